This design comes from an exercise in tuning for a short achievable clock period and few clock cycles on the open sky130 flow, not from production work.
In this exercise RTL edits were held to simulation tests only and were not proved equivalent to the original.
Order is by start time. A run may have started before the one above it ended, and the first run may already hold edits.
Not every run is shown, and edits may drop behaviour that the tests do not exercise.
Power figures rest on the tool's default switching activity, not on a simulated workload.

[flow/design.v]
package pipeline_types_pkg;
  typedef struct packed {
    logic [31:0] instr;
    logic [31:0] pc_plus4;
  } id_pipe_t;
  typedef struct packed {
    logic        we_reg;
    logic [1:0]  dm2reg;
    logic        we_dm;
    logic [1:0]  rf_awd_src;
    logic [2:0]  alu_ctrl;
    logic        alu_src;
    logic [1:0]  reg_dst;
    logic        hilo_we;
    logic [31:0] rd1_rf;
    logic [31:0] rd2_rf;
    logic [31:0] sext_imm;
    logic [4:0]  rs;
    logic [4:0]  rt;
    logic [4:0]  rd;
    logic [4:0]  shamt;
    logic [31:0] pc_plus4;
  } exe_pipe_t;
  typedef struct packed {
    logic [31:0] alu_out;
    logic [31:0] lowd_rf;
    logic [31:0] hiwd_rf;
    logic [4:0]  rf_wa;
    logic        we_reg;
    logic [1:0]  dm2reg;
    logic        we_dm;
    logic [1:0]  rf_awd_src;
    logic [31:0] wd_dm;
    logic [31:0] pc_plus4;
  } mem_pipe_t;
  typedef struct packed {
    logic [31:0] rd_dm;
    logic [31:0] awd_rf;
    logic        we_reg;
    logic [1:0]  dm2reg;
    logic [4:0]  rf_wa;
    logic [31:0] pc_plus4;
  } wb_pipe_t;
endpackage
module adder #(
    parameter int WIDTH = 32
) (
    input  wire [WIDTH-1:0] a,
    input  wire [WIDTH-1:0] b,
    output wire [WIDTH-1:0] y
);
  assign y = a + b;
endmodule
module alu #(
    parameter int WIDTH = 32
) (
    input  wire [      2:0] op,
    input  wire [WIDTH-1:0] a,
    input  wire [WIDTH-1:0] b,
    input  wire [      4:0] shamt,
    output wire             zero,
    output reg  [WIDTH-1:0] y
);
  assign zero = (y == 0);
  always_comb begin
    case (op)
      3'b010:  y = a + b;   
      3'b110:  y = a - b;   
      3'b000:  y = a & b;   
      3'b001:  y = a | b;   
      3'b111:  y = ($signed(a) < $signed(b)) ? 32'd1 : 32'd0;   
      3'b100:  y = b << shamt;   
      3'b101:  y = b >> shamt;   
      default: y = 'x;
    endcase
  end
endmodule
module down_cnt #(
    parameter int WIDTH = 32
) (
    input clk,
    input en,
    input load_cnt,
    input [WIDTH-1:0] d,
    output reg [WIDTH-1:0] q
);
  always @(posedge clk) begin
    if (load_cnt) q <= d;
    else if (en) q <= q - 1;
  end
endmodule
module dreg #(
    parameter int WIDTH = 32
) (
    input wire clk,
    input wire rst,
    input wire clr,
    input wire en,
    input wire [WIDTH-1:0] d,
    output reg [WIDTH-1:0] q
);
  always @(posedge clk) begin
    if (rst) q <= 0;
    else if (clr && en) q <= 0;
    else if (en) q <= d;
  end
endmodule
module mult #(
    parameter int WIDTH = 32
) (
    input wire [WIDTH-1:0] a,
    input wire [WIDTH-1:0] b,
    output wire [(WIDTH*2)-1:0] y
);
  assign y = a * b;
endmodule
module mux2 #(
    parameter int WIDTH = 32
) (
    input  wire             sel,
    input  wire [WIDTH-1:0] a,
    input  wire [WIDTH-1:0] b,
    output wire [WIDTH-1:0] y
);
  assign y = (sel) ? b : a;
endmodule
module mux3 #(
    parameter int WIDTH = 32
) (
    input  wire [      1:0] sel,
    input  wire [WIDTH-1:0] a,
    input  wire [WIDTH-1:0] b,
    input  wire [WIDTH-1:0] c,
    output wire [WIDTH-1:0] y
);
  assign y = (sel == 2'd2) ? c : (sel == 2'd1) ? b : a;
endmodule
module mux4 #(
    parameter int WIDTH = 32
) (
    input  wire [      1:0] sel,
    input  wire [WIDTH-1:0] a,
    input  wire [WIDTH-1:0] b,
    input  wire [WIDTH-1:0] c,
    input  wire [WIDTH-1:0] d,
    output wire [WIDTH-1:0] y
);
  assign y = (sel == 2'd3) ? d : (sel == 2'd2) ? c : (sel == 2'd1) ? b : a;
endmodule
module signext #(
    parameter int INWIDTH  = 16,
    parameter int OUTWIDTH = 32
) (
    input  wire [ INWIDTH-1:0] a,
    output wire [OUTWIDTH-1:0] y
);
  localparam int EXTBITS = OUTWIDTH - INWIDTH;
  assign y = {{EXTBITS{a[INWIDTH-1]}}, a};
endmodule
module maindec (
    input  wire [5:0] opcode,
    output wire       we_reg,
    output wire [1:0] reg_dst,   
    output wire       alu_src,   
    output wire       branch,
    output wire       we_dm,
    output wire [1:0] dm2reg,    
    output wire       jump,
    output wire [1:0] alu_op
);
  localparam logic [1:0] REGDSTRT = 2'b00;
  localparam logic [1:0] REGDSTRD = 2'b01;
  localparam logic [1:0] REGDSTRA = 2'b10;
  localparam logic [1:0] DM2REGALU = 2'b00;
  localparam logic [1:0] DM2REGDM = 2'b01;
  localparam logic [1:0] DM2REGPC4 = 2'b10;
  localparam logic [1:0] ALUOPADD = 2'b00;
  localparam logic [1:0] ALUOPSUB = 2'b01;
  localparam logic [1:0] ALUOPFUNCT = 2'b10;
  localparam logic WREGEN = 1'b1;
  localparam logic ALUSRCREG = 1'b0;
  localparam logic ALUSRCIMM = 1'b1;
  localparam logic BRANCHEN = 1'b1;
  localparam logic WDMEN = 1'b1;
  localparam logic JUMPEN = 1'b1;
  reg [10:0] ctrl;
  assign {we_reg, reg_dst, alu_src, branch, we_dm, dm2reg, jump, alu_op} = ctrl;
  always_comb begin
    case (opcode)
      6'b00_0000:   
      ctrl = {WREGEN, REGDSTRD, ALUSRCREG, !BRANCHEN, !WDMEN, DM2REGALU, !JUMPEN, ALUOPFUNCT};
      6'b10_0011:   
      ctrl = {WREGEN, REGDSTRT, ALUSRCIMM, !BRANCHEN, !WDMEN, DM2REGDM, !JUMPEN, ALUOPADD};
      6'b10_1011:   
      ctrl = {!WREGEN, REGDSTRT, ALUSRCIMM, !BRANCHEN, WDMEN, DM2REGALU, !JUMPEN, ALUOPADD};
      6'b00_0100:   
      ctrl = {!WREGEN, REGDSTRT, ALUSRCREG, BRANCHEN, !WDMEN, DM2REGALU, !JUMPEN, ALUOPSUB};
      6'b00_1000:   
      ctrl = {WREGEN, REGDSTRT, ALUSRCIMM, !BRANCHEN, !WDMEN, DM2REGALU, !JUMPEN, ALUOPADD};
      6'b00_0010:   
      ctrl = {!WREGEN, REGDSTRT, ALUSRCREG, !BRANCHEN, !WDMEN, DM2REGALU, JUMPEN, ALUOPADD};
      6'b00_0011:   
      ctrl = {WREGEN, REGDSTRA, ALUSRCREG, !BRANCHEN, !WDMEN, DM2REGPC4, JUMPEN, ALUOPADD};
      default: ctrl = 11'bx_xx_x_x_x_xx_x_xx;
    endcase
  end
endmodule
module auxdec (
    input  wire [1:0] alu_op,
    input  wire [5:0] funct,
    output wire [2:0] alu_ctrl,     
    output wire [1:0] rf_awd_src,   
    output wire       hilo_we,      
    output wire       j_src         
);
  localparam logic [2:0] ALUADD = 3'b010;
  localparam logic [2:0] ALUSUB = 3'b110;
  localparam logic [2:0] ALUAND = 3'b000;
  localparam logic [2:0] ALUOR = 3'b001;
  localparam logic [2:0] ALUSLT = 3'b111;
  localparam logic [2:0] ALUSLL = 3'b100;
  localparam logic [2:0] ALUSRL = 3'b101;
  localparam logic [1:0] RFAWDALU = 2'b00;
  localparam logic [1:0] RFAWDHI = 2'b01;
  localparam logic [1:0] RFAWDLO = 2'b10;
  localparam logic HILOEN = 1'b1;
  localparam logic JNEXTPC = 1'b0;
  localparam logic JREG = 1'b1;
  reg [6:0] ctrl;
  assign {alu_ctrl, rf_awd_src, hilo_we, j_src} = ctrl;
  always_comb begin
    case (alu_op)
      2'b00:   
      ctrl = {ALUADD, RFAWDALU, !HILOEN, JNEXTPC};
      2'b01:   
      ctrl = {ALUSUB, RFAWDALU, !HILOEN, JNEXTPC};
      2'b10:   
      case (funct)
        6'b10_0000:   
        ctrl = {ALUADD, RFAWDALU, !HILOEN, JNEXTPC};
        6'b10_0010:   
        ctrl = {ALUSUB, RFAWDALU, !HILOEN, JNEXTPC};
        6'b10_0100:   
        ctrl = {ALUAND, RFAWDALU, !HILOEN, JNEXTPC};
        6'b10_0101:   
        ctrl = {ALUOR, RFAWDALU, !HILOEN, JNEXTPC};
        6'b10_1010:   
        ctrl = {ALUSLT, RFAWDALU, !HILOEN, JNEXTPC};
        6'b00_0000:   
        ctrl = {ALUSLL, RFAWDALU, !HILOEN, JNEXTPC};
        6'b00_0010:   
        ctrl = {ALUSRL, RFAWDALU, !HILOEN, JNEXTPC};
        6'b01_1001:   
        ctrl = {ALUAND, RFAWDALU, HILOEN, JNEXTPC};
        6'b01_0000:   
        ctrl = {ALUAND, RFAWDHI, !HILOEN, JNEXTPC};
        6'b01_0010:   
        ctrl = {ALUAND, RFAWDLO, !HILOEN, JNEXTPC};
        6'b00_1000:   
        ctrl = {ALUAND, RFAWDALU, !HILOEN, JREG};
        default: ctrl = 7'bxxx_xx_x_x;
      endcase
      default: ctrl = 7'bxxx_xx_x_x;
    endcase
  end
endmodule
module controlunit (
    input  wire [5:0] opcode,
    output wire       we_reg,
    output wire [1:0] reg_dst,
    output wire       alu_src,
    output wire       branch,
    output wire       we_dm,
    output wire [1:0] dm2reg,
    output wire       jump,
    input  wire [5:0] funct,
    output wire [2:0] alu_ctrl,
    output wire [1:0] rf_awd_src,
    output wire       hilo_we,
    output wire       j_src
);
  wire [1:0] alu_op;
  maindec md (
      .opcode (opcode),
      .we_reg (we_reg),
      .reg_dst(reg_dst),
      .alu_src(alu_src),
      .branch (branch),
      .we_dm  (we_dm),
      .dm2reg (dm2reg),
      .alu_op (alu_op),
      .jump   (jump)
  );
  auxdec ad (
      .alu_op    (alu_op),
      .funct     (funct),
      .alu_ctrl  (alu_ctrl),
      .rf_awd_src(rf_awd_src),
      .hilo_we   (hilo_we),
      .j_src     (j_src)
  );
endmodule
module hazardunit (
    input wire [4:0] rse,
    input wire [4:0] rte,
    input wire [4:0] rf_wae,
    input wire [4:0] rf_wam,
    input wire [4:0] rf_waw,
    input wire       we_rege,
    input wire       we_regm,
    input wire       we_regw,
    input wire       lw_dm2rege,
    input wire [1:0] dm2regm,
    input wire [ 4:0] rsd,
    input wire [ 4:0] rtd,
    input wire        branch,
    input wire        j_src,
    output wire       stall_f,
    output wire [1:0] forward_ae,
    output wire [1:0] forward_be,
    output wire       forward_ad,
    output wire       forward_bd,
    output wire       stall_d,
    output wire       flush_e
);
  assign forward_ae =   
      ((rse != 5'd0) && (rse == rf_wam) && we_regm) ? 2'b10 :   
      ((rse != 5'd0) && (rse == rf_waw) && we_regw) ? 2'b01 :   
      2'b00;
  assign forward_be =
        ((rte != 5'd0) && (rte == rf_wam) && we_regm) ? 2'b10 :
        ((rte != 5'd0) && (rte == rf_waw) && we_regw) ? 2'b01 :
        2'b00;
  assign forward_ad =   
      (rsd != 5'd0) && (rsd == rf_wam) && we_regm;
  assign forward_bd = (rtd != 5'd0) && (rtd == rf_wam) && we_regm;
  wire lwstall =  
    ((rsd == rte) || (rtd == rte)) && lw_dm2rege;
  wire branchstall =
        (branch && we_rege &&  
            ((rsd == rf_wae) || (rtd == rf_wae))) ||
        (branch && (dm2regm[0] || dm2regm[1]) &&  
            ((rsd == rf_wam) || (rtd == rf_wam)));
  wire jrstall =
        (j_src && we_rege && (rsd == rf_wae)) ||
        (j_src && (dm2regm[0] || dm2regm[1]) && (rsd == rf_wam));
  wire stall_all = lwstall || branchstall || jrstall;
  assign stall_f = stall_all;
  assign stall_d = stall_all;
  assign flush_e = stall_all;
endmodule
module pipeline (
    input wire clk,
    input wire rst,
    input wire [31:0] awd_rf,
    input wire [31:0] rd_dm,
    input wire [ 4:0] rf_wa,
    input wire [31:0] hiwd_rf,
    input wire [31:0] lowd_rf,
    input wire [31:0] alu_out,
    input wire [31:0] wd_rf,
    input wire [31:0] sext_imm,
    input wire [31:0] rd2_rf,
    input wire [31:0] rd1_rf,
    input wire [31:0] pc_plus4,
    input wire [31:0] instr,
    input wire       hilo_we,
    input wire [1:0] reg_dst,
    input wire       alu_src,
    input wire [2:0] alu_ctrl,
    input wire [1:0] rf_awd_src,
    input wire       we_dm,
    input wire [1:0] dm2reg,
    input wire       we_reg,
    input wire       jump,
    input wire       j_src,
    input wire       branch,
    input wire       stall_d,
    input wire       forward_ad,
    input wire       forward_bd,
    input wire       flush_e,
    input wire [1:0] forward_ae,
    input wire [1:0] forward_be,
    output wire [31:0] instrd,
    output wire [31:0] pc_plus4d,
    output wire [31:0] rd1_rfd,
    output wire pc_src,
    output wire [31:0] sext_imme,
    output wire [ 4:0] rse,
    output wire [ 4:0] rte,
    output wire [ 4:0] rde,
    output wire [ 4:0] shamte,
    output wire [31:0] alu_pae,
    output wire [31:0] wd_dme,
    output wire        we_rege,
    output wire [ 1:0] dm2rege,
    output wire [ 2:0] alu_ctrle,
    output wire        alu_srce,
    output wire [ 1:0] reg_dste,
    output wire        hilo_wee,
    output wire [31:0] alu_outm,
    output wire [31:0] lowd_rfm,
    output wire [31:0] hiwd_rfm,
    output wire [ 4:0] rf_wam,
    output wire [31:0] wd_dmm,
    output wire        we_regm,
    output wire [ 1:0] dm2regm,
    output wire        we_dmm,
    output wire [ 1:0] rf_awd_srcm,
    output wire [31:0] rd_dmw,
    output wire [31:0] awd_rfw,
    output wire [ 4:0] rf_waw,
    output wire [31:0] pc_plus4w,
    output wire        we_regw,
    output wire [ 1:0] dm2regw
);
  localparam int IdW = 64;
  localparam int ExeW = 161;
  localparam int MemW = 171;
  localparam int WbW = 104;
  pipeline_types_pkg::id_pipe_t id_next, id_current;
  pipeline_types_pkg::exe_pipe_t exe_next, exe_current;
  pipeline_types_pkg::mem_pipe_t mem_next, mem_current;
  pipeline_types_pkg::wb_pipe_t wb_next, wb_current;
  logic [IdW-1:0] id_next_flat, id_current_flat;
  logic [ExeW-1:0] exe_next_flat, exe_current_flat;
  logic [MemW-1:0] mem_next_flat, mem_current_flat;
  logic [WbW-1:0] wb_next_flat, wb_current_flat;
  wire        we_dme;
  wire [31:0] rd2_rfd;
  wire        cmp_out;
  wire [ 1:0] rf_awd_srce;
  wire [31:0] pc_plus4e;
  wire [31:0] rd1_rfe;
  wire [31:0] rd2_rfe;
  wire [31:0] pc_plus4m;
  wire [31:0] fwd_m;
  always_comb begin
    id_next.instr    = instr;   
    id_next.pc_plus4 = pc_plus4;   
  end
  assign instrd    = id_current.instr;
  assign pc_plus4d = id_current.pc_plus4;
  assign cmp_out   = rd1_rfd == rd2_rfd;
  assign pc_src    = branch && cmp_out;
  assign id_next_flat = id_next;
  assign id_current   = id_current_flat;
  dreg #(IdW) id (
      .en (!stall_d),
      .rst(rst),
      .clr(jump | j_src | pc_src),
      .clk(clk),
      .d  (id_next_flat),
      .q  (id_current_flat)
  );
  assign fwd_m = (dm2regm == 2'b10) ? pc_plus4m : awd_rf;
  mux2 #(32) rd1_rf_mux (
      .sel(forward_ad),
      .a  (rd1_rf),
      .b  (fwd_m),
      .y  (rd1_rfd)
  );
  mux2 #(32) rd2_rf_mux (
      .sel(forward_bd),
      .a  (rd2_rf),
      .b  (fwd_m),
      .y  (rd2_rfd)
  );
  always_comb begin
    exe_next.we_reg     = we_reg;   
    exe_next.dm2reg     = dm2reg;   
    exe_next.we_dm      = we_dm;   
    exe_next.rf_awd_src = rf_awd_src;   
    exe_next.alu_ctrl   = alu_ctrl;   
    exe_next.alu_src    = alu_src;   
    exe_next.reg_dst    = reg_dst;   
    exe_next.hilo_we    = hilo_we;   
    exe_next.sext_imm   = sext_imm;   
    exe_next.rd1_rf     = rd1_rfd;   
    exe_next.rd2_rf     = rd2_rfd;   
    exe_next.rs         = instrd[25:21];   
    exe_next.rt         = instrd[20:16];   
    exe_next.rd         = instrd[15:11];   
    exe_next.shamt      = instrd[10:6];   
    exe_next.pc_plus4   = pc_plus4d;   
  end
  assign we_rege     = exe_current.we_reg;
  assign dm2rege     = exe_current.dm2reg;
  assign we_dme      = exe_current.we_dm;
  assign rf_awd_srce = exe_current.rf_awd_src;
  assign alu_ctrle   = exe_current.alu_ctrl;
  assign alu_srce    = exe_current.alu_src;
  assign reg_dste    = exe_current.reg_dst;
  assign hilo_wee    = exe_current.hilo_we;
  assign sext_imme   = exe_current.sext_imm;
  assign rd1_rfe     = exe_current.rd1_rf;
  assign rd2_rfe     = exe_current.rd2_rf;
  assign rse         = exe_current.rs;
  assign rte         = exe_current.rt;
  assign rde         = exe_current.rd;
  assign shamte      = exe_current.shamt;
  assign pc_plus4e   = exe_current.pc_plus4;
  assign exe_next_flat = exe_next;
  assign exe_current   = exe_current_flat;
  dreg #(ExeW) exe (
      .en (1'b1),
      .rst(rst),
      .clr(flush_e),
      .clk(clk),
      .d  (exe_next_flat),
      .q  (exe_current_flat)
  );
  mux3 #(32) rd1_rfe_mux (
      .sel(forward_ae),
      .a  (rd1_rfe),
      .b  (wd_rf),
      .c  (fwd_m),
      .y  (alu_pae)
  );
  mux3 #(32) rd2_rfe_mux (
      .sel(forward_be),
      .a  (rd2_rfe),
      .b  (wd_rf),
      .c  (fwd_m),
      .y  (wd_dme)
  );
  always_comb begin
    mem_next.alu_out    = alu_out;   
    mem_next.lowd_rf    = lowd_rf;   
    mem_next.hiwd_rf    = hiwd_rf;   
    mem_next.rf_wa      = rf_wa;   
    mem_next.we_reg     = we_rege;   
    mem_next.dm2reg     = dm2rege;   
    mem_next.we_dm      = we_dme;   
    mem_next.rf_awd_src = rf_awd_srce;   
    mem_next.pc_plus4   = pc_plus4e;   
    mem_next.wd_dm      = wd_dme;   
  end
  assign alu_outm    = mem_current.alu_out;
  assign lowd_rfm    = mem_current.lowd_rf;
  assign hiwd_rfm    = mem_current.hiwd_rf;
  assign rf_wam      = mem_current.rf_wa;
  assign we_regm     = mem_current.we_reg;
  assign dm2regm     = mem_current.dm2reg;
  assign we_dmm      = mem_current.we_dm;
  assign rf_awd_srcm = mem_current.rf_awd_src;
  assign wd_dmm      = mem_current.wd_dm;
  assign pc_plus4m   = mem_current.pc_plus4;
  assign mem_next_flat = mem_next;
  assign mem_current   = mem_current_flat;
  dreg #(MemW) mem (
      .en (1'b1),
      .rst(rst),
      .clr(1'b0),
      .clk(clk),
      .d  (mem_next_flat),
      .q  (mem_current_flat)
  );
  always_comb begin
    wb_next.rd_dm    = rd_dm;   
    wb_next.awd_rf   = awd_rf;   
    wb_next.we_reg   = we_regm;   
    wb_next.dm2reg   = dm2regm;   
    wb_next.rf_wa    = rf_wam;   
    wb_next.pc_plus4 = pc_plus4m;   
  end
  assign rd_dmw    = wb_current.rd_dm;
  assign awd_rfw   = wb_current.awd_rf;
  assign we_regw   = wb_current.we_reg;
  assign dm2regw   = wb_current.dm2reg;
  assign rf_waw    = wb_current.rf_wa;
  assign pc_plus4w = wb_current.pc_plus4;
  assign wb_next_flat = wb_next;
  assign wb_current   = wb_current_flat;
  dreg #(WbW) wb (
      .en (1'b1),
      .rst(rst),
      .clr(1'b0),
      .clk(clk),
      .d  (wb_next_flat),
      .q  (wb_current_flat)
  );
endmodule
module regfile (
    input  wire        clk,
    input  wire        rst,
    input  wire        we,
    input  wire [ 4:0] ra1,
    input  wire [ 4:0] ra2,
    input  wire [ 4:0] ra3,
    input  wire [ 4:0] wa,
    input  wire [31:0] wd,
    output logic [31:0] rd1,
    output logic [31:0] rd2,
    output logic [31:0] rd3
);
  reg [31:0] rf[32];
  integer i;
  always @(posedge clk) begin
    if (rst) begin
      for (i = 0; i < 32; i = i + 1)
        rf[i] <= 32'b0;
      rf[29] <= 32'h100;  
    end
    else if (we && wa != 0) begin
      rf[wa] <= wd;
    end
  end
  always_comb begin
    rd1 = (ra1 == 0) ? 32'b0 : rf[ra1];
    rd2 = (ra2 == 0) ? 32'b0 : rf[ra2];
    rd3 = (ra3 == 0) ? 32'b0 : rf[ra3];
    if (we && (wa != 0) && (wa == ra1)) rd1 = wd;
    if (we && (wa != 0) && (wa == ra2)) rd2 = wd;
    if (we && (wa != 0) && (wa == ra3)) rd3 = wd;
  end
endmodule
module datapath (
    input wire clk,
    input wire rst,
    input wire [31:0] awd_rfw,
    input wire [31:0] rd_dmw,
    input wire [ 4:0] rte,
    input wire [ 4:0] rde,
    input wire [25:0] targetd,  
    input wire [15:0] immd,  
    input wire [ 4:0] ra1d,  
    input wire [ 4:0] ra2d,  
    input wire [ 4:0] ra3,
    input wire [31:0] rd1_rfd,
    input wire [31:0] pc_plus4d,
    input wire [31:0] pc_plus4w,
    input wire [31:0] alu_pae,
    input wire [31:0] wd_dme,
    input wire [31:0] sext_imme,
    input wire [ 4:0] rf_waw,
    input wire [31:0] alu_outm,
    input wire [31:0] hiwd_rfm,
    input wire [31:0] lowd_rfm,
    input wire [ 4:0] shamte,
    input wire       hilo_wee,
    input wire       alu_srce,
    input wire [2:0] alu_ctrle,
    input wire [1:0] rf_awd_srcm,
    input wire [1:0] dm2regw,
    input wire [1:0] reg_dste,
    input wire       we_regw,
    input wire       pc_src,
    input wire       jump,
    input wire       j_src,
    input wire stall_f,
    output wire [31:0] lowd_rf,
    output wire [31:0] hiwd_rf,
    output wire [31:0] alu_out,
    output wire [31:0] awd_rf,
    output wire [31:0] wd_rf,
    output wire [ 4:0] rf_wa,
    output wire [31:0] sext_imm,
    output wire [31:0] rd3,
    output wire [31:0] rd2_rf,
    output wire [31:0] rd1_rf,
    output wire [31:0] pc_plus4,
    output wire [31:0] pc_current
);
  wire [63:0] mult_out;
  wire [31:0] alu_pb;
  wire [31:0] ba;
  wire [31:0] bta;
  wire [31:0] jta;
  wire [31:0] pc_pre_jmp;
  wire [31:0] pc_pre_jr;
  wire [31:0] pc_next;
  assign ba  = {sext_imm[29:0], 2'b0};
  assign jta = {pc_plus4d[31:28], targetd, 2'b0};
  mult #(32) mult (
      .a(alu_pae),
      .b(wd_dme),
      .y(mult_out)
  );
  dreg #(32) lo (
      .en (hilo_wee),
      .rst(rst),
      .clr(1'b0),
      .clk(clk),
      .d  (mult_out[31:0]),
      .q  (lowd_rf)
  );
  dreg #(32) hi (
      .en (hilo_wee),
      .rst(rst),
      .clr(1'b0),
      .clk(clk),
      .d  (mult_out[63:32]),
      .q  (hiwd_rf)
  );
  mux2 #(32) alu_pb_mux (
      .sel(alu_srce),
      .a  (wd_dme),
      .b  (sext_imme),
      .y  (alu_pb)
  );
  alu #(32) alu (
      .op   (alu_ctrle),
      .a    (alu_pae),
      .b    (alu_pb),
      .shamt(shamte),
      .zero (),
      .y    (alu_out)
  );
  mux3 #(32) rf_awd_mux (
      .sel(rf_awd_srcm),
      .a  (alu_outm),
      .b  (hiwd_rfm),
      .c  (lowd_rfm),
      .y  (awd_rf)
  );
  mux3 #(32) rf_mwd_mux (
      .sel(dm2regw),
      .a  (awd_rfw),
      .b  (rd_dmw),
      .c  (pc_plus4w),
      .y  (wd_rf)
  );
  mux3 #(5) rf_wa_mux (
      .sel(reg_dste),
      .a  (rte),
      .b  (rde),
      .c  (5'd31),
      .y  (rf_wa)
  );
  signext #(
      .INWIDTH (16),
      .OUTWIDTH(32)
  ) se (
      .a(immd),
      .y(sext_imm)
  );
  regfile rf (
      .rst(rst),
      .clk(clk),
      .we (we_regw),
      .rd3(rd3),
      .ra1(ra1d),
      .ra2(ra2d),
      .ra3(ra3),
      .wa (rf_waw),
      .wd (wd_rf),
      .rd1(rd1_rf),
      .rd2(rd2_rf)
  );
  adder #(32) pc_plus_4 (
      .a(pc_current),
      .b(32'd4),
      .y(pc_plus4)
  );
  adder #(32) pc_plus_br (
      .a(pc_plus4d),
      .b(ba),
      .y(bta)
  );
  mux2 #(32) pc_src_mux (
      .sel(pc_src),
      .a  (pc_plus4),
      .b  (bta),
      .y  (pc_pre_jmp)
  );
  mux2 #(32) pc_jmp_mux (
      .sel(jump),
      .a  (pc_pre_jmp),
      .b  (jta),
      .y  (pc_pre_jr)
  );
  mux2 #(32) pc_jr_mux (
      .sel(j_src),
      .a  (pc_pre_jr),
      .b  (rd1_rfd),
      .y  (pc_next)
  );
  dreg #(32) pc_reg (
      .en (!stall_f),
      .rst(rst),
      .clr(1'b0),
      .clk(clk),
      .d  (pc_next),
      .q  (pc_current)
  );
endmodule
module mips_core (
    input wire        clk,
    input wire        rst,
    input wire [ 4:0] ra3,
    input wire [31:0] instr,
    input wire [31:0] rd_dm,
    output wire [31:0] alu_out,
    output wire [31:0] wd_dm,
    output wire        we_dm,
    output wire [31:0] pc_current,
    output wire [31:0] rd3
);
  wire [31:0] instrd;
  wire        branch;
  wire [ 1:0] reg_dst;
  wire        we_reg;
  wire        alu_src;
  wire [ 1:0] dm2reg;
  wire [ 2:0] alu_ctrl;
  wire [ 1:0] rf_awd_src;
  wire        hilo_we;
  wire        we_dm_cu;
  wire        jump;
  wire        j_src;
  wire [31:0] pc_plus4;
  wire [31:0] rd1_rf;
  wire [31:0] rd2_rf;
  wire [31:0] sext_imm;
  wire [31:0] wd_rf;
  wire [31:0] alu_out_dp;
  wire [31:0] lowd_rf;
  wire [31:0] hiwd_rf;
  wire [ 4:0] rf_wa;
  wire [31:0] awd_rf;
  wire        hilo_wee;
  wire        alu_srce;
  wire [ 2:0] alu_ctrle;
  wire [ 1:0] rf_awd_srcm;
  wire [ 1:0] dm2regw;
  wire [ 1:0] reg_dste;
  wire        we_regw;
  wire        pc_src;
  wire [ 4:0] shamte;
  wire [31:0] lowd_rfm;
  wire [31:0] hiwd_rfm;
  wire [ 4:0] rf_waw;
  wire [31:0] sext_imme;
  wire [31:0] wd_dme;
  wire [31:0] alu_pae;
  wire [31:0] pc_plus4w;
  wire [31:0] pc_plus4d;
  wire [31:0] rd1_rfd;
  wire [ 4:0] rde;
  wire [ 4:0] rte;
  wire [31:0] rd_dmw;
  wire [31:0] awd_rfw;
  wire        stall_f;
  wire [ 1:0] forward_ae;
  wire [ 1:0] forward_be;
  wire        forward_ad;
  wire        forward_bd;
  wire        stall_d;
  wire        flush_e;
  wire [ 4:0] rse;
  wire [ 4:0] rf_wam;
  wire        we_rege;
  wire        we_regm;
  wire [ 1:0] dm2rege;
  wire [ 1:0] dm2regm;
  controlunit cu (
      .opcode(instrd[31:26]),
      .funct (instrd[5:0]),
      .branch    (branch),
      .reg_dst   (reg_dst),
      .we_reg    (we_reg),
      .alu_src   (alu_src),
      .dm2reg    (dm2reg),
      .alu_ctrl  (alu_ctrl),
      .rf_awd_src(rf_awd_src),
      .hilo_we   (hilo_we),
      .we_dm     (we_dm_cu),
      .jump      (jump),
      .j_src     (j_src)
  );
  datapath dp (
      .clk        (clk),
      .rst        (rst),
      .jump       (jump),
      .j_src      (j_src),
      .hilo_wee   (hilo_wee),
      .alu_srce   (alu_srce),
      .alu_ctrle  (alu_ctrle),
      .rf_awd_srcm(rf_awd_srcm),
      .dm2regw    (dm2regw),
      .reg_dste   (reg_dste),
      .we_regw    (we_regw),
      .pc_src     (pc_src),
      .shamte     (shamte),
      .lowd_rfm   (lowd_rfm),
      .hiwd_rfm   (hiwd_rfm),
      .alu_outm   (alu_out),
      .rf_waw     (rf_waw),
      .sext_imme  (sext_imme),
      .wd_dme     (wd_dme),
      .alu_pae    (alu_pae),
      .pc_plus4w  (pc_plus4w),
      .pc_plus4d  (pc_plus4d),
      .rd1_rfd    (rd1_rfd),
      .rde        (rde),
      .rte        (rte),
      .rd_dmw     (rd_dmw),
      .awd_rfw    (awd_rfw),
      .stall_f    (stall_f),
      .targetd    (instrd[25:0]),
      .immd       (instrd[15:0]),
      .ra1d       (instrd[25:21]),
      .ra2d       (instrd[20:16]),
      .ra3        (ra3),
      .pc_plus4  (pc_plus4),
      .rd1_rf    (rd1_rf),
      .rd2_rf    (rd2_rf),
      .sext_imm  (sext_imm),
      .wd_rf     (wd_rf),
      .alu_out   (alu_out_dp),
      .lowd_rf   (lowd_rf),
      .hiwd_rf   (hiwd_rf),
      .rf_wa     (rf_wa),
      .awd_rf    (awd_rf),
      .pc_current(pc_current),
      .rd3       (rd3)
  );
  hazardunit hu (
      .stall_f   (stall_f),
      .forward_ae(forward_ae),
      .forward_be(forward_be),
      .forward_ad(forward_ad),
      .forward_bd(forward_bd),
      .stall_d   (stall_d),
      .flush_e   (flush_e),
      .rf_waw    (rf_waw),
      .we_regw   (we_regw),
      .rse       (rse),
      .rte       (rte),
      .rf_wae    (rf_wa),
      .rf_wam    (rf_wam),
      .we_rege   (we_rege),
      .we_regm   (we_regm),
      .lw_dm2rege(dm2rege[0]),
      .dm2regm   (dm2regm),
      .rsd       (instrd[25:21]),
      .rtd       (instrd[20:16]),
      .branch    (branch),
      .j_src     (j_src)
  );
  pipeline pl (
      .clk       (clk),
      .rst       (rst),
      .instr     (instr),
      .rd_dm     (rd_dm),
      .branch    (branch),
      .reg_dst   (reg_dst),
      .we_reg    (we_reg),
      .alu_src   (alu_src),
      .dm2reg    (dm2reg),
      .alu_ctrl  (alu_ctrl),
      .rf_awd_src(rf_awd_src),
      .hilo_we   (hilo_we),
      .we_dm     (we_dm_cu),
      .jump      (jump),
      .j_src     (j_src),
      .pc_plus4  (pc_plus4),
      .rd1_rf    (rd1_rf),
      .rd2_rf    (rd2_rf),
      .sext_imm  (sext_imm),
      .wd_rf     (wd_rf),
      .alu_out   (alu_out_dp),
      .lowd_rf   (lowd_rf),
      .hiwd_rf   (hiwd_rf),
      .awd_rf    (awd_rf),
      .rf_wa     (rf_wa),
      .forward_ae(forward_ae),
      .forward_be(forward_be),
      .forward_ad(forward_ad),
      .forward_bd(forward_bd),
      .stall_d   (stall_d),
      .flush_e   (flush_e),
      .alu_outm   (alu_out),
      .wd_dmm     (wd_dm),
      .we_dmm     (we_dm),
      .instrd     (instrd),
      .hilo_wee   (hilo_wee),
      .alu_srce   (alu_srce),
      .alu_ctrle  (alu_ctrle),
      .rf_awd_srcm(rf_awd_srcm),
      .dm2regw    (dm2regw),
      .reg_dste   (reg_dste),
      .pc_src     (pc_src),
      .shamte     (shamte),
      .lowd_rfm   (lowd_rfm),
      .hiwd_rfm   (hiwd_rfm),
      .sext_imme  (sext_imme),
      .wd_dme     (wd_dme),
      .alu_pae    (alu_pae),
      .pc_plus4w  (pc_plus4w),
      .pc_plus4d  (pc_plus4d),
      .rd1_rfd    (rd1_rfd),
      .rde        (rde),
      .rd_dmw     (rd_dmw),
      .awd_rfw    (awd_rfw),
      .rte        (rte),
      .we_regw    (we_regw),
      .rf_waw     (rf_waw),
      .rse        (rse),
      .rf_wam     (rf_wam),
      .we_rege    (we_rege),
      .we_regm    (we_regm),
      .dm2regm    (dm2regm),
      .dm2rege    (dm2rege)
  );
endmodule
module dmem (
    input  wire        clk,
    input  wire        we,
    input  wire [ 5:0] a,
    input  wire [31:0] d,
    output wire [31:0] q,
    input  wire        rst
);
  reg [31:0] ram[64];
  integer i;
  always @(posedge clk) begin
    if (rst) begin
      for (i = 0; i < 32; i = i + 1)
        ram[i] <= 32'hFFFFFFFF;
    end
    else if (we) begin
      ram[a] <= d;
    end
  end
  assign q = ram[a];
endmodule
module fact_ad (
    input  wire [1:0] a,
    input  wire       we,
    output reg        we1,
    output reg        we2,
    output wire [1:0] rdsel
);
  always_comb begin
    case (a)
      2'b00: begin
        we1 = we;
        we2 = 1'b0;
      end
      2'b01: begin
        we1 = 1'b0;
        we2 = we;
      end
      2'b10: begin
        we1 = 1'b0;
        we2 = 1'b0;
      end
      2'b11: begin
        we1 = 1'b0;
        we2 = 1'b0;
      end
      default: begin
        we1 = 1'bx;
        we2 = 1'bx;
      end
    endcase
  end
  assign rdsel = a;
endmodule
module fact_cu (
    input clk,
    input rst,
    input go,
    input gt_in,
    input gt_fact,
    output reg load_cnt,
    output reg en,
    output reg sel_1,
    output reg load_reg,
    output reg sel_2,
    output reg done,
    output reg error
);
  localparam logic [2:0]
    S0 = 3'd0,
    S1 = 3'd1,
    S2 = 3'd2,
    S3 = 3'd3,
    S4 = 3'd4;
  reg [2:0] cs, ns;
  always @(posedge clk) begin
    if (rst) cs <= S0;
    else cs <= ns;
  end
  always_comb begin
    ns = cs;
    load_cnt = 1'b0;
    en = 1'b0;
    sel_1 = 1'b0;
    load_reg = 1'b0;
    sel_2 = 1'b0;
    done = 1'b0;
    error = 1'b0;
    case (cs)
      S0: begin
        if (!go) begin
          ns = S0;
          done = 1'b1;
          sel_2 = 1'b1;
        end else if (gt_in) begin
          ns = S0;
          done = 1'b1;
          error = 1'b1;
        end else begin
          ns = S1;
          load_cnt = 1'b1;
          load_reg = 1'b1;
        end
      end
      S1: begin
        ns = S2;
        sel_1 = 1'b1;
        load_reg = 1'b1;
      end
      S2: begin
        if (gt_fact) begin
          ns = S4;
          en = 1'b1;
          sel_1 = 1'b1;
        end else begin
          ns   = S3;
          done = 1'b1;
        end
      end
      S3: begin
        ns = S0;
        sel_2 = 1'b1;
        done = 1'b1;
      end
      S4: begin
        ns = S2;
        sel_1 = 1'b1;
        load_reg = 1'b1;
      end
      default: ns = S0;
    endcase
  end
endmodule
module fact_dp #(
    parameter int WIDTH = 32
) (
    input clk,
    input rst,
    input load_cnt,
    input en,
    input sel_1,
    input load_reg,
    input sel_2,
    input [WIDTH-1:0] n,
    output gt_in,
    output gt_fact,
    output [WIDTH-1:0] nf
);
  wire [WIDTH-1:0] n_internal;
  wire [WIDTH-1:0] curr_prod;
  wire [(WIDTH*2)-1:0] mul_prod;
  wire [WIDTH-1:0] next_prod;
  assign gt_in = n > 12;
  assign gt_fact = n_internal > 1;
  assign mul_prod = curr_prod * n_internal;
  assign next_prod = (sel_1) ? mul_prod[31:0] : 1;
  assign nf = (sel_2) ? curr_prod : 0;
  down_cnt #(
      .WIDTH(WIDTH)
  ) cnt (
      .clk(clk),
      .en(en),
      .load_cnt(load_cnt),
      .d(n),
      .q(n_internal)
  );
  dreg #(
      .WIDTH(WIDTH)
  ) register (
      .clk(clk),
      .rst(rst),
      .clr(1'b0),
      .en (load_reg),
      .d  (next_prod),
      .q  (curr_prod)
  );
endmodule
module fact #(
    parameter int WIDTH = 32
) (
    input clk,
    input rst,
    input [WIDTH-1:0] n,
    input go,
    output done,
    output err,
    output [WIDTH-1:0] nf
);
  wire load_cnt;
  wire en;
  wire sel_1;
  wire load_reg;
  wire sel_2;
  wire gt_in;
  wire gt_fact;
  fact_cu cu (
      .clk(clk),
      .rst(rst),
      .go(go),
      .gt_in(gt_in),
      .gt_fact(gt_fact),
      .load_cnt(load_cnt),
      .en(en),
      .sel_1(sel_1),
      .load_reg(load_reg),
      .sel_2(sel_2),
      .done(done),
      .error(err)
  );
  fact_dp #(
      .WIDTH(WIDTH)
  ) dp (
      .clk(clk),
      .rst(rst),
      .load_cnt(load_cnt),
      .en(en),
      .sel_1(sel_1),
      .load_reg(load_reg),
      .sel_2(sel_2),
      .n(n),
      .gt_in(gt_in),
      .gt_fact(gt_fact),
      .nf(nf)
  );
endmodule
module fact_top (
    input clk,
    input rst,
    input [1:0] a,
    input we,
    input [3:0] wd,
    output [31:0] rd
);
  wire we2;
  wire we1;
  wire [1:0] rdsel;
  wire [31:0] n_curr;
  wire go_curr;
  wire go_pulse_curr;
  wire done_next, err_next;
  wire [31:0] nf_next;
  wire done_curr, err_curr;
  wire [31:0] nf_curr;
  wire we2_and_we0 = we2 & wd[0];
  fact_ad fact_ad (
      .a(a),
      .we(we),
      .we2(we2),
      .we1(we1),
      .rdsel(rdsel)
  );
  dreg #(32) n_reg (
      .d  ({28'b0, wd}),
      .en (we1),
      .rst(rst),
      .clr(1'b0),
      .clk(clk),
      .q  (n_curr)
  );
  dreg #(1) go_reg (
      .d  (wd[0]),
      .en (we2),
      .rst(rst),
      .clr(1'b0),
      .clk(clk),
      .q  (go_curr)
  );
  dreg #(1) go_pulse_reg (
      .d  (we2_and_we0),
      .en (1'b1),
      .rst(rst),
      .clr(1'b0),
      .clk(clk),
      .q  (go_pulse_curr)
  );
  fact #(32) fact (
      .n(n_curr),
      .go(go_pulse_curr),
      .rst(rst),
      .clk(clk),
      .done(done_next),
      .err(err_next),
      .nf(nf_next)
  );
  dreg #(1) done_reg (
      .d  (done_next),
      .en (1'b1),
      .rst(we2_and_we0),
      .clr(1'b0),
      .clk(clk),
      .q  (done_curr)
  );
  dreg #(1) err_reg (
      .d  (err_next),
      .en (1'b1),
      .rst(we2_and_we0),
      .clr(1'b0),
      .clk(clk),
      .q  (err_curr)
  );
  dreg #(32) res_reg (
      .d  (nf_next),
      .en (done_next),
      .rst(rst),
      .clr(1'b0),
      .clk(clk),
      .q  (nf_curr)
  );
  mux4 #(32) rd_mux (
      .a  (n_curr),
      .b  ({31'b0, go_curr}),
      .c  ({30'b0, err_curr, done_curr}),
      .d  (nf_curr),
      .sel(rdsel),
      .y  (rd)
  );
endmodule
module gpio_ad (
    input  wire [1:0] a,
    input  wire       we,
    output reg        we1,
    output reg        we2,
    output wire [1:0] rdsel
);
  always_comb begin
    case (a)
      2'b00: begin
        we1 = 1'b0;
        we2 = 1'b0;
      end
      2'b01: begin
        we1 = 1'b0;
        we2 = 1'b0;
      end
      2'b10: begin
        we1 = we;
        we2 = 1'b0;
      end
      2'b11: begin
        we1 = 1'b0;
        we2 = we;
      end
      default: begin
        we1 = 1'bx;
        we2 = 1'bx;
      end
    endcase
  end
  assign rdsel = a;
endmodule
module gpio_top (
    input clk,
    input rst,
    input [1:0] a,
    input we,
    input [31:0] wd,
    input [31:0] gpi1,
    input [31:0] gpi2,
    output [31:0] rd,
    output [31:0] gpo1,
    output [31:0] gpo2
);
  wire we2;
  wire we1;
  wire [1:0] rdsel;
  gpio_ad gpio_ad (
      .a(a),
      .we(we),
      .we2(we2),
      .we1(we1),
      .rdsel(rdsel)
  );
  dreg #(32) gpo1_reg (
      .d  (wd),
      .en (we1),
      .rst(rst),
      .clr(1'b0),
      .clk(clk),
      .q  (gpo1)
  );
  dreg #(32) gpo2_reg (
      .d  (wd),
      .en (we2),
      .rst(rst),
      .clr(1'b0),
      .clk(clk),
      .q  (gpo2)
  );
  mux4 #(32) rd_mux (
      .a  (gpi1),
      .b  (gpi2),
      .c  (gpo1),
      .d  (gpo2),
      .sel(rdsel),
      .y  (rd)
  );
endmodule
module mips_ad (
    input  wire [31:0] a,
    input  wire        we,
    output reg         we1,
    output reg         we2,
    output reg         wem,
    output reg  [ 1:0] rdsel
);
  always_comb begin
    casez (a)
      32'h000000??: begin
        we1   = 1'b0;
        we2   = 1'b0;
        wem   = we;
        rdsel = 2'b00;
      end
      32'h000008??: begin
        we1   = we;
        we2   = 1'b0;
        wem   = 1'b0;
        rdsel = 2'b10;
      end
      32'h000009??: begin
        we1   = 1'b0;
        we2   = we;
        wem   = 1'b0;
        rdsel = 2'b11;
      end
      default: begin
        we1   = 1'b0;
        we2   = 1'b0;
        wem   = 1'b0;
        rdsel = 2'b00;
      end
    endcase
  end
endmodule
module mips_soc (
    input wire        clk,
    input wire        rst,
    input wire [ 4:0] ra3,
    input wire [31:0] gpi1,
    input wire [31:0] gpi2,
    input wire [31:0] instr,
    output wire [31:0] rd3,
    output wire [31:0] pc_current,
    output wire        we_dm,
    output wire [31:0] wd_dm,
    output wire [31:0] alu_out,
    output wire [31:0] gpo1,
    output wire [31:0] gpo2
);
  wire we2;
  wire we1;
  wire wem;
  wire [1:0] rdsel;
  wire [31:0] rd_fact;
  wire [31:0] rd_gpio;
  wire [31:0] rd;
  wire [31:0] rd_dm;
  mips_core mips (
      .clk       (clk),
      .rst       (rst),
      .ra3       (ra3),
      .pc_current(pc_current),
      .instr     (instr),
      .alu_out   (alu_out),
      .wd_dm     (wd_dm),
      .we_dm     (we_dm),
      .rd_dm     (rd),
      .rd3       (rd3)
  );
  mips_ad mips_ad (
      .a(alu_out),
      .we(we_dm),
      .we2(we2),
      .we1(we1),
      .wem(wem),
      .rdsel(rdsel)
  );
  dmem dmem (
      .clk(clk),
      .rst(rst),
      .we (wem),
      .a  (alu_out[7:2]),
      .d  (wd_dm),
      .q  (rd_dm)
  );
  fact_top fact (
      .clk(clk),
      .rst(rst),
      .a  (alu_out[3:2]),
      .we (we1),
      .wd (wd_dm[3:0]),
      .rd (rd_fact)
  );
  gpio_top gpio (
      .clk(clk),
      .rst(rst),
      .a(alu_out[3:2]),
      .we(we2),
      .wd(wd_dm),
      .gpi1(gpi1),
      .gpi2(gpi2),
      .rd(rd_gpio),
      .gpo1(gpo1),
      .gpo2(gpo2)
  );
  mux4 #(32) rd_mux (
      .sel(rdsel),
      .a  (rd_dm),
      .b  (rd_dm),
      .c  (rd_fact),
      .d  (rd_gpio),
      .y  (rd)
  );
endmodule
[flow/run.sh]
#!/bin/bash
# synth_recipe.tcl (not shown) runs the flow's synth.tcl, then flattens the netlist and writes it again
# the make line also repeats each setting of config.mk as NAME=value (left out here)
make -C /OpenROAD-flow-scripts/flow DESIGN_CONFIG=/design/flow/config.mk WORK_HOME=/design/flow/orfs CLKGATE_MAP_FILE= SYNTH_SCRIPT=/design/flow/synth_recipe.tcl finish
[flow/config.mk]
export PLATFORM = sky130hd
export DESIGN_NAME = mips_soc
export DESIGN_NICKNAME = mips_soc
export VERILOG_FILES = /design/flow/design.v
export SDC_FILE = /design/flow/constraint.sdc
export NUM_CORES = 4
export LEC_CHECK = 0
export CAP_MARGIN = 20
export CORE_MARGIN = 2
export CORE_UTILIZATION = 40
export SLEW_MARGIN = 20
[flow/constraint.sdc]
create_clock -name core_clock -period 14.0 [get_ports {clk}]
set_input_delay 2.8000 -clock core_clock [delete_from_list [all_inputs] [get_ports {clk}]]
set_output_delay 2.8000 -clock core_clock [all_outputs]
set_load 0.01 [all_outputs]
==> flow_metrics.tcl, run 1 <==
set metrics [dict create \
    cts_max_path_buffers 4 \
    max_stage_delay_ps 850 \
    yosys_warnings 17 \
    first_global_vias 164209 \
    fp.dieArea_um2 593000 \
    synthDistinctLibCells 104 \
    numCtsBuffers 413 \
    fmax_mhz 81.5 \
    grt_max_degree 218 \
    fp.coreArea_um2 585000 \
    startpoint "mips.pl.wb.q[37]$_SDFF_PP0_" \
    worstSetupEndpointType "flop" \
    drc 0 \
    cts_tree "built" \
    drt_wl_total_um 921000 \
    detailroute.via_count 167932 \
    fin_crit_ps 12270 \
    syn_to_final_growth_pct 11.1 \
    synth-edff-count 3104 \
    setup_slack_ps 1730 \
    cap_violations 0 \
    start_util_pct 40.1 \
    ys_async_sr_fraction_pct 0 \
    die_h_um 770 \
    status "no timing/DRC/antenna violations" \
    place_ws_ps 2100 \
    hold_start "mips.pl.exe.q[0]$_SDFF_PP0_" \
    clockRootBuffer "clkbuf_16" \
    path_class "reg2reg" \
    grt_overflow_total 0 \
    cp-endpoint "mips.dp.hi.q[30]$_SDFFE_PP0P_" \
    gp_congestion 1.03 \
    reg2reg_depth 35 \
    cpMostUsedCell "fa_1" \
    slew_violations 0 \
    nets 20771 \
    place_area_um2 247000 \
    fin_crit_sh_pct 87.7 \
    finClkSkew_ps 130 \
    setup_viol 0 \
    first_pass_iters 7 \
    cts_num_sinks 3822 \
    r2r_end "mips.dp.hi.q[30]$_SDFFE_PP0P_" \
    portBuffers 295 \
    synth_area_per_cell_um2 12.2 \
    rows 281 \
    vias_per_cell 6.21 \
    cp_max_fo 20 \
    relSlewSlack_pct 8.91 \
    ys.flop_type "edfxtp_1" \
    fillers 53156 \
    p_leak_nw 90.5 \
    postLayoutCellArea_um2 261000 \
    pin_count 296 \
    ys_ff_latch 3822 \
    cts_hold_buf 0 \
    arrival_ps 13150 \
    synth_cells 19239 \
    final-hold-violation-count 0 \
    detailed_place_hpwl_um 611000 \
    track_usage_pct 30.5 \
    power-per-cell-area_nw_per_um2 131 \
    die_width_um 770 \
    drive_gt1_share_pct 16.4 \
    rsz0062_at_grt "no" \
    reg2reg_slack_ps 1730 \
    yosysSeqAreaShare_pct 45.8 \
    routedWlPerCell_um 34.1 \
    r2r_start "mips.pl.wb.q[37]$_SDFF_PP0_" \
    drt_iter0_markers 24633 \
    worstMarginPinSlew_ps 1350 \
    grt_pass1_wl_um 1290000 \
    ctsResizeCount 0 \
    postRouteAntennaNets 0 \
    tns_ps 0 \
    syn_area_um2 235000 \
    cts_max_level 5 \
    crit_required_ps 14870 \
    post_cts_buffers 0 \
    clk_pin_slew_ps 60 \
    startpoint_type "flop" \
    insertion_delay_ps 1090 \
    cpMaxStageDelayCell "a21bo_1" \
    hp-class "reg2reg" \
    final_util_pct 44.6 \
    antenna_found_initial 89 \
    max-vdd-ir-drop_v 0.000149 \
]
-- worst max-delay path: cells and delay by family, from the launching register on --
| family | cells | cell delay [ps] |
|---|---|---|
| adders and majority gates | 9 | 4460 |
| DFF | 1 | 700 |
| xor gates and xnor gates | 1 | 140 |
| and+or+nand+nor | 7 | 1450 |
| buffers and inverters | 7 | 1500 |
| AOI/OAI and AO/OA | 11 | 3840 |
-- how the worst min path moves through the flow --
stage,slack [ps],cells past startpoint,to
finish,430,1,mips.pl.mem.q[0]$_SDFF_PP0_
global route,450,1,mips.pl.mem.q[30]$_SDFF_PP0_
detailed placement,420,1,mips.pl.mem.q[6]$_SDFF_PP0_
global placement,420,1,mips.pl.mem.q[5]$_SDFF_PP0_
CTS,430,1,mips.pl.mem.q[27]$_SDFF_PP0_
floorplan,410,1,mips.pl.mem.q[0]$_SDFF_PP0_
-- layout by cell type (no fill, tap or decap), drive strengths merged, types with 590 or more instances in the layout --
cell,n
edfxtp,3104
mux2i,590
inv,1514
buf,600
nor2,2390
mux4,1364
nand2,1508
dfxtp,718
fa,1307
or3,1053
-- through the flow --
stage,hold slack [ps],total power (W),cells
5_1_grt,447,0.0350,27000
3_5_place_dp,420,0.0227,26211
4_1_cts,434,0.0338,26986
2_1_floorplan,414,0.0186,19270
3_3_place_gp,422,0.0227,26211
6_report,429,0.0341,27026
-- sequential cells by signal, indices dropped and copies added (netlist names), named ones only --
signal	cells
dmem.ram	2048
mips.dp.rf.rf	1024
mips.pl.mem.q	171
mips.pl.exe.q	134
mips.pl.wb.q	104
mips.pl.id.q	64
fact.fact.dp.cnt.q	32
fact.fact.dp.register.q	32
fact.res_reg.q	32
gpio.gpo1_reg.q	32
gpio.gpo2_reg.q	32
mips.dp.hi.q	32
mips.dp.lo.q	32
mips.dp.pc_reg.q	32
fact.n_reg.q	4
fact.fact.cu.cs	3
fact.done_reg.q	1
fact.err_reg.q	1
fact.go_pulse_reg.q	1
fact.go_reg.q	1
-- synthesized netlist by cell type (all sizes together), types with 13 or more instances --
master | instances | area, um^2
buf | 399 | 2200
nand4 | 28 | 181
a2bb2oi | 16 | 140
o22a | 31 | 272
a211oi | 147 | 1160
o211ai | 81 | 613
o31ai | 26 | 220
dfxtp | 718 | 14400
mux2i | 590 | 5910
edfxtp | 3104 | 93200
or2 | 18 | 113
nor2 | 2390 | 8970
or3b | 27 | 236
mux4 | 1364 | 30700
a221o | 13 | 130
a21oi | 461 | 2310
nand3 | 99 | 495
ha | 514 | 6430
nor4 | 34 | 219
and2 | 194 | 1220
a22oi | 166 | 1250
or3 | 1053 | 6590
a31o | 13 | 114
o221ai | 36 | 322
nor2b | 187 | 1180
xnor2 | 228 | 2000
nand2 | 1508 | 5660
o221a | 31 | 349
o22ai | 85 | 532
a221oi | 134 | 1190
a31oi | 52 | 325
a32oi | 13 | 114
fa | 1307 | 26200
and3 | 134 | 838
o21bai | 37 | 278
a21o | 78 | 586
mux2 | 125 | 1410
clkbuf | 1330 | 4990
inv | 1495 | 5610
nor3 | 87 | 440
o21a | 67 | 503
xor2 | 113 | 990
nand2b | 49 | 307
o21ai | 465 | 2330
a311oi | 13 | 114
-- per-layer routing --
metal	wire (um)	vias to the layer above	global-route usage, %
met3	125000	2270	10.4
li1	-	67878	-
met5	563	-	0.268
met1	339000	86353	39.8
met4	60900	48	16.2
met2	396000	11383	44.8
-- cell families after synthesis --
group	synth area share (%)
AOI/OAI and AO/OA	5.93
xor gates and xnor gates	1.27
adders and majority gates	13.9
buffers and inverters	5.47
DFF	45.8
muxes	16.2
other	0.00160
and+or+nand+nor	11.4
-- where the power goes --
group / internal (W) / switching [W] / total (W)
Clock: 0.00636 / 0.00489 / 0.0113
Combinational: 0.00324 / 0.00665 / 0.00989
Sequential: 0.0125 / 0.000471 / 0.0130
-- cell type report --
class	count	area, um^2	area share [%]
Multi-Input combinational cell	12214	116000	44.6
Sequential cell	3822	108000	41.3
Clock buffer	533	11200	4.29
Tap cell	7782	9740	3.73
Timing Repair Buffer	891	7670	2.94
Inverter	1505	5660	2.17
Clock inverter	242	2520	0.966
Antenna cell	37	92.6	0.0355
Testbench counts, summed over its fixed seeds: cycles 36,958.
==> run 2, diff against run 1 <==
==> flow/design.v (replaced) <==
module mips_soc (
    input wire        clk,
    input wire        rst,
    input wire [ 4:0] ra3,
    input wire [31:0] gpi1,
    input wire [31:0] gpi2,
    input wire [31:0] instr,
    output wire [31:0] rd3,
    output wire [31:0] pc_current,
    output wire        we_dm,
    output wire [31:0] wd_dm,
    output wire [31:0] alu_out,
    output wire [31:0] gpo1,
    output wire [31:0] gpo2
);
  integer i;
  reg  [31:0] pc_q;
  reg  [31:0] rf       [32];
  reg  [31:0] ram      [64];
  reg  [31:0] hi_q, lo_q;
  reg  [31:0] gpo1_q, gpo2_q;
  reg  [ 3:0] n_q;
  reg         go_q;
  reg         err_q;
  reg  [31:0] fres_q;
  reg         e_we;   
  reg  [ 4:0] e_rd;
  reg         e_st, e_ld, e_mul, e_br;
  reg         e_fa, e_fb;   
  reg  [31:0] e_a, e_b, e_imm, e_pc4, e_bta;
  reg  [ 4:0] e_sh;
  reg e_s_add, e_s_sub, e_s_and, e_s_or, e_s_slt, e_s_sll, e_s_srl;
  reg e_s_asum, e_s_ld, e_s_hi, e_s_lo, e_s_pc4;
  reg  [31:0] res_q;   
  reg         m1v, m2v;
  reg  [31:0] ma, mb;
  reg  [47:0] pp0, pp1;
  wire [ 5:0] op = instr[31:26];
  wire [ 4:0] rs = instr[25:21];
  wire [ 4:0] rt = instr[20:16];
  wire [ 4:0] rdf = instr[15:11];
  wire [ 5:0] fn = instr[5:0];
  wire        rtype = (op == 6'h00);
  wire        f_add = rtype && (fn == 6'h20);
  wire        f_sub = rtype && (fn == 6'h22);
  wire        f_and = rtype && (fn == 6'h24);
  wire        f_or = rtype && (fn == 6'h25);
  wire        f_slt = rtype && (fn == 6'h2a);
  wire        f_sll = rtype && (fn == 6'h00);
  wire        f_srl = rtype && (fn == 6'h02);
  wire        f_multu = rtype && (fn == 6'h19);
  wire        f_mfhi = rtype && (fn == 6'h10);
  wire        f_mflo = rtype && (fn == 6'h12);
  wire        f_jr = rtype && (fn == 6'h08);
  wire        f_lw = (op == 6'h23);
  wire        f_sw = (op == 6'h2b);
  wire        f_beq = (op == 6'h04);
  wire        f_addi = (op == 6'h08);
  wire        f_j = (op == 6'h02);
  wire        f_jal = (op == 6'h03);
  wire [31:0] rs_val = (rs == 5'd0) ? 32'd0 : rf[rs];
  wire [31:0] rt_val = (rt == 5'd0) ? 32'd0 : rf[rt];
  wire        dep_rs = e_we && (e_rd == rs);
  wire        dep_rt = e_we && (e_rd == rt);
  wire        f_stall = (f_jr && dep_rs) || ((f_mfhi || f_mflo) && (e_mul || m1v));
  wire        beq_same = (rs == rt);
  wire        beq_dep = !beq_same && (dep_rs || dep_rt);
  wire        f_taken = f_beq && (beq_same || (!beq_dep && (rs_val == rt_val)));
  wire        f_ebr = f_beq && beq_dep;
  wire [31:0] pc4 = pc_q + 32'd4;
  wire [31:0] sext = {{16{instr[15]}}, instr[15:0]};
  wire [31:0] bta = pc4 + {sext[29:0], 2'b00};
  wire [31:0] jta = {pc4[31:28], instr[25:0], 2'b00};
  wire        f_rwr = f_add | f_sub | f_and | f_or | f_slt | f_sll | f_srl | f_mfhi | f_mflo;
  wire [ 4:0] f_wa = f_jal ? 5'd31 : f_rwr ? rdf : rt;
  wire        f_we = (f_rwr | f_addi | f_lw | f_jal) && (f_wa != 5'd0);
  wire [31:0] a = e_fa ? res_q : e_a;
  wire [31:0] b = e_fb ? res_q : e_b;
  wire [31:0] asum = a + e_imm;
  wire [31:0] add = a + b;
  wire [31:0] sub = a - b;
  wire        slt = (a[31] ^ b[31]) ? a[31] : sub[31];
  wire [31:0] sll = b << e_sh;
  wire [31:0] srl = b >> e_sh;
  wire        a_ram = (asum[31:8] == 24'h0);
  wire        a_fact = (asum[31:8] == 24'h8);
  wire        a_gpio = (asum[31:8] == 24'h9);
  reg  [31:0] fact_rd, gpio_rd;
  always_comb begin
    case (asum[3:2])
      2'd0: fact_rd = {28'd0, n_q};
      2'd1: fact_rd = {31'd0, go_q};
      2'd2: fact_rd = {30'd0, err_q, 1'b1};
      default: fact_rd = fres_q;
    endcase
    case (asum[3:2])
      2'd0: gpio_rd = gpi1;
      2'd1: gpio_rd = gpi2;
      2'd2: gpio_rd = gpo1_q;
      default: gpio_rd = gpo2_q;
    endcase
  end
  wire [31:0] ram_q = ram[asum[7:2]];
  wire [31:0] ld = a_fact ? fact_rd : a_gpio ? gpio_rd : ram_q;
  wire [31:0] result =
      ({32{e_s_add}} & add) | ({32{e_s_sub}} & sub) | ({32{e_s_and}} & (a & b)) |
      ({32{e_s_or}} & (a | b)) | {31'd0, e_s_slt & slt} | ({32{e_s_sll}} & sll) |
      ({32{e_s_srl}} & srl) | ({32{e_s_asum}} & asum) | ({32{e_s_ld}} & ld) |
      ({32{e_s_hi}} & hi_q) | ({32{e_s_lo}} & lo_q) | ({32{e_s_pc4}} & e_pc4);
  wire        e_redirect = e_br && (a == b);
  reg  [31:0] fact_tab;
  always_comb begin
    case (n_q)
      4'd0: fact_tab = 32'd0;
      4'd1: fact_tab = 32'd1;
      4'd2: fact_tab = 32'd2;
      4'd3: fact_tab = 32'd6;
      4'd4: fact_tab = 32'd24;
      4'd5: fact_tab = 32'd120;
      4'd6: fact_tab = 32'd720;
      4'd7: fact_tab = 32'd5040;
      4'd8: fact_tab = 32'd40320;
      4'd9: fact_tab = 32'd362880;
      4'd10: fact_tab = 32'd3628800;
      4'd11: fact_tab = 32'd39916800;
      4'd12: fact_tab = 32'd479001600;
      default: fact_tab = 32'd0;
    endcase
  end
  assign pc_current = pc_q;
  assign we_dm = e_st;
  assign alu_out = asum;
  assign wd_dm = b;
  assign gpo1 = gpo1_q;
  assign gpo2 = gpo2_q;
  assign rd3 = (ra3 == 5'd0) ? 32'd0 : rf[ra3];
  wire kill = rst || e_redirect || f_stall;   
  always @(posedge clk) begin
    if (rst) pc_q <= 32'd0;
    else if (e_redirect) pc_q <= e_bta;
    else if (!f_stall) begin
      if (f_taken) pc_q <= bta;
      else if (f_j || f_jal) pc_q <= jta;
      else if (f_jr) pc_q <= rs_val;
      else pc_q <= pc4;
    end
  end
  always @(posedge clk) begin
    e_we     <= !kill && f_we;
    e_st     <= !kill && f_sw;
    e_ld     <= !kill && f_lw;
    e_mul    <= !kill && f_multu;
    e_br     <= !kill && f_ebr;
    e_fa     <= dep_rs;
    e_fb     <= dep_rt;
    e_rd     <= f_wa;
    e_a      <= rs_val;
    e_b      <= rt_val;
    e_imm    <= sext;
    e_sh     <= instr[10:6];
    e_pc4    <= pc4;
    e_bta    <= bta;
    e_s_add  <= f_add;
    e_s_sub  <= f_sub;
    e_s_and  <= f_and;
    e_s_or   <= f_or;
    e_s_slt  <= f_slt;
    e_s_sll  <= f_sll;
    e_s_srl  <= f_srl;
    e_s_asum <= f_addi;
    e_s_ld   <= f_lw;
    e_s_hi   <= f_mfhi;
    e_s_lo   <= f_mflo;
    e_s_pc4  <= f_jal;
    res_q    <= result;
  end
  always @(posedge clk) begin
    if (rst) begin
      for (i = 0; i < 32; i = i + 1) rf[i] <= 32'd0;
      rf[29] <= 32'h100;
    end else if (e_we) rf[e_rd] <= result;
  end
  always @(posedge clk) begin
    if (rst) begin
      for (i = 0; i < 32; i = i + 1) ram[i] <= 32'hFFFFFFFF;
    end else if (e_st && a_ram) ram[asum[7:2]] <= b;
  end
  always @(posedge clk) begin
    if (rst) begin
      gpo1_q <= 32'd0;
      gpo2_q <= 32'd0;
      n_q    <= 4'd0;
      go_q   <= 1'b0;
      err_q  <= 1'b0;
      fres_q <= 32'd0;
    end else if (e_st) begin
      if (a_gpio && asum[3:2] == 2'd2) gpo1_q <= b;
      if (a_gpio && asum[3:2] == 2'd3) gpo2_q <= b;
      if (a_fact && asum[3:2] == 2'd0) n_q <= b[3:0];
      if (a_fact && asum[3:2] == 2'd1) begin
        go_q <= b[0];
        if (b[0]) begin
          if (n_q > 4'd12) err_q <= 1'b1;
          else begin
            err_q  <= 1'b0;
            fres_q <= fact_tab;
          end
        end
      end
    end
  end
  always @(posedge clk) begin
    ma  <= a;
    mb  <= b;
    pp0 <= ma * mb[15:0];
    pp1 <= ma * mb[31:16];
    if (rst) begin
      m1v  <= 1'b0;
      m2v  <= 1'b0;
      hi_q <= 32'd0;
      lo_q <= 32'd0;
    end else begin
      m1v <= e_mul;
      m2v <= m1v;
      if (m2v) {hi_q, lo_q} <= {16'd0, pp0} + {pp1, 16'd0};
    end
  end
endmodule
--- a/flow/config.mk
+++ b/flow/config.mk
@@ -5,7 +5,9 @@
 export SDC_FILE = /design/flow/constraint.sdc
 export NUM_CORES = 4
 export LEC_CHECK = 0
+export ABC_CLOCK_PERIOD_IN_PS = 7000
 export CAP_MARGIN = 20
 export CORE_MARGIN = 2
 export CORE_UTILIZATION = 40
+export SETUP_SLACK_MARGIN = 5
 export SLEW_MARGIN = 20
==> flow_metrics.tcl, run 2 <==
set metrics [dict create \
    hp-class "reg2reg" \
    fin_crit_sh_pct 64.9 \
    first_pass_iters 7 \
    grt_max_degree 112 \
    slew_violations 0 \
    clockRootBuffer "clkbuf_16" \
    met3_length_um 102000 \
    relSlewSlack_pct 10.5 \
    track_usage_pct 30.5 \
    worstSetupEndpointType "flop" \
    ys_ff_latch 3618 \
    max-vdd-ir-drop_v 0.000495 \
    synth.most_common_cell "edfxtp_1" \
    detailed_place_hpwl_um 524000 \
    synthDistinctLibCells 93 \
    fp.coreArea_um2 521000 \
    tns_ps 0 \
    cpMaxStageDelayCell "a21oi_4" \
    top_register "ram" \
    synth-edff-count 3072 \
    synth_mux_area_share_pct 13.8 \
    die_width_um 728 \
    cp_max_fo 36 \
    p_leak_nw 81.1 \
    path_class "reg2reg" \
    cts_max_path_buffers 4 \
    pin_count 296 \
    ys_top_cells_by_count "edfxtp_1, nand2_1, nor2_1" \
    largest_reg_flops 2048 \
    numCtsBuffers 391 \
    startpoint_type "flop" \
    first_global_vias 151426 \
    synth_area_per_cell_um2 11.9 \
    syn_to_final_growth_pct 11.9 \
    yosys-top-cells-area "edfxtp_1, mux4_2, fa_1" \
    syn_area_um2 209000 \
    status "no timing/DRC/antenna violations" \
    ys_async_sr_fraction_pct 0 \
    path_delay_family "compound AO/OA/AOI/OAI gates" \
    arrival_ps 9750 \
    pwr-share-comb_pct 52.1 \
    insertion_delay_ps 1090 \
    setup_viol 0 \
    grt_overflow_total 0 \
    detailroute.via_count 156014 \
    nets 18797 \
    drc 0 \
    portBuffers 295 \
    drt_wl_total_um 827000 \
    max_stage_delay_ps 960 \
    yosys_warnings 1 \
    worstMarginPinSlew_ps 1340 \
    crit_required_ps 14670 \
    p_clk_share_pct 21.7 \
    yosysSeqAreaShare_pct 49.3 \
    cpMostUsedCell "o211ai_1" \
    synth_top_area_share_pct 44.0 \
    drt_iter0_markers 23757 \
    yosys.area_share.adder_pct 10.6 \
    finClkSkew_ps 144 \
    fmax_mhz 110 \
    routedWlPerCell_um 33.4 \
    met2_length_um 364000 \
    synth_cells 17671 \
    cts_max_level 5 \
    grt_pass1_wl_um 1160000 \
    p_int_w 0.0271 \
    ys.flop_type "edfxtp_1" \
    final_common_cell "edfxtp_1" \
    drt-met1-wl_um 309000 \
    final-hold-violation-count 0 \
    rsz0062_at_grt "yes" \
    cap_violations 0 \
    rows 265 \
    die_h_um 728 \
    cts_tree "built" \
    synth_top_family_by_area "multiplexers" \
    start_util_pct 40.2 \
    antenna_found_initial 50 \
    fp.dieArea_um2 529000 \
    fin_crit_ps 9080 \
    reg_top3 "ram: 2048 flops, rf: 1024 flops" \
    sw_frac_of_total_pct 43.6 \
    postRouteAntennaNets 0 \
    synth_xor_area_share_pct 0.983 \
    yosysTopAreaCell "edfxtp_1" \
    synth_compound_area_share_pct 8.55 \
    final_cell_mix "edfxtp_1, nand2_1, nor2_1, inv_1, mux4_2" \
    power-per-cell-area_nw_per_um2 205 \
    cts_num_sinks 3618 \
    worstPathCellList "buf_4 -> mux2i_4 -> buf_4 -> inv_2 -> ha_1 -> o21bai_1 -> a221oi_1 -> a2bb2oi_1 -> o211ai_1 -> a21oi_1 -> o2111a_1 -> or3_1 -> o211ai_1 -> o21ba_2 -> o21bai_1 -> fa_1 -> a22oi_1 -> o211ai_1 -> a221o_1 -> a31oi_1 -> o21ai_0 -> a21oi_4 -> a21oi_1" \
    top_layer "met5" \
    vias_per_cell 6.31 \
    gp_congestion 0.994 \
    synthSimpleGateAreaFrac_pct 11.9 \
    power.switching_w 0.0210 \
    final_util_pct 45.0 \
    drive_gt1_share_pct 15.0 \
    cp_num_buf_inv 3 \
    fillers 47503 \
    clk_pin_slew_ps 60 \
    p_seq_share_pct 26.2 \
]
-- run 2: cell types whose count changed in the layout (fill, tap and decap cells not counted), sizes merged, moves of 334 or more --
cell	previous run	this run
fa	1307	842
inv	1514	1119
mux4	1364	1030
nand2	1508	2711
nor2	2390	1482
or3	1053	66
-- run 2: stage by stage --
step / cells / hold WS (ps) / area [um^2] / worst slack, ps / total power (W)
final: 24741 / 462 / 234000 / 4920 / 0.0481
after global routing: 24716 / 478 / 234000 / 4930 / 0.0512
after CTS: 24695 / 458 / 234000 / 4960 / 0.0481
after detailed placement: 23961 / 449 / 221000 / 4110 / 0.0376
after global placement: 23957 / 441 / 221000 / 4170 / 0.0375
after floorplan: 17671 / 351 / 209000 / 6000 / 0.0292
-- run 2: worst paths after layout --
path | from | endpoint | slack, ps | depth (start not counted)
setup / recovery | e_fb$_DFF_P_ | rf[5][31]$_SDFFCE_PN0P_ | 4920 | 23
hold / removal | fres_q[10]$_SDFFE_PP0P_ | fres_q[10]$_SDFFE_PP0P_ | 460 | 2
setup reg to reg | e_fb$_DFF_P_ | rf[5][31]$_SDFFCE_PN0P_ | 4920 | 23
hold reg to reg | fres_q[10]$_SDFFE_PP0P_ | fres_q[10]$_SDFFE_PP0P_ | 460 | 2
-- run 2: timing repair --
action / in CTS / in global routing
cloned: 1 / 2
endpoints found under the setup margin: 36 / 18
setup buffers: 1 / 0
hold buffers: 0 / 0
resized for setup: 17 / 6
endpoints found under the hold margin: 0 / 0
pin swaps: 1 / 0
-- run 2: cells by family (layout without fill, tap and decap cells) --
group,Yosys count,count (layout)
simple gates,5685,5685
flops,3618,3618
compound gates,2683,2683
buf+inv,2582,2668
mux,1592,1592
fa+ha+maj,1276,1276
xor+xnor,235,235
other cells,0,42
-- run 2: power by group through the flow --
stage / clock, W / sequential, W / combinational (W)
after floorplan: 0 / 0.0127 / 0.0165
after global placement: 0 / 0.0128 / 0.0247
after detailed placement: 0 / 0.0128 / 0.0248
after CTS: 0.0105 / 0.0126 / 0.0250
after global routing: 0.0109 / 0.0126 / 0.0276
final: 0.0104 / 0.0126 / 0.0251
-- run 2: routing by layer --
layer | vias up | GRT usage [%]
li1 | 63410 | -
met1 | 79736 | 40.5
met5 | - | 0
met3 | 2078 | 7.71
met2 | 10770 | 46.1
met4 | 20 | 16.4
-- run 2: cell type report --
cell class	count	area, um^2	area share [%]
clock inverter	214	2120	0.903
antenna	42	105	0.0448
inverter	1115	4220	1.80
clock buffer	518	10600	4.53
tap	6942	8690	3.71
timing repair buffer	821	7450	3.18
sequential	3618	103000	44.0
multi-input combinational	11471	98000	41.8
-- run 2: worst reg2reg max path: stages (launching register included) --
cell and delay, ps:
dfxtp_4 710, buf_4 690, mux2i_4 370, buf_4 570
inv_2 480, ha_1 350, o21bai_1 220, a221oi_1 130
a2bb2oi_1 350, o211ai_1 300, a21oi_1 420, o2111a_1 330
or3_1 140, o211ai_1 150, o21ba_2 240, o21bai_1 280
fa_1 480, a22oi_1 240, o211ai_1 150, a221o_1 330
a31oi_1 240, o21ai_0 380, a21oi_4 960, a21oi_1 220
Testbench counts for the RTL of run 2, summed over its fixed seeds: cycles 28,092.
==> run 3, diff against run 2 <==
--- a/flow/design.v
+++ b/flow/design.v
@@ -27,14 +27,14 @@
   reg  [ 4:0] e_rd;
   reg         e_st, e_ld, e_mul, e_br;
   reg         e_fa, e_fb;   
-  reg  [31:0] e_a, e_b, e_imm, e_pc4, e_bta;
+  reg  [31:0] e_a, e_b, e_imm, e_pc4, e_bta, e_addr;
   reg  [ 4:0] e_sh;
   reg e_s_add, e_s_sub, e_s_and, e_s_or, e_s_slt, e_s_sll, e_s_srl;
   reg e_s_asum, e_s_ld, e_s_hi, e_s_lo, e_s_pc4;
   reg  [31:0] res_q;   
   reg         m1v, m2v;
   reg  [31:0] ma, mb;
-  reg  [47:0] pp0, pp1;
+  reg  [31:0] p00, p01, p10, p11;
   wire [ 5:0] op = instr[31:26];
   wire [ 4:0] rs = instr[25:21];
   wire [ 4:0] rt = instr[20:16];
@@ -62,7 +62,8 @@
   wire [31:0] rt_val = (rt == 5'd0) ? 32'd0 : rf[rt];
   wire        dep_rs = e_we && (e_rd == rs);
   wire        dep_rt = e_we && (e_rd == rt);
-  wire        f_stall = (f_jr && dep_rs) || ((f_mfhi || f_mflo) && (e_mul || m1v));
+  wire        f_stall = ((f_jr || f_lw || f_sw) && dep_rs) ||
+                        ((f_mfhi || f_mflo) && (e_mul || m1v));
   wire        beq_same = (rs == rt);
   wire        beq_dep = !beq_same && (dep_rs || dep_rt);
   wire        f_taken = f_beq && (beq_same || (!beq_dep && (rs_val == rt_val)));
@@ -71,6 +72,28 @@
   wire [31:0] sext = {{16{instr[15]}}, instr[15:0]};
   wire [31:0] bta = pc4 + {sext[29:0], 2'b00};
   wire [31:0] jta = {pc4[31:28], instr[25:0], 2'b00};
+  wire [31:0] f_addr = rs_val + sext;
+  localparam int NB = 4;
+  reg         bt_v  [NB];
+  reg  [29:0] bt_tag[NB];
+  reg  [29:0] bt_tgt[NB];
+  reg  [ 1:0] bt_ptr;
+  reg  [29:0] last_pc;   
+  reg         last_ok;   
+  reg         bt_hit;
+  reg  [29:0] bt_dst;
+  always_comb begin
+    bt_hit = 1'b0;
+    bt_dst = 30'd0;
+    for (int k = 0; k < NB; k++)
+      if (bt_v[k] && bt_tag[k] == pc_q[31:2]) begin
+        bt_hit = 1'b1;
+        bt_dst = bt_tgt[k];
+      end
+  end
+  wire        f_uncond = f_j || (f_beq && beq_same);
+  wire [31:0] f_utgt = f_j ? jta : bta;
+  wire        bt_fill = f_uncond && last_ok;
   wire        f_rwr = f_add | f_sub | f_and | f_or | f_slt | f_sll | f_srl | f_mfhi | f_mflo;
   wire [ 4:0] f_wa = f_jal ? 5'd31 : f_rwr ? rdf : rt;
   wire        f_we = (f_rwr | f_addi | f_lw | f_jal) && (f_wa != 5'd0);
@@ -82,25 +105,25 @@
   wire        slt = (a[31] ^ b[31]) ? a[31] : sub[31];
   wire [31:0] sll = b << e_sh;
   wire [31:0] srl = b >> e_sh;
-  wire        a_ram = (asum[31:8] == 24'h0);
-  wire        a_fact = (asum[31:8] == 24'h8);
-  wire        a_gpio = (asum[31:8] == 24'h9);
+  wire        a_ram = (e_addr[31:8] == 24'h0);
+  wire        a_fact = (e_addr[31:8] == 24'h8);
+  wire        a_gpio = (e_addr[31:8] == 24'h9);
   reg  [31:0] fact_rd, gpio_rd;
   always_comb begin
-    case (asum[3:2])
+    case (e_addr[3:2])
       2'd0: fact_rd = {28'd0, n_q};
       2'd1: fact_rd = {31'd0, go_q};
       2'd2: fact_rd = {30'd0, err_q, 1'b1};
       default: fact_rd = fres_q;
     endcase
-    case (asum[3:2])
+    case (e_addr[3:2])
       2'd0: gpio_rd = gpi1;
       2'd1: gpio_rd = gpi2;
       2'd2: gpio_rd = gpo1_q;
       default: gpio_rd = gpo2_q;
     endcase
   end
-  wire [31:0] ram_q = ram[asum[7:2]];
+  wire [31:0] ram_q = ram[e_addr[7:2]];
   wire [31:0] ld = a_fact ? fact_rd : a_gpio ? gpio_rd : ram_q;
   wire [31:0] result =
       ({32{e_s_add}} & add) | ({32{e_s_sub}} & sub) | ({32{e_s_and}} & (a & b)) |
@@ -129,7 +152,7 @@
   end
   assign pc_current = pc_q;
   assign we_dm = e_st;
-  assign alu_out = asum;
+  assign alu_out = e_addr;
   assign wd_dm = b;
   assign gpo1 = gpo1_q;
   assign gpo2 = gpo2_q;
@@ -142,6 +165,7 @@
       if (f_taken) pc_q <= bta;
       else if (f_j || f_jal) pc_q <= jta;
       else if (f_jr) pc_q <= rs_val;
+      else if (bt_hit) pc_q <= {bt_dst, 2'b00};
       else pc_q <= pc4;
     end
   end
@@ -160,6 +184,7 @@
     e_sh     <= instr[10:6];
     e_pc4    <= pc4;
     e_bta    <= bta;
+    e_addr   <= f_addr;
     e_s_add  <= f_add;
     e_s_sub  <= f_sub;
     e_s_and  <= f_and;
@@ -176,6 +201,26 @@
   end
   always @(posedge clk) begin
     if (rst) begin
+      for (int k = 0; k < NB; k++) bt_v[k] <= 1'b0;
+      bt_ptr  <= 2'd0;
+      last_ok <= 1'b0;
+    end else begin
+      if (!e_redirect && !f_stall) begin
+        last_pc <= pc_q[31:2];
+        last_ok <= !(f_taken || f_j || f_jal || f_jr || bt_hit);
+        if (bt_fill) begin
+          bt_v[bt_ptr]   <= 1'b1;
+          bt_tag[bt_ptr] <= last_pc;
+          bt_tgt[bt_ptr] <= f_utgt[31:2];
+          bt_ptr <= bt_ptr + 2'd1;
+        end
+      end else if (e_redirect) begin
+        last_ok <= 1'b0;
+      end
+    end
+  end
+  always @(posedge clk) begin
+    if (rst) begin
       for (i = 0; i < 32; i = i + 1) rf[i] <= 32'd0;
       rf[29] <= 32'h100;
     end else if (e_we) rf[e_rd] <= result;
@@ -183,7 +228,7 @@
   always @(posedge clk) begin
     if (rst) begin
       for (i = 0; i < 32; i = i + 1) ram[i] <= 32'hFFFFFFFF;
-    end else if (e_st && a_ram) ram[asum[7:2]] <= b;
+    end else if (e_st && a_ram) ram[e_addr[7:2]] <= b;
   end
   always @(posedge clk) begin
     if (rst) begin
@@ -194,10 +239,10 @@
       err_q  <= 1'b0;
       fres_q <= 32'd0;
     end else if (e_st) begin
-      if (a_gpio && asum[3:2] == 2'd2) gpo1_q <= b;
-      if (a_gpio && asum[3:2] == 2'd3) gpo2_q <= b;
-      if (a_fact && asum[3:2] == 2'd0) n_q <= b[3:0];
-      if (a_fact && asum[3:2] == 2'd1) begin
+      if (a_gpio && e_addr[3:2] == 2'd2) gpo1_q <= b;
+      if (a_gpio && e_addr[3:2] == 2'd3) gpo2_q <= b;
+      if (a_fact && e_addr[3:2] == 2'd0) n_q <= b[3:0];
+      if (a_fact && e_addr[3:2] == 2'd1) begin
         go_q <= b[0];
         if (b[0]) begin
           if (n_q > 4'd12) err_q <= 1'b1;
@@ -212,8 +257,10 @@
   always @(posedge clk) begin
     ma  <= a;
     mb  <= b;
-    pp0 <= ma * mb[15:0];
-    pp1 <= ma * mb[31:16];
+    p00 <= ma[15:0] * mb[15:0];
+    p01 <= ma[15:0] * mb[31:16];
+    p10 <= ma[31:16] * mb[15:0];
+    p11 <= ma[31:16] * mb[31:16];
     if (rst) begin
       m1v  <= 1'b0;
       m2v  <= 1'b0;
@@ -222,7 +269,7 @@
     end else begin
       m1v <= e_mul;
       m2v <= m1v;
-      if (m2v) {hi_q, lo_q} <= {16'd0, pp0} + {pp1, 16'd0};
+      if (m2v) {hi_q, lo_q} <= {p11, p00} + {16'd0, p01, 16'd0} + {16'd0, p10, 16'd0};
     end
   end
 endmodule
==> flow/flow/run.sh (new file) <==
#!/bin/bash
set -euo pipefail
export SETUP_SLACK_MARGIN=7
bash standard.sh finish > standard_flow.log 2>&1
==> flow/standard.sh (new file) <==
#!/bin/bash
# synth_recipe.tcl (not shown) runs the flow's synth.tcl, then flattens the netlist and writes it again
# the make line also repeats each setting of config.mk as NAME=value (left out here)
make -C /OpenROAD-flow-scripts/flow DESIGN_CONFIG=/design/flow/config.mk WORK_HOME=/design/flow/orfs CLKGATE_MAP_FILE= SYNTH_SCRIPT=/design/flow/synth_recipe.tcl "${@:-finish}"
--- a/flow/config.mk
+++ b/flow/config.mk
@@ -8,6 +8,6 @@
 export ABC_CLOCK_PERIOD_IN_PS = 7000
 export CAP_MARGIN = 20
 export CORE_MARGIN = 2
-export CORE_UTILIZATION = 40
-export SETUP_SLACK_MARGIN = 5
+export CORE_UTILIZATION = 55
+export PLACE_DENSITY = 0.65
 export SLEW_MARGIN = 20
removed: flow/run.sh
==> flow_metrics.tcl, run 3 <==
set metrics [dict create \
    nets 18630 \
    cts_tree "built" \
    yosys.area_share.adder_pct 11.0 \
    synthSimpleGateAreaFrac_pct 9.65 \
    fp.coreArea_um2 402000 \
    detailed_place_hpwl_um 524000 \
    met3_length_um 131000 \
    place_area_um2 232000 \
    syn_to_final_growth_pct 12.9 \
    path_class "in2out" \
    max-vdd-ir-drop_v 0.000286 \
    postLayoutCellArea_um2 251000 \
    synth-edff-count 3346 \
    detailroute.via_count 157205 \
    largest_reg_flops 2048 \
    place_ws_ps 4170 \
    yosys_warnings 1 \
    vias_per_cell 6.91 \
    ys_ff_latch 3959 \
    yosys-top-cells-area "edfxtp_1, mux4_2, fa_1" \
    worstPathCellList "buf_16 -> buf_12 -> buf_12 -> buf_16 -> buf_16 -> buf_12 -> mux4_2 -> mux4_2 -> mux2i_4 -> nor2_1 -> buf_2" \
    reg2reg_depth 27 \
    ys_async_sr_fraction_pct 0 \
    ys_top_cells_by_count "edfxtp_1, nand2_1, nor2_1" \
    relSlewSlack_pct 19.4 \
    setup_viol 0 \
    startpoint_type "primary input" \
    antenna_found_initial 63 \
    syn_area_um2 222000 \
    synth_cells 16969 \
    synth.most_common_cell "edfxtp_1" \
    cp_max_fo 6 \
    drt_iter0_markers 25855 \
    die_h_um 639 \
    pin_count 296 \
    status "no timing/DRC/antenna violations" \
    hold_start "pc_q[1]$_SDFFE_PP0P_" \
    fp.dieArea_um2 409000 \
    reg2reg_slack_ps 6860 \
    reg_top3 "ram: 2048 flops, rf: 1024 flops" \
    synth_top_area_share_pct 45.3 \
    crit_required_ps 11200 \
    grt_pass1_wl_um 1160000 \
    drc 0 \
    synth_compound_area_share_pct 5.59 \
    drt_wl_total_um 843000 \
    fmax_mhz 126 \
    drt-met1-wl_um 294000 \
    numCtsBuffers 415 \
    portBuffers 295 \
    max_stage_delay_ps 570 \
    cap_violations 0 \
    cts_num_sinks 3959 \
    postRouteAntennaNets 0 \
    r2r_start "e_fa$_DFF_P_" \
    tns_ps 0 \
    final_common_cell "edfxtp_1" \
    first_pass_iters 8 \
    die_width_um 639 \
    rsz0062_at_grt "yes" \
    synthDistinctLibCells 96 \
    worstMarginPinSlew_ps 1210 \
    synth_mux_area_share_pct 16.9 \
    cts_hold_buf 0 \
    fin_hold_ws_ps 373 \
    total_power_w 0.0448 \
    top_register "ram" \
    top_layer "met5" \
    ys.flop_type "edfxtp_1" \
    clockRootBuffer "clkbuf_16" \
    first_global_vias 150569 \
    start_util_pct 55.2 \
    grt_overflow_total 0 \
    yosysSeqAreaShare_pct 50.8 \
    rows 233 \
    track_usage_pct 40.8 \
    hp-class "reg2reg" \
    gp_congestion 1.06 \
    arrival_ps 5130 \
    routedWlPerCell_um 37.0 \
    worstSetupEndpointType "output port" \
    finClkSkew_ps 101 \
    synth_top_family_by_area "multiplexers" \
    grt_max_degree 99 \
    p_leak_nw 88.5 \
    slew_violations 0 \
    fin_crit_ps 7930 \
    drive_gt1_share_pct 19.1 \
    cts_max_level 5 \
    yosysTopAreaCell "edfxtp_1" \
    fin_crit_sh_pct 56.7 \
    met2_length_um 353000 \
    hold_path_depth 0 \
    setup_slack_ps 6070 \
    clk_pin_slew_ps 60 \
    final-hold-violation-count 0 \
    cpMaxStageDelayCell "mux4_2" \
    holdPathEnd "e_bta[1]$_DFF_P_" \
    insertion_delay_ps 1070 \
    power-per-cell-area_nw_per_um2 179 \
    synth_xor_area_share_pct 1.69 \
    cts_max_path_buffers 4 \
    r2r_end "rf[11][31]$_SDFFCE_PN0P_" \
    final_cell_mix "edfxtp_1, nand2_1, nor2_1, mux4_2, inv_1" \
    synth_area_per_cell_um2 13.1 \
]
-- run 3: cell types whose count changed in the layout (fill, tap and decap cells not counted), moves of 133 or more --
cell      delta
a21oi_1    -288
a31oi_1    -133
edfxtp_1   +274
ha_1       +199
mux4_2     +406
nand2_1    -545
o21ai_0    -192
xnor2_1    +154
-- run 3: critical path, delay by kind of cell --
kind / cells / cell delay (ps)
buffers and inverters: 7 / 950
AND/OR/NAND/NOR: 1 / 60
multiplexers: 3 / 1290
-- run 3: cell type report --
| class | instances | area, um^2 |
|---|---|---|
| inverters | 1129 | 4250 |
| clock buffers | 517 | 11100 |
| flip-flops and latches | 3959 | 113000 |
| fillers | 30496 | 152000 |
| diodes | 48 | 120 |
| clock inverters | 259 | 2450 |
| repair buffers | 988 | 11000 |
| multi-input cells | 10574 | 102000 |
| well taps | 5287 | 6620 |
-- run 3: cells by family after synthesis --
group / count (synthesis)
mux: 1935
fa+ha+maj: 1460
simple gates: 4936
flops: 3959
compound gates: 1813
xor+xnor: 428
buf+inv: 2438
-- run 3: routing by layer --
| metal | global-route usage, % | vias to the layer above |
|---|---|---|
| met5 | 0.0827 | - |
| li1 | - | 61917 |
| met2 | 57.5 | 13048 |
| met1 | 53.7 | 79347 |
| met4 | 24.6 | 24 |
| met3 | 15.3 | 2869 |
-- run 3: where the power goes --
| part | switching (W) | total, W | internal [W] |
|---|---|---|---|
| Combinational | 0.0118 | 0.0196 | 0.00779 |
| Sequential | 0.000586 | 0.0140 | 0.0134 |
| Clock | 0.00487 | 0.0112 | 0.00628 |
| Total | 0.0173 | 0.0448 | 0.0275 |
-- run 3: worst max-delay path by stage --
stage / end / from / slack, ps / depth (start not counted)
floorplan: rd3[11] / ra3[0] / 6780 / 7
global placement: rd3[3] / ra3[0] / 4220 / 7
detailed placement: rd3[3] / ra3[0] / 4170 / 7
CTS: rd3[18] / ra3[0] / 6170 / 9
global route: rd3[3] / ra3[0] / 6060 / 9
finish: rd3[15] / ra3[0] / 6070 / 11
-- run 3: what timing repair did --
item	4_1_cts	5_1_grt
buffers inserted	77	61
resized for setup	417	200
endpoints found under the setup margin	594	495
pin swaps	14	33
cloned	47	10
-- run 3: through the flow --
step | cells | utilization, %
after global routing | 22714 | 62.2
final | 22761 | 62.3
after CTS | 22641 | 61.8
after detailed placement | 21741 | 57.6
after floorplan | 16969 | -
after global placement | 21739 | 57.6
Testbench counts for the RTL of run 3, summed over its fixed seeds: cycles 27,536.
==> run 4, diff against run 3 <==
==> flow/design.v (replaced) <==
module mips_idec (
    input  wire [31:0] i,
    output wire        alu,      
    output wire [ 6:0] alusel,   
    output wire        addi,
    output wire        lw,
    output wire        sw,
    output wire        beq,
    output wire        j,
    output wire        jal,
    output wire        jr,
    output wire        multu,
    output wire        mfhi,
    output wire        mflo,
    output wire        we,       
    output wire [ 4:0] wa,
    output wire        simple    
);
  wire [5:0] op = i[31:26];
  wire [5:0] fn = i[5:0];
  wire rtype = (op == 6'h00);
  assign alusel = {
    rtype && (fn == 6'h02),   
    rtype && (fn == 6'h00),   
    rtype && (fn == 6'h2a),   
    rtype && (fn == 6'h25),   
    rtype && (fn == 6'h24),   
    rtype && (fn == 6'h22),   
    rtype && (fn == 6'h20)   
  };
  assign alu = |alusel;
  assign multu = rtype && (fn == 6'h19);
  assign mfhi = rtype && (fn == 6'h10);
  assign mflo = rtype && (fn == 6'h12);
  assign jr = rtype && (fn == 6'h08);
  assign lw = (op == 6'h23);
  assign sw = (op == 6'h2b);
  assign beq = (op == 6'h04);
  assign addi = (op == 6'h08);
  assign j = (op == 6'h02);
  assign jal = (op == 6'h03);
  wire rwr = alu | mfhi | mflo;
  assign wa = jal ? 5'd31 : rwr ? i[15:11] : i[20:16];
  assign we = (rwr | addi | lw | jal) && (wa != 5'd0);
  assign simple = alu | addi | lw | sw;
endmodule
module mips_alu (
    input  wire [31:0] a,
    input  wire [31:0] b,
    input  wire [31:0] imm,
    input  wire [ 4:0] sh,
    input  wire [ 6:0] alusel,   
    input  wire        s_asum,
    output wire [31:0] y
);
  wire [31:0] add = a + b;
  wire [31:0] sub = a - b;
  wire [31:0] asum = a + imm;
  wire        slt = (a[31] ^ b[31]) ? a[31] : sub[31];
  assign y = ({32{alusel[0]}} & add) | ({32{alusel[1]}} & sub) |
      ({32{alusel[2]}} & (a & b)) | ({32{alusel[3]}} & (a | b)) |
      {31'd0, alusel[4] & slt} | ({32{alusel[5]}} & (b << sh)) |
      ({32{alusel[6]}} & (b >> sh)) | ({32{s_asum}} & asum);
endmodule
module mips_soc (
    input wire        clk,
    input wire        rst,
    input wire [ 4:0] ra3,
    input wire [31:0] gpi1,
    input wire [31:0] gpi2,
    input wire [31:0] instr,
    output wire [31:0] rd3,
    output wire [31:0] pc_current,
    output wire        we_dm,
    output wire [31:0] wd_dm,
    output wire [31:0] alu_out,
    output wire [31:0] gpo1,
    output wire [31:0] gpo2
);
  integer i;
  reg  [31:0] pc_q;
  reg  [31:0] rf       [32];
  reg  [31:0] ram      [64];
  reg  [31:0] hi_q, lo_q;
  reg  [31:0] gpo1_q, gpo2_q;
  reg  [ 3:0] n_q;
  reg         go_q;
  reg         err_q;
  reg  [31:0] fres_q;
  reg         e_we;   
  reg  [ 4:0] e_rd;
  reg         e_mul;
  reg  [31:0] e_a, e_b, e_imm, e_pc4;
  reg  [ 4:0] e_sh;
  reg  [ 6:0] e_alusel;
  reg e_s_asum, e_s_ld, e_s_hi, e_s_lo, e_s_pc4;
  reg         e2_we;
  reg  [ 4:0] e2_rd;
  reg  [31:0] e2_a, e2_b, e2_imm;
  reg  [ 4:0] e2_sh;
  reg  [ 6:0] e2_alusel;
  reg e2_s_asum, e2_s_ld;
  reg         e_st;
  reg  [31:0] e_addr, e_sd;
  reg         m1v, m2v;
  reg  [31:0] ma, mb;
  reg  [31:0] p00, p01, p10, p11;
  reg         ic_v  [16];
  reg  [25:0] ic_tag[16];
  reg  [31:0] ic_d  [16];
  wire [31:0] res1, res2;   
  wire [31:0] pc4 = pc_q + 32'd4;
  wire [31:0] pc8 = pc_q + 32'd8;
  wire [31:0] iA = instr;
  wire        A_alu, A_addi, A_lw, A_sw, A_beq, A_j, A_jal, A_jr, A_multu, A_mfhi, A_mflo;
  wire        A_we, A_simple;
  wire [ 6:0] A_alusel;
  wire [ 4:0] A_wa;
  mips_idec decA (
      .i(iA), .alu(A_alu), .alusel(A_alusel), .addi(A_addi), .lw(A_lw), .sw(A_sw),
      .beq(A_beq), .j(A_j), .jal(A_jal), .jr(A_jr), .multu(A_multu), .mfhi(A_mfhi),
      .mflo(A_mflo), .we(A_we), .wa(A_wa), .simple(A_simple)
  );
  wire [4:0] A_rs = iA[25:21];
  wire [4:0] A_rt = iA[20:16];
  wire [ 3:0] ixB = pc4[5:2];
  wire        hitB = ic_v[ixB] && (ic_tag[ixB] == pc4[31:6]);
  wire [31:0] iB = ic_d[ixB];
  wire        B_alu, B_addi, B_lw, B_sw, B_beq, B_j, B_jal, B_jr, B_multu, B_mfhi, B_mflo;
  wire        B_we, B_simple;
  wire [ 6:0] B_alusel;
  wire [ 4:0] B_wa;
  mips_idec decB (
      .i(iB), .alu(B_alu), .alusel(B_alusel), .addi(B_addi), .lw(B_lw), .sw(B_sw),
      .beq(B_beq), .j(B_j), .jal(B_jal), .jr(B_jr), .multu(B_multu), .mfhi(B_mfhi),
      .mflo(B_mflo), .we(B_we), .wa(B_wa), .simple(B_simple)
  );
  wire [4:0] B_rs = iB[25:21];
  wire [4:0] B_rt = iB[20:16];
  wire        A_rs_d1 = e_we && (e_rd == A_rs), A_rs_d2 = e2_we && (e2_rd == A_rs);
  wire        A_rt_d1 = e_we && (e_rd == A_rt), A_rt_d2 = e2_we && (e2_rd == A_rt);
  wire        B_rs_d1 = e_we && (e_rd == B_rs), B_rs_d2 = e2_we && (e2_rd == B_rs);
  wire        B_rt_d1 = e_we && (e_rd == B_rt), B_rt_d2 = e2_we && (e2_rd == B_rt);
  wire [31:0] A_rs_rf = (A_rs == 5'd0) ? 32'd0 : rf[A_rs];
  wire [31:0] A_rt_rf = (A_rt == 5'd0) ? 32'd0 : rf[A_rt];
  wire [31:0] B_rs_rf = (B_rs == 5'd0) ? 32'd0 : rf[B_rs];
  wire [31:0] B_rt_rf = (B_rt == 5'd0) ? 32'd0 : rf[B_rt];
  wire [31:0] A_rs_v = A_rs_d2 ? res2 : A_rs_d1 ? res1 : A_rs_rf;
  wire [31:0] A_rt_v = A_rt_d2 ? res2 : A_rt_d1 ? res1 : A_rt_rf;
  wire [31:0] B_rs_v = B_rs_d2 ? res2 : B_rs_d1 ? res1 : B_rs_rf;
  wire [31:0] B_rt_v = B_rt_d2 ? res2 : B_rt_d1 ? res1 : B_rt_rf;
  wire [31:0] A_sext = {{16{iA[15]}}, iA[15:0]};
  wire [31:0] B_sext = {{16{iB[15]}}, iB[15:0]};
  wire [31:0] A_addr = A_rs_rf + A_sext;
  wire [31:0] B_addr = B_rs_rf + B_sext;
  wire        A_mem = A_lw | A_sw;
  wire        B_mem = B_lw | B_sw;
  wire        f_stall = (A_mem && (A_rs_d1 || A_rs_d2)) ||
                        ((A_mfhi || A_mflo) && (e_mul || m1v));
  wire        dual = A_simple && hitB && B_simple && !(A_mem && B_mem) &&
                     !(A_we && ((A_wa == B_rs) || (A_wa == B_rt))) &&
                     !(B_mem && (B_rs_d1 || B_rs_d2)) && !f_stall;
  wire        beq_same = (A_rs == A_rt);
  wire        f_taken = A_beq && (beq_same || (A_rs_v == A_rt_v));
  wire [31:0] bta = pc4 + {A_sext[29:0], 2'b00};
  wire [31:0] jta = {pc4[31:28], iA[25:0], 2'b00};
  localparam int NB = 4;
  reg         bt_v  [NB];
  reg  [29:0] bt_tag[NB];
  reg  [29:0] bt_tgt[NB];
  reg  [ 1:0] bt_ptr;
  reg  [29:0] last_pc;   
  reg         last_ok;   
  reg         btA_hit, btB_hit;
  reg  [29:0] btA_dst, btB_dst;
  always_comb begin
    btA_hit = 1'b0;
    btA_dst = 30'd0;
    btB_hit = 1'b0;
    btB_dst = 30'd0;
    for (int k = 0; k < NB; k++) begin
      if (bt_v[k] && bt_tag[k] == pc_q[31:2]) begin
        btA_hit = 1'b1;
        btA_dst = bt_tgt[k];
      end
      if (bt_v[k] && bt_tag[k] == pc4[31:2]) begin
        btB_hit = 1'b1;
        btB_dst = bt_tgt[k];
      end
    end
  end
  wire        f_uncond = A_j || (A_beq && beq_same);
  wire [31:0] f_utgt = A_j ? jta : bta;
  wire        bt_fill = f_uncond && last_ok;
  wire        f_ctl = f_taken || A_j || A_jal || A_jr;
  wire        f_fold = dual ? btB_hit : btA_hit;
  wire        a_ram = (e_addr[31:8] == 24'h0);
  wire        a_fact = (e_addr[31:8] == 24'h8);
  wire        a_gpio = (e_addr[31:8] == 24'h9);
  reg  [31:0] fact_rd, gpio_rd;
  always_comb begin
    case (e_addr[3:2])
      2'd0: fact_rd = {28'd0, n_q};
      2'd1: fact_rd = {31'd0, go_q};
      2'd2: fact_rd = {30'd0, err_q, 1'b1};
      default: fact_rd = fres_q;
    endcase
    case (e_addr[3:2])
      2'd0: gpio_rd = gpi1;
      2'd1: gpio_rd = gpi2;
      2'd2: gpio_rd = gpo1_q;
      default: gpio_rd = gpo2_q;
    endcase
  end
  wire [31:0] ram_q = ram[e_addr[7:2]];
  wire [31:0] ld = a_fact ? fact_rd : a_gpio ? gpio_rd : ram_q;
  wire [31:0] alu1, alu2;
  mips_alu aluA (
      .a(e_a), .b(e_b), .imm(e_imm), .sh(e_sh), .alusel(e_alusel), .s_asum(e_s_asum),
      .y(alu1)
  );
  mips_alu aluB (
      .a(e2_a), .b(e2_b), .imm(e2_imm), .sh(e2_sh), .alusel(e2_alusel), .s_asum(e2_s_asum),
      .y(alu2)
  );
  assign res1 = alu1 | ({32{e_s_ld}} & ld) | ({32{e_s_hi}} & hi_q) |
      ({32{e_s_lo}} & lo_q) | ({32{e_s_pc4}} & e_pc4);
  assign res2 = alu2 | ({32{e2_s_ld}} & ld);
  reg [31:0] fact_tab;
  always_comb begin
    case (n_q)
      4'd0: fact_tab = 32'd0;
      4'd1: fact_tab = 32'd1;
      4'd2: fact_tab = 32'd2;
      4'd3: fact_tab = 32'd6;
      4'd4: fact_tab = 32'd24;
      4'd5: fact_tab = 32'd120;
      4'd6: fact_tab = 32'd720;
      4'd7: fact_tab = 32'd5040;
      4'd8: fact_tab = 32'd40320;
      4'd9: fact_tab = 32'd362880;
      4'd10: fact_tab = 32'd3628800;
      4'd11: fact_tab = 32'd39916800;
      4'd12: fact_tab = 32'd479001600;
      default: fact_tab = 32'd0;
    endcase
  end
  assign pc_current = pc_q;
  assign we_dm = e_st;
  assign alu_out = e_addr;
  assign wd_dm = e_sd;
  assign gpo1 = gpo1_q;
  assign gpo2 = gpo2_q;
  assign rd3 = (ra3 == 5'd0) ? 32'd0 : rf[ra3];
  wire kill = rst || f_stall;   
  wire dual_ok = dual && !rst;
  always @(posedge clk) begin
    if (rst) pc_q <= 32'd0;
    else if (!f_stall) begin
      if (f_taken) pc_q <= bta;
      else if (A_j || A_jal) pc_q <= jta;
      else if (A_jr) pc_q <= A_rs_v;
      else if (f_fold) pc_q <= {dual ? btB_dst : btA_dst, 2'b00};
      else if (dual) pc_q <= pc8;
      else pc_q <= pc4;
    end
  end
  always @(posedge clk) begin
    e_we      <= !kill && A_we;
    e_mul     <= !kill && A_multu;
    e_rd      <= A_wa;
    e_a       <= A_rs_v;
    e_b       <= A_rt_v;
    e_imm     <= A_sext;
    e_sh      <= iA[10:6];
    e_pc4     <= pc4;
    e_alusel  <= A_alusel;
    e_s_asum  <= A_addi;
    e_s_ld    <= A_lw;
    e_s_hi    <= A_mfhi;
    e_s_lo    <= A_mflo;
    e_s_pc4   <= A_jal;
    e2_we     <= dual_ok && B_we;
    e2_rd     <= B_wa;
    e2_a      <= B_rs_v;
    e2_b      <= B_rt_v;
    e2_imm    <= B_sext;
    e2_sh     <= iB[10:6];
    e2_alusel <= B_alusel;
    e2_s_asum <= B_addi;
    e2_s_ld   <= B_lw;
    e_st      <= (!kill && A_sw) || (dual_ok && B_sw);
    e_addr    <= A_mem ? A_addr : B_addr;
    e_sd      <= A_mem ? A_rt_v : B_rt_v;
  end
  always @(posedge clk) begin
    if (rst) begin
      for (i = 0; i < 16; i = i + 1) ic_v[i] <= 1'b0;
    end else begin
      ic_v[pc_q[5:2]]   <= 1'b1;
      ic_tag[pc_q[5:2]] <= pc_q[31:6];
      ic_d[pc_q[5:2]]   <= instr;
    end
  end
  always @(posedge clk) begin
    if (rst) begin
      for (int k = 0; k < NB; k++) bt_v[k] <= 1'b0;
      bt_ptr  <= 2'd0;
      last_ok <= 1'b0;
    end else if (!f_stall) begin
      last_pc <= dual ? pc4[31:2] : pc_q[31:2];
      last_ok <= !(f_ctl || f_fold);
      if (bt_fill) begin
        bt_v[bt_ptr]   <= 1'b1;
        bt_tag[bt_ptr] <= last_pc;
        bt_tgt[bt_ptr] <= f_utgt[31:2];
        bt_ptr         <= bt_ptr + 2'd1;
      end
    end
  end
  always @(posedge clk) begin
    if (rst) begin
      for (i = 0; i < 32; i = i + 1) rf[i] <= 32'd0;
      rf[29] <= 32'h100;
    end else begin
      for (i = 1; i < 32; i = i + 1)
        if (e2_we && e2_rd == i[4:0]) rf[i] <= res2;
        else if (e_we && e_rd == i[4:0]) rf[i] <= res1;
    end
  end
  always @(posedge clk) begin
    if (rst) begin
      for (i = 0; i < 32; i = i + 1) ram[i] <= 32'hFFFFFFFF;
    end else if (e_st && a_ram) ram[e_addr[7:2]] <= e_sd;
  end
  always @(posedge clk) begin
    if (rst) begin
      gpo1_q <= 32'd0;
      gpo2_q <= 32'd0;
      n_q    <= 4'd0;
      go_q   <= 1'b0;
      err_q  <= 1'b0;
      fres_q <= 32'd0;
    end else if (e_st) begin
      if (a_gpio && e_addr[3:2] == 2'd2) gpo1_q <= e_sd;
      if (a_gpio && e_addr[3:2] == 2'd3) gpo2_q <= e_sd;
      if (a_fact && e_addr[3:2] == 2'd0) n_q <= e_sd[3:0];
      if (a_fact && e_addr[3:2] == 2'd1) begin
        go_q <= e_sd[0];
        if (e_sd[0]) begin
          if (n_q > 4'd12) err_q <= 1'b1;
          else begin
            err_q  <= 1'b0;
            fres_q <= fact_tab;
          end
        end
      end
    end
  end
  always @(posedge clk) begin
    ma  <= e_a;
    mb  <= e_b;
    p00 <= ma[15:0] * mb[15:0];
    p01 <= ma[15:0] * mb[31:16];
    p10 <= ma[31:16] * mb[15:0];
    p11 <= ma[31:16] * mb[31:16];
    if (rst) begin
      m1v  <= 1'b0;
      m2v  <= 1'b0;
      hi_q <= 32'd0;
      lo_q <= 32'd0;
    end else begin
      m1v <= e_mul;
      m2v <= m1v;
      if (m2v) {hi_q, lo_q} <= {p11, p00} + {16'd0, p01, 16'd0} + {16'd0, p10, 16'd0};
    end
  end
endmodule
==> flow_metrics.tcl, run 4 <==
set metrics [dict create \
    die_width_um 739 \
    ys.flop_type "edfxtp_1" \
    stop_stage "global routing (5_1_grt)" \
    yosys_warnings 2 \
    synthDistinctLibCells 112 \
    start_util_pct 55.1 \
    cts_num_sinks 4933 \
    ys_async_sr_fraction_pct 0 \
    pin_count 296 \
    yosysTopAreaCell "edfxtp_1" \
    cts_hold_buf 0 \
    gp_congestion 1.24 \
    detailed_place_hpwl_um 1200000 \
    ys_top_cells_by_count "nor2_1, edfxtp_1, a21oi_1" \
    grt_overflow_total 1 \
    cts_max_level 6 \
    yosys-top-cells-area "edfxtp_1, dfxtp_1, mux4_2" \
    rows 270 \
    numCtsBuffers 526 \
    synth_area_per_cell_um2 10.2 \
    track_usage_pct 71.6 \
    synth_cells 29093 \
    status "stopped before the end" \
    synth.most_common_cell "nor2_1" \
    syn_area_um2 297000 \
    grt_max_degree 197 \
    synth_top_area_share_pct 32.8 \
    ys_ff_latch 4933 \
    clockRootBuffer "clkbuf_16" \
    cts_max_path_buffers 4 \
    synth-edff-count 3250 \
    die_h_um 739 \
    tool.error "[ERROR GRT-0232] Routing congestion too high. Check the congestion heatmap in the GUI." \
    yosysSeqAreaShare_pct 44.2 \
    portBuffers 295 \
]
## run 4: cell families after synthesis
kind of cell	count (synthesis)	synth area share [%]
AOI/OAI and AO/OA	7275	16.7
DFF	4933	44.2
and+or+nand+nor	9287	14.8
xor gates and xnor gates	697	2.06
buffers and inverters	3781	5.01
muxes	1493	8.39
adders and majority gates	1627	8.92
## run 4: routing by layer
layer / GRT usage [%] / overflow
met5: 36.8 / 0
met4: 65.9 / 0
met3: 56.4 / 0
met2: 85.8 / 0
met1: 74.7 / 1
## run 4: power groups by stage
stage	sequential, W	clock, W	combinational, W
CTS	0.0164	0.0141	0.0121
detailed placement	0.0167	0	0.0109
floorplan	0.0163	0	0.00587
global placement	0.0167	0	0.0108
## run 4: worst min path at each step
stage	startpoint	endpoint	cells past startpoint
after CTS	e_a[13]$_DFF_P_	ma[13]$_DFF_P_	0
after detailed placement	ic_v[5]$_DFF_P_	ic_v[5]$_DFF_P_	1
after global placement	ic_v[11]$_DFF_P_	ic_v[11]$_DFF_P_	1
after floorplan	pc_q[0]$_SDFFE_PP0P_	e_pc4[0]$_DFF_P_	0
## run 4: repair_timing
item | CTS
setup buffers | 565
gates cloned | 57
endpoints found under the setup margin | 655
gates resized for setup | 1580
pin swaps | 273
## run 4: metrics by stage
stage | cells | instance area, um^2 | worst slack (ps) | total power, W
4_1_cts | 36947 | 343000 | 6200 | 0.0425
3_5_place_dp | 35376 | 313000 | 3310 | 0.0277
3_3_place_gp | 35369 | 313000 | 3150 | 0.0276
2_1_floorplan | 29093 | 299000 | 6560 | 0.0222
Testbench counts for the RTL of run 4, summed over its fixed seeds: cycles 25,203.
==> run 5, diff against run 4 <==
--- a/flow/design.v
+++ b/flow/design.v
@@ -101,17 +101,27 @@
   reg  [ 6:0] e2_alusel;
   reg e2_s_asum, e2_s_ld;
   reg         e_st;
-  reg  [31:0] e_addr, e_sd;
+  reg  [31:0] e_mbase, e_moff, e_sd;
   reg         m1v, m2v;
   reg  [31:0] ma, mb;
   reg  [31:0] p00, p01, p10, p11;
-  reg         ic_v  [16];
-  reg  [25:0] ic_tag[16];
-  reg  [31:0] ic_d  [16];
+  reg         ic_v  [32];
+  reg  [ 4:0] ic_tag[32];
+  reg  [31:0] ic_d  [32];
+  reg  [31:0] pf_q;   
+  reg         hA_q, hB_q;
   wire [31:0] res1, res2;   
   wire [31:0] pc4 = pc_q + 32'd4;
   wire [31:0] pc8 = pc_q + 32'd8;
-  wire [31:0] iA = instr;
+  wire [ 4:0] ixA = pc_q[6:2];
+  wire [ 4:0] ixB = pc4[6:2];
+  wire        hitA = hA_q;
+  wire        hitB = hB_q;
+  wire [31:0] pf_d = pf_q - pc_q;
+  wire        pf_go = (pf_d[31:6] == 26'd0);
+  wire        pf_hold = hitA && hitB && !pf_go;   
+  assign pc_current = !hitA ? pc_q : !hitB ? pc4 : pf_q;
+  wire [31:0] iA = hitA ? ic_d[ixA] : instr;
   wire        A_alu, A_addi, A_lw, A_sw, A_beq, A_j, A_jal, A_jr, A_multu, A_mfhi, A_mflo;
   wire        A_we, A_simple;
   wire [ 6:0] A_alusel;
@@ -123,9 +133,8 @@
   );
   wire [4:0] A_rs = iA[25:21];
   wire [4:0] A_rt = iA[20:16];
-  wire [ 3:0] ixB = pc4[5:2];
-  wire        hitB = ic_v[ixB] && (ic_tag[ixB] == pc4[31:6]);
-  wire [31:0] iB = ic_d[ixB];
+  wire        vB = hitA || hitB;
+  wire [31:0] iB = hitB ? ic_d[ixB] : instr;
   wire        B_alu, B_addi, B_lw, B_sw, B_beq, B_j, B_jal, B_jr, B_multu, B_mfhi, B_mflo;
   wire        B_we, B_simple;
   wire [ 6:0] B_alusel;
@@ -151,15 +160,11 @@
   wire [31:0] B_rt_v = B_rt_d2 ? res2 : B_rt_d1 ? res1 : B_rt_rf;
   wire [31:0] A_sext = {{16{iA[15]}}, iA[15:0]};
   wire [31:0] B_sext = {{16{iB[15]}}, iB[15:0]};
-  wire [31:0] A_addr = A_rs_rf + A_sext;
-  wire [31:0] B_addr = B_rs_rf + B_sext;
   wire        A_mem = A_lw | A_sw;
   wire        B_mem = B_lw | B_sw;
-  wire        f_stall = (A_mem && (A_rs_d1 || A_rs_d2)) ||
-                        ((A_mfhi || A_mflo) && (e_mul || m1v));
-  wire        dual = A_simple && hitB && B_simple && !(A_mem && B_mem) &&
-                     !(A_we && ((A_wa == B_rs) || (A_wa == B_rt))) &&
-                     !(B_mem && (B_rs_d1 || B_rs_d2)) && !f_stall;
+  wire        f_stall = (A_mfhi || A_mflo) && (e_mul || m1v);
+  wire        dual = A_simple && vB && B_simple && !(A_mem && B_mem) &&
+                     !(A_we && ((A_wa == B_rs) || (A_wa == B_rt))) && !f_stall;
   wire        beq_same = (A_rs == A_rt);
   wire        f_taken = A_beq && (beq_same || (A_rs_v == A_rt_v));
   wire [31:0] bta = pc4 + {A_sext[29:0], 2'b00};
@@ -194,6 +199,7 @@
   wire        bt_fill = f_uncond && last_ok;
   wire        f_ctl = f_taken || A_j || A_jal || A_jr;
   wire        f_fold = dual ? btB_hit : btA_hit;
+  wire [31:0] e_addr = e_mbase + e_moff;
   wire        a_ram = (e_addr[31:8] == 24'h0);
   wire        a_fact = (e_addr[31:8] == 24'h8);
   wire        a_gpio = (e_addr[31:8] == 24'h9);
@@ -245,7 +251,6 @@
       default: fact_tab = 32'd0;
     endcase
   end
-  assign pc_current = pc_q;
   assign we_dm = e_st;
   assign alu_out = e_addr;
   assign wd_dm = e_sd;
@@ -290,16 +295,71 @@
     e2_s_asum <= B_addi;
     e2_s_ld   <= B_lw;
     e_st      <= (!kill && A_sw) || (dual_ok && B_sw);
-    e_addr    <= A_mem ? A_addr : B_addr;
+    e_mbase   <= A_mem ? A_rs_v : B_rs_v;
+    e_moff    <= A_mem ? A_sext : B_sext;
     e_sd      <= A_mem ? A_rt_v : B_rt_v;
   end
+  wire        fill = !pf_hold;
+  function automatic logic look(input logic [31:0] y, input logic v, input logic [4:0] tag,
+                                input logic [31:0] fa, input logic fe);
+    if (fe && fa[6:2] == y[6:2]) look = (fa[31:2] == y[31:2]) && (y[31:12] == 20'd0);
+    else look = v && (tag == y[11:7]) && (y[31:12] == 20'd0);
+  endfunction
+  wire [31:0] pc12 = pc_q + 32'd12;
+  wire [31:0] tA = {btA_dst, 2'b00};
+  wire [31:0] tA4 = tA + 32'd4;
+  wire [31:0] tB = {btB_dst, 2'b00};
+  wire [31:0] tB4 = tB + 32'd4;
+  wire        l_pc = look(pc_q, ic_v[pc_q[6:2]], ic_tag[pc_q[6:2]], pc_current, fill);
+  wire        l_pc4 = look(pc4, ic_v[pc4[6:2]], ic_tag[pc4[6:2]], pc_current, fill);
+  wire        l_pc8 = look(pc8, ic_v[pc8[6:2]], ic_tag[pc8[6:2]], pc_current, fill);
+  wire        l_pc12 = look(pc12, ic_v[pc12[6:2]], ic_tag[pc12[6:2]], pc_current, fill);
+  wire        l_tA = look(tA, ic_v[tA[6:2]], ic_tag[tA[6:2]], pc_current, fill);
+  wire        l_tA4 = look(tA4, ic_v[tA4[6:2]], ic_tag[tA4[6:2]], pc_current, fill);
+  wire        l_tB = look(tB, ic_v[tB[6:2]], ic_tag[tB[6:2]], pc_current, fill);
+  wire        l_tB4 = look(tB4, ic_v[tB4[6:2]], ic_tag[tB4[6:2]], pc_current, fill);
+  wire [31:0] bta4 = bta + 32'd4;
+  wire [31:0] jta4 = jta + 32'd4;
+  wire        l_bta = look(bta, ic_v[bta[6:2]], ic_tag[bta[6:2]], pc_current, fill);
+  wire        l_bta4 = look(bta4, ic_v[bta4[6:2]], ic_tag[bta4[6:2]], pc_current, fill);
+  wire        l_jta = look(jta, ic_v[jta[6:2]], ic_tag[jta[6:2]], pc_current, fill);
+  wire        l_jta4 = look(jta4, ic_v[jta4[6:2]], ic_tag[jta4[6:2]], pc_current, fill);
   always @(posedge clk) begin
     if (rst) begin
-      for (i = 0; i < 16; i = i + 1) ic_v[i] <= 1'b0;
+      hA_q <= 1'b0;
+      hB_q <= 1'b0;
+    end else if (f_stall) begin
+      hA_q <= l_pc;
+      hB_q <= l_pc4;
+    end else if (f_taken) begin
+      hA_q <= l_bta;
+      hB_q <= l_bta4;
+    end else if (A_j || A_jal) begin
+      hA_q <= l_jta;
+      hB_q <= l_jta4;
+    end else if (A_jr) begin
+      hA_q <= 1'b0;
+      hB_q <= 1'b0;
+    end else if (f_fold) begin
+      hA_q <= dual ? l_tB : l_tA;
+      hB_q <= dual ? l_tB4 : l_tA4;
+    end else if (dual) begin
+      hA_q <= l_pc8;
+      hB_q <= l_pc12;
     end else begin
-      ic_v[pc_q[5:2]]   <= 1'b1;
-      ic_tag[pc_q[5:2]] <= pc_q[31:6];
-      ic_d[pc_q[5:2]]   <= instr;
+      hA_q <= l_pc4;
+      hB_q <= l_pc8;
+    end
+  end
+  always @(posedge clk) begin
+    if (rst) begin
+      for (i = 0; i < 32; i = i + 1) ic_v[i] <= 1'b0;
+      pf_q <= 32'd0;
+    end else if (!pf_hold) begin
+      ic_v[pc_current[6:2]]   <= 1'b1;
+      ic_tag[pc_current[6:2]] <= pc_current[11:7];
+      ic_d[pc_current[6:2]]   <= instr;
+      pf_q <= pc_current + 32'd4;
     end
   end
   always @(posedge clk) begin
--- a/flow/config.mk
+++ b/flow/config.mk
@@ -6,8 +6,7 @@
 export NUM_CORES = 4
 export LEC_CHECK = 0
 export ABC_CLOCK_PERIOD_IN_PS = 7000
-export CAP_MARGIN = 20
+export CAP_MARGIN = 35
 export CORE_MARGIN = 2
-export CORE_UTILIZATION = 55
-export PLACE_DENSITY = 0.65
+export CORE_UTILIZATION = 40
 export SLEW_MARGIN = 20
==> flow_metrics.tcl, run 5 <==
set metrics [dict create \
    status "stopped before the end" \
    stop_stage "global routing (5_1_grt)" \
    tool.error "[ERROR GRT-0232] Routing congestion too high. Check the congestion heatmap in the GUI." \
    cts_max_path_buffers 4 \
    synth_cells 35097 \
    ys_top_cells_by_count "nor2_1, edfxtp_1, nand2_1" \
    synth_top_area_share_pct 30.3 \
    die_h_um 936 \
    grt_max_degree 207 \
    ys_async_sr_fraction_pct 0 \
    cts_max_level 6 \
    numCtsBuffers 605 \
    syn_area_um2 347000 \
    synthDistinctLibCells 117 \
    synth_area_per_cell_um2 9.89 \
    ys.flop_type "edfxtp_1" \
    yosys_warnings 2 \
    ys_ff_latch 5260 \
    track_usage_pct 51.9 \
    portBuffers 295 \
    synth-edff-count 3506 \
    gp_congestion 1.15 \
    grt_overflow_total 1 \
    place_ws_ps 2500 \
    yosysTopAreaCell "edfxtp_1" \
    clockRootBuffer "clkbuf_16" \
    pin_count 296 \
    synth.most_common_cell "nor2_1" \
    yosys-top-cells-area "edfxtp_1, dfxtp_1, mux4_2" \
    detailed_place_hpwl_um 1540000 \
    cts_num_sinks 5260 \
    rows 342 \
    start_util_pct 40.1 \
    die_width_um 936 \
    yosysSeqAreaShare_pct 40.4 \
]
[run 5: changes by cell type after synthesis, moves of 251 or more]
cell and change:
a22oi_1 -251, or2_2 -493, nand2_1 +885, clkbuf_1 +628, a211oi_1 +385, o21ai_0 +376, edfxtp_1 +256, xnor2_1 +336
or3_1 +550, a31oi_1 +263, mux4_2 +475
[run 5: timing repair]
action,4_1_cts
endpoints found under the setup margin,4022
hold buffers,0
pin swaps,314
endpoints found under the hold margin,0
gates cloned,88
setup buffers,610
gates resized for setup,1974
[run 5: how the worst max path moves through the flow]
| stage | to | slack [ps] |
|---|---|---|
| after CTS | rd3[25] | 6020 |
| after floorplan | hB_q$_SDFF_PP0_ | 6120 |
| after detailed placement | flop | 2500 |
| after global placement | flop | 1880 |
[run 5: kinds of logic after synthesis]
| family | count (synthesis) | synth area share, % |
|---|---|---|
| flip-flops | 5260 | 40.4 |
| adder cells (fa/ha/maj) | 1634 | 7.66 |
| XOR/XNOR | 1094 | 2.77 |
| AO/OA/AOI/OAI | 9235 | 18.2 |
| buffers and inverters | 4766 | 5.28 |
| AND/OR/NAND/NOR | 10938 | 14.8 |
| multiplexers | 2170 | 10.9 |
[run 5: through the flow]
stage / std cells / instance area (um^2) / hold WS, ps / total power [W] / utilization, %
3_5_place_dp: 45417 / 373000 / 444 / 0.0241 / 43.0
4_1_cts: 47220 / 408000 / 438 / 0.0409 / 47.1
2_1_floorplan: 35097 / 349000 / 361 / 0.0208 / -
3_3_place_gp: 45197 / 369000 / 440 / 0.0239 / 42.6
[run 5: layer usage]
layer / GRT overflow / global-route usage (%)
met5: 0 / 9.34
met4: 0 / 40.8
met3: 0 / 27.8
met2: 1 / 68.7
met1: 0 / 61.3
[run 5: power by group through the flow]
| stage | registers [W] | clock network, W | logic, W |
|---|---|---|---|
| 2_1_floorplan | 0.0170 | 0 | 0.00373 |
| 3_3_place_gp | 0.0171 | 0 | 0.00680 |
| 3_5_place_dp | 0.0171 | 0 | 0.00694 |
| 4_1_cts | 0.0168 | 0.0165 | 0.00755 |
Testbench counts for the RTL of run 5, summed over its fixed seeds: cycles 23,856.
==> run 6, diff against run 5 <==
==> flow/design.v (replaced) <==
module mips_soc (
    input wire        clk,
    input wire        rst,
    input wire [ 4:0] ra3,
    input wire [31:0] gpi1,
    input wire [31:0] gpi2,
    input wire [31:0] instr,
    output wire [31:0] rd3,
    output wire [31:0] pc_current,
    output wire        we_dm,
    output wire [31:0] wd_dm,
    output wire [31:0] alu_out,
    output wire [31:0] gpo1,
    output wire [31:0] gpo2
);
  integer i;
  reg  [31:0] pc_q;
  reg  [31:0] rf       [32];
  reg  [31:0] rfd      [32];
  reg         d_we;
  reg  [ 4:0] d_rd;
  reg  [31:0] d_res;
  reg  [31:0] ram      [64];
  reg  [31:0] hi_q, lo_q;
  reg  [31:0] gpo1_q, gpo2_q;
  reg  [ 3:0] n_q;
  reg         go_q;
  reg         err_q;
  reg  [31:0] fres_q;
  reg         e_we;   
  reg  [ 4:0] e_rd;
  reg         e_st, e_ld, e_mul;
  reg  [31:0] e_a, e_b, e_imm, e_pc4, e_addr;
  reg  [ 4:0] e_sh;
  reg e_s_add, e_s_sub, e_s_and, e_s_or, e_s_slt, e_s_sll, e_s_srl;
  reg e_s_asum, e_s_ld, e_s_hi, e_s_lo, e_s_pc4;
  reg         m1v, m2v;
  reg  [31:0] ma, mb;
  reg  [31:0] p00, p01, p10, p11;
  wire [ 5:0] op = instr[31:26];
  wire [ 4:0] rs = instr[25:21];
  wire [ 4:0] rt = instr[20:16];
  wire [ 4:0] rdf = instr[15:11];
  wire [ 5:0] fn = instr[5:0];
  wire        rtype = (op == 6'h00);
  wire        f_add = rtype && (fn == 6'h20);
  wire        f_sub = rtype && (fn == 6'h22);
  wire        f_and = rtype && (fn == 6'h24);
  wire        f_or = rtype && (fn == 6'h25);
  wire        f_slt = rtype && (fn == 6'h2a);
  wire        f_sll = rtype && (fn == 6'h00);
  wire        f_srl = rtype && (fn == 6'h02);
  wire        f_multu = rtype && (fn == 6'h19);
  wire        f_mfhi = rtype && (fn == 6'h10);
  wire        f_mflo = rtype && (fn == 6'h12);
  wire        f_jr = rtype && (fn == 6'h08);
  wire        f_lw = (op == 6'h23);
  wire        f_sw = (op == 6'h2b);
  wire        f_beq = (op == 6'h04);
  wire        f_addi = (op == 6'h08);
  wire        f_j = (op == 6'h02);
  wire        f_jal = (op == 6'h03);
  wire [31:0] result;   
  wire        dep_rs = e_we && (e_rd == rs);
  wire        dep_rt = e_we && (e_rd == rt);
  wire [31:0] rs_rf = (rs == 5'd0) ? 32'd0 : rf[rs];
  wire [31:0] rs_val = dep_rs ? result : rs_rf;
  wire [31:0] rt_val = dep_rt ? result : (rt == 5'd0) ? 32'd0 : rf[rt];
  wire        f_stall = ((f_lw || f_sw) && dep_rs) || ((f_mfhi || f_mflo) && (e_mul || m1v));
  wire        beq_same = (rs == rt);
  wire        f_taken = f_beq && (beq_same || (rs_val == rt_val));
  wire [31:0] pc4 = pc_q + 32'd4;
  wire [31:0] sext = {{16{instr[15]}}, instr[15:0]};
  wire [31:0] bta = pc4 + {sext[29:0], 2'b00};
  wire [31:0] jta = {pc4[31:28], instr[25:0], 2'b00};
  wire [31:0] f_addr = rs_rf + sext;
  localparam int NB = 4;
  reg         bt_v  [NB];
  reg  [29:0] bt_tag[NB];
  reg  [29:0] bt_tgt[NB];
  reg  [ 1:0] bt_ptr;
  reg  [29:0] last_pc;   
  reg         last_ok;   
  reg         bt_hit;
  reg  [29:0] bt_dst;
  always_comb begin
    bt_hit = 1'b0;
    bt_dst = 30'd0;
    for (int k = 0; k < NB; k++)
      if (bt_v[k] && bt_tag[k] == pc_q[31:2]) begin
        bt_hit = 1'b1;
        bt_dst = bt_tgt[k];
      end
  end
  wire        f_uncond = f_j || (f_beq && beq_same);
  wire [31:0] f_utgt = f_j ? jta : bta;
  wire        bt_fill = f_uncond && last_ok;
  wire        f_rwr = f_add | f_sub | f_and | f_or | f_slt | f_sll | f_srl | f_mfhi | f_mflo;
  wire [ 4:0] f_wa = f_jal ? 5'd31 : f_rwr ? rdf : rt;
  wire        f_we = (f_rwr | f_addi | f_lw | f_jal) && (f_wa != 5'd0);
  wire [31:0] a = e_a;
  wire [31:0] b = e_b;
  wire [31:0] asum = a + e_imm;
  wire [31:0] add = a + b;
  wire [31:0] sub = a - b;
  wire        slt = (a[31] ^ b[31]) ? a[31] : sub[31];
  wire [31:0] sll = b << e_sh;
  wire [31:0] srl = b >> e_sh;
  wire        a_ram = (e_addr[31:8] == 24'h0);
  wire        a_fact = (e_addr[31:8] == 24'h8);
  wire        a_gpio = (e_addr[31:8] == 24'h9);
  reg  [31:0] fact_rd, gpio_rd;
  always_comb begin
    case (e_addr[3:2])
      2'd0: fact_rd = {28'd0, n_q};
      2'd1: fact_rd = {31'd0, go_q};
      2'd2: fact_rd = {30'd0, err_q, 1'b1};
      default: fact_rd = fres_q;
    endcase
    case (e_addr[3:2])
      2'd0: gpio_rd = gpi1;
      2'd1: gpio_rd = gpi2;
      2'd2: gpio_rd = gpo1_q;
      default: gpio_rd = gpo2_q;
    endcase
  end
  wire [31:0] ram_q = ram[e_addr[7:2]];
  wire [31:0] ld = a_fact ? fact_rd : a_gpio ? gpio_rd : ram_q;
  assign result =
      ({32{e_s_add}} & add) | ({32{e_s_sub}} & sub) | ({32{e_s_and}} & (a & b)) |
      ({32{e_s_or}} & (a | b)) | {31'd0, e_s_slt & slt} | ({32{e_s_sll}} & sll) |
      ({32{e_s_srl}} & srl) | ({32{e_s_asum}} & asum) | ({32{e_s_ld}} & ld) |
      ({32{e_s_hi}} & hi_q) | ({32{e_s_lo}} & lo_q) | ({32{e_s_pc4}} & e_pc4);
  reg  [31:0] fact_tab;
  always_comb begin
    case (n_q)
      4'd0: fact_tab = 32'd0;
      4'd1: fact_tab = 32'd1;
      4'd2: fact_tab = 32'd2;
      4'd3: fact_tab = 32'd6;
      4'd4: fact_tab = 32'd24;
      4'd5: fact_tab = 32'd120;
      4'd6: fact_tab = 32'd720;
      4'd7: fact_tab = 32'd5040;
      4'd8: fact_tab = 32'd40320;
      4'd9: fact_tab = 32'd362880;
      4'd10: fact_tab = 32'd3628800;
      4'd11: fact_tab = 32'd39916800;
      4'd12: fact_tab = 32'd479001600;
      default: fact_tab = 32'd0;
    endcase
  end
  assign pc_current = pc_q;
  assign we_dm = e_st;
  assign alu_out = e_addr;
  assign wd_dm = b;
  assign gpo1 = gpo1_q;
  assign gpo2 = gpo2_q;
  assign rd3 = (ra3 == 5'd0) ? 32'd0 : rfd[ra3];
  wire kill = rst || f_stall;   
  always @(posedge clk) begin
    if (rst) pc_q <= 32'd0;
    else if (!f_stall) begin
      if (f_taken) pc_q <= bta;
      else if (f_j || f_jal) pc_q <= jta;
      else if (f_jr) pc_q <= rs_val;
      else if (bt_hit) pc_q <= {bt_dst, 2'b00};
      else pc_q <= pc4;
    end
  end
  always @(posedge clk) begin
    e_we     <= !kill && f_we;
    e_st     <= !kill && f_sw;
    e_ld     <= !kill && f_lw;
    e_mul    <= !kill && f_multu;
    e_rd     <= f_wa;
    e_a      <= rs_val;
    e_b      <= rt_val;
    e_imm    <= sext;
    e_sh     <= instr[10:6];
    e_pc4    <= pc4;
    e_addr   <= f_addr;
    e_s_add  <= f_add;
    e_s_sub  <= f_sub;
    e_s_and  <= f_and;
    e_s_or   <= f_or;
    e_s_slt  <= f_slt;
    e_s_sll  <= f_sll;
    e_s_srl  <= f_srl;
    e_s_asum <= f_addi;
    e_s_ld   <= f_lw;
    e_s_hi   <= f_mfhi;
    e_s_lo   <= f_mflo;
    e_s_pc4  <= f_jal;
  end
  always @(posedge clk) begin
    if (rst) begin
      for (int k = 0; k < NB; k++) bt_v[k] <= 1'b0;
      bt_ptr  <= 2'd0;
      last_ok <= 1'b0;
    end else begin
      if (!f_stall) begin
        last_pc <= pc_q[31:2];
        last_ok <= !(f_taken || f_j || f_jal || f_jr || bt_hit);
        if (bt_fill) begin
          bt_v[bt_ptr]   <= 1'b1;
          bt_tag[bt_ptr] <= last_pc;
          bt_tgt[bt_ptr] <= f_utgt[31:2];
          bt_ptr <= bt_ptr + 2'd1;
        end
      end
    end
  end
  always @(posedge clk) begin
    if (rst) begin
      d_we <= 1'b0;
      for (i = 0; i < 32; i = i + 1) rfd[i] <= 32'd0;
      rfd[29] <= 32'h100;
    end else begin
      d_we <= e_we;
      if (d_we) rfd[d_rd] <= d_res;
    end
    d_rd  <= e_rd;
    d_res <= result;
  end
  always @(posedge clk) begin
    if (rst) begin
      for (i = 0; i < 32; i = i + 1) rf[i] <= 32'd0;
      rf[29] <= 32'h100;
    end else if (e_we) rf[e_rd] <= result;
  end
  always @(posedge clk) begin
    if (rst) begin
      for (i = 0; i < 32; i = i + 1) ram[i] <= 32'hFFFFFFFF;
    end else if (e_st && a_ram) ram[e_addr[7:2]] <= b;
  end
  always @(posedge clk) begin
    if (rst) begin
      gpo1_q <= 32'd0;
      gpo2_q <= 32'd0;
      n_q    <= 4'd0;
      go_q   <= 1'b0;
      err_q  <= 1'b0;
      fres_q <= 32'd0;
    end else if (e_st) begin
      if (a_gpio && e_addr[3:2] == 2'd2) gpo1_q <= b;
      if (a_gpio && e_addr[3:2] == 2'd3) gpo2_q <= b;
      if (a_fact && e_addr[3:2] == 2'd0) n_q <= b[3:0];
      if (a_fact && e_addr[3:2] == 2'd1) begin
        go_q <= b[0];
        if (b[0]) begin
          if (n_q > 4'd12) err_q <= 1'b1;
          else begin
            err_q  <= 1'b0;
            fres_q <= fact_tab;
          end
        end
      end
    end
  end
  always @(posedge clk) begin
    ma  <= a;
    mb  <= b;
    p00 <= ma[15:0] * mb[15:0];
    p01 <= ma[15:0] * mb[31:16];
    p10 <= ma[31:16] * mb[15:0];
    p11 <= ma[31:16] * mb[31:16];
    if (rst) begin
      m1v  <= 1'b0;
      m2v  <= 1'b0;
      hi_q <= 32'd0;
      lo_q <= 32'd0;
    end else begin
      m1v <= e_mul;
      m2v <= m1v;
      if (m2v) {hi_q, lo_q} <= {p11, p00} + {16'd0, p01, 16'd0} + {16'd0, p10, 16'd0};
    end
  end
endmodule
==> flow_metrics.tcl, run 6 <==
set metrics [dict create \
    drt_iter0_markers 29472 \
    p_seq_share_pct 34.9 \
    startpoint_type "primary input" \
    synth.most_common_cell "edfxtp_1" \
    antenna_found_initial 103 \
    detailroute.via_count 185156 \
    setup_slack_ps 6170 \
    die_h_um 817 \
    largest_reg_flops 2048 \
    pin_count 296 \
    cts_hold_buf 0 \
    drc 0 \
    cts_max_level 6 \
    hp-class "reg2reg" \
    die_width_um 817 \
    arrival_ps 5030 \
    postRouteAntennaNets 0 \
    synthDistinctLibCells 110 \
    slew_violations 0 \
    power.switching_w 0.0182 \
    cp_max_fo 6 \
    drt-met1-wl_um 383000 \
    final_common_cell "edfxtp_1" \
    syn_area_um2 264000 \
    clk_pin_slew_ps 60 \
    met2_length_um 459000 \
    grt_overflow_total 0 \
    gp_congestion 1.00 \
    place_ws_ps 4230 \
    path_delay_family "multiplexers" \
    path_class "in2out" \
    rsz0062_at_grt "yes" \
    power-per-cell-area_nw_per_um2 163 \
    status "no timing/DRC/antenna violations" \
    yosysTopAreaCell "edfxtp_1" \
    met3_length_um 136000 \
    cap_violations 0 \
    top_layer "met5" \
    synth_top_area_share_pct 49.6 \
    fp.coreArea_um2 658000 \
    max_stage_delay_ps 600 \
    detailed_place_hpwl_um 643000 \
    grt_pass1_wl_um 1430000 \
    fin_crit_ps 7830 \
    yosys_warnings 1 \
    routedWlPerCell_um 35.4 \
    synth_cells 20124 \
    reg_top3 "ram: 2048 flops, rf: 1024 flops, rfd: 1024 flops" \
    final-hold-violation-count 0 \
    finClkSkew_ps 115 \
    top_register "ram" \
    cts_max_path_buffers 4 \
    rows 298 \
    cpMostUsedCell "buf_16" \
    yosysSeqAreaShare_pct 54.1 \
    relSlewSlack_pct 11.8 \
    grt_max_degree 191 \
    cpMaxStageDelayCell "mux4_2" \
    numCtsBuffers 545 \
    portBuffers 295 \
    first_pass_iters 7 \
    syn_to_final_growth_pct 15.2 \
    setup_viol 0 \
    ys_top_cells_by_count "edfxtp_1, nor2_1, and2_1" \
    cts_num_sinks 4956 \
    p_leak_nw 106 \
    first_global_vias 179529 \
    worstSetupEndpointType "output port" \
    ys.flop_type "edfxtp_1" \
    fin_hold_ws_ps 375 \
    final_cell_mix "edfxtp_1, nor2_1, and2_1, mux4_2, nand2_1" \
    start_util_pct 40.1 \
    insertion_delay_ps 1150 \
    p_int_w 0.0314 \
    yosys-top-cells-area "edfxtp_1, mux4_2, fa_1" \
    clockRootBuffer "clkbuf_16" \
    fp.dieArea_um2 667000 \
    drive_gt1_share_pct 19.1 \
    synth-edff-count 4370 \
    fin_crit_sh_pct 55.9 \
    tns_ps 0 \
    vias_per_cell 6.28 \
    ys_async_sr_fraction_pct 0 \
    p_clk_share_pct 29.0 \
    sw_frac_of_total_pct 36.7 \
    cts_tree "built" \
    drt_wl_total_um 1040000 \
    crit_required_ps 11200 \
    fmax_mhz 128 \
    cp_num_buf_inv 6 \
    track_usage_pct 30.2 \
    max-vdd-ir-drop_v 0.000187 \
    ys_ff_latch 4956 \
    nets 21819 \
    worstMarginPinSlew_ps 1320 \
    worstPathCellList "buf_16 -> buf_16 -> buf_6 -> buf_12 -> buf_16 -> mux4_2 -> mux4_2 -> mux2i_4 -> nor2_1 -> buf_2" \
    pwr-share-comb_pct 36.1 \
    synth_area_per_cell_um2 13.1 \
]
## run 6: cell count changes after synthesis, sizes merged, moves of 805 or more
cell	before	now
clkbuf	2674	1309
a21oi	2411	449
and2	527	1443
or3	1128	45
nand2	3003	1409
a211oi	1081	99
dfxtp	1754	586
nor2	3578	1642
a22oi	1063	258
edfxtp	3506	4370
## run 6: layout make-up
class | count | area (um^2)
well taps | 8700 | 10900
multi-input cells | 12308 | 113000
clock inverters | 291 | 2780
repair buffers | 1303 | 15300
flip-flops and latches | 4956 | 143000
clock buffers | 692 | 14700
diodes | 71 | 178
inverters | 1142 | 4350
fillers | 57787 | 354000
## run 6: layer usage
layer	track usage, %	vias to the layer above
li1	-	73854
met1	39.5	95188
met2	45.3	13293
met3	9.23	2759
met4	16.1	62
met5	0.385	-
## run 6: metrics by stage
step           util [%]  cells  total power [W]  cell area (um^2)
2_1_floorplan         -  20124           0.0280            265000
3_3_place_gp       42.2  28012           0.0340            278000
3_5_place_dp       42.5  28111           0.0342            280000
4_1_cts            45.8  29255           0.0489            301000
5_1_grt            46.2  29402           0.0516            305000
6_report           46.3  29463           0.0496            305000
## run 6: worst paths after layout
| check | cells past startpoint | slack (ps) | startpoint | endpoint |
|---|---|---|---|---|
| min | 0 | 370 | pc_q[1]$_SDFFE_PP0P_ | e_pc4[1]$_DFF_P_ |
| min reg2reg | 0 | 370 | pc_q[1]$_SDFFE_PP0P_ | e_pc4[1]$_DFF_P_ |
| max reg2reg | 19 | 6370 | e_addr[5]$_DFF_P_ | pc_q[2]$_SDFFE_PP0N_ |
| max | 10 | 6170 | ra3[0] | rd3[20] |
## run 6: cells by family (layout without fill, tap and decap cells)
family	Yosys count	count (layout)	share of synthesized area, %
muxes	1957	1957	14.0
buffers and inverters	2864	3428	4.35
other	0	71	0
DFF	4956	4956	54.1
and+or+nand+nor	6473	6475	11.9
AOI/OAI and AO/OA	2006	2008	5.14
adders and majority gates	1460	1460	9.22
xor gates and xnor gates	408	408	1.35
## run 6: what timing repair did
action / 4_1_cts / 5_1_grt
resized for setup: 570 / 300
pin swaps: 44 / 49
cloned: 53 / 26
endpoints found under the setup margin: 152 / 103
buffers inserted: 108 / 80
## run 6: power groups by stage
stage                     Clock, W  Combinational [W]  Sequential [W]
final                       0.0144             0.0179          0.0173
after global routing        0.0150             0.0192          0.0173
after CTS                   0.0144             0.0172          0.0173
after detailed placement         0             0.0166          0.0176
after global placement           0             0.0164          0.0177
after floorplan                  0             0.0107          0.0173
Testbench counts for the RTL of run 6, summed over its fixed seeds: cycles 27,224.

[afterwards: timing with drivers on the ports]
How much do the figures lean on ideal ports? The routed layouts below were timed once more, with nothing changed but the port constraints.
Step 1 (the two cells are an assumption about what drives the block):
set clk [get_ports {clk}]
set_driving_cell -lib_cell sky130_fd_sc_hd__clkbuf_16 $clk
set_driving_cell -lib_cell sky130_fd_sc_hd__buf_2 [delete_from_list [all_inputs] $clk]
Step 2 also shifts input and output timing later by t, the mid clock arrival at the registers, as if the neighbouring blocks saw the same clock.
a / b / c = no drivers / after step 1 / after step 2; a / b = the first two.
run | t, ns | slack for setup (ns) | worst slew at a driven data input, ns
run 1 | 1.151 | 1.729 / 1.729 / 1.729 | 0.28
run 2 | 1.143 | 4.916 / 4.844 / 4.693 | 0.16
run 3 | 1.127 | 6.065 / 5.656 / 5.656 | 0.47
run 6 | 1.222 | 6.171 / 5.866 / 5.218 | 0.41
After both steps setup and hold are still met in every run listed. For run 6, which loses most, drivers alone change the setup slack by -0.305 ns; drivers and shift together by -0.953 ns.
